This design comes from an exercise in tuning for small area on the open sky130 flow, not from production work. Where RTL was checked, it was by simulation tests only, not by an equivalence proof against the original. Order is by start time. A run may have started before the one above it ended, and the first run may already hold edits. Not every run is shown, and edits may drop behaviour that the tests do not exercise. For run 2, only the layout was checked, not whether the RTL still works. Power and IR drop assume default switching activity.

$ cat flow/design.v
module mac #(
    parameter WIDTH = 8
) (
    input logic [WIDTH-1 : 0] a_in, b_in,
    input logic valid_a, valid_b, reset, clk,
    output logic [WIDTH-1 : 0] a_out, b_out,
    output logic [WIDTH*4-1 : 0] acc_out,
    output logic valid_a_out, valid_b_out
);
    logic [WIDTH*2-1 : 0] x;
    always_comb begin : multiply
        x = a_in * b_in;
    end
    always_ff @(posedge clk) begin : valid_reg
        if (~reset) begin
            valid_a_out <= 0;
            valid_b_out <= 0;
        end
        else begin
            valid_a_out <= valid_a;
            valid_b_out <= valid_b;
        end
    end
    always_ff @(posedge clk) begin : accumulator
        if (~reset) begin
            a_out   <= 0;
            b_out   <= 0;
            acc_out <= 0;
        end
        else begin
            if (valid_a && valid_b) begin
                a_out <= a_in;
                b_out <= b_in;
            end
            if (valid_a && valid_b)
                acc_out <= acc_out + x;
        end
    end
endmodule
module systolic #(parameter SIZE = 4) (
    input  logic                     clk, reset,
    input  logic [SIZE*8-1:0]        a_in,
    input  logic [SIZE*8-1:0]        b_in,
    input  logic [SIZE-1:0]          valid_a,
    input  logic [SIZE-1:0]          valid_b,
    output logic [SIZE*SIZE*32-1:0]  out
    );
    logic [7:0] a_bus [SIZE][SIZE+1];
    logic       valid_a_bus [SIZE][SIZE+1];
    logic [7:0] b_bus [SIZE+1][SIZE];
    logic       valid_b_bus [SIZE+1][SIZE];
    genvar i, j;
    generate
        for (i = 0; i < SIZE; i = i + 1) begin : g_edge
            assign a_bus[i][0]       = a_in[8*i +: 8];
            assign valid_a_bus[i][0] = valid_a[i];
            assign b_bus[0][i]       = b_in[8*i +: 8];
            assign valid_b_bus[0][i] = valid_b[i];
        end
        for (i = 0; i < SIZE; i = i + 1) begin : g_systolic_row
            for (j = 0; j < SIZE; j = j + 1) begin : g_systolic_col
                mac u_mac (
                    .clk(clk),
                    .reset(reset),
                    .a_in(a_bus[i][j]),
                    .valid_a(valid_a_bus[i][j]),
                    .b_in(b_bus[i][j]),
                    .valid_b(valid_b_bus[i][j]),
                    .a_out(a_bus[i][j+1]),
                    .valid_a_out(valid_a_bus[i][j+1]),
                    .b_out(b_bus[i+1][j]),
                    .valid_b_out(valid_b_bus[i+1][j]),
                    .acc_out(out[32*(i*SIZE+j) +: 32])
                );
            end
        end
    endgenerate
endmodule
$ cat flow/run.sh
#!/bin/bash
# synth_recipe.tcl (not shown) runs the flow's synth.tcl, then flattens the netlist and writes it again
# the make line also repeats each setting of config.mk as NAME=value (left out here)
make -C /OpenROAD-flow-scripts/flow DESIGN_CONFIG=/design/flow/config.mk WORK_HOME=/design/flow/orfs CLKGATE_MAP_FILE= SYNTH_SCRIPT=/design/flow/synth_recipe.tcl finish
$ cat flow/config.mk
export PLATFORM = sky130hd
export DESIGN_NAME = systolic
export DESIGN_NICKNAME = systolic
export VERILOG_FILES = /design/flow/design.v
export SDC_FILE = /design/flow/constraint.sdc
export NUM_CORES = 4
export LEC_CHECK = 0
export CAP_MARGIN = 20
export CORE_MARGIN = 2
export CORE_UTILIZATION = 40
export SLEW_MARGIN = 20
$ cat flow/constraint.sdc
create_clock -name core_clock -period 8.0 [get_ports {clk}]
set_input_delay 1.6000 -clock core_clock [delete_from_list [all_inputs] [get_ports {clk}]]
set_output_delay 1.6000 -clock core_clock [all_outputs]
set_load 0.01 [all_outputs]
==> results of run 1 <==
metrics by stage:
stage | setup WS, ns | instance area [um^2] | hold slack [ns]
final | 1.78 | 82300 | 0.467
after global routing | 1.47 | 82300 | 0.487
after CTS | 1.89 | 82300 | 0.469
after detailed placement | 1.09 | 79100 | 0.461
after global placement | 1.17 | 79100 | 0.457
after floorplan | 2.04 | 71500 | 0.444
cell families after synthesis:
kind of cell | after synthesis | synth area share
XOR/XNOR | 211 | 0.0258
multiplexers | 72 | 0.0101
buffers and inverters | 1952 | 0.103
flip-flops | 728 | 0.204
adder cells (fa/ha/maj) | 1456 | 0.339
AO/OA/AOI/OAI | 1318 | 0.113
AND/OR/NAND/NOR | 3018 | 0.206
cell usage in the layout, fill, tap and decap left out, types with 39 or more instances in the layout:
| cell type | synthesis | routed |
|---|---|---|
| a211oi_1 | 62 | 62 |
| a21o_1 | 74 | 74 |
| a21oi_1 | 587 | 587 |
| and2_1 | 633 | 634 |
| and3_1 | 73 | 73 |
| buf_4 | 1 | 39 |
| clkbuf_16 | 0 | 98 |
| clkdlybuf4s50_1 | 0 | 584 |
| dfxtp_1 | 728 | 728 |
| fa_1 | 800 | 800 |
| ha_1 | 656 | 656 |
| inv_1 | 1546 | 1545 |
| mux2i_1 | 68 | 68 |
| nand2_1 | 1393 | 1392 |
| nand2b_1 | 86 | 86 |
| nand3_1 | 189 | 189 |
| nand4_1 | 74 | 74 |
| nor2_1 | 269 | 269 |
| nor3_1 | 53 | 53 |
| o211ai_1 | 67 | 67 |
| o21a_1 | 52 | 52 |
| o21ai_0 | 210 | 210 |
| o31ai_1 | 39 | 39 |
| or3_1 | 56 | 56 |
| xnor2_1 | 112 | 112 |
| xor2_1 | 99 | 99 |
critical path: cells and delay by family:
family                   cells  cell delay [ns]
AO/OA/AOI/OAI                4             1.36
multiplexers                 1             0.18
AND/OR/NAND/NOR              3             0.52
adder cells (fa/ha/maj)      5             2.34
buffers and inverters        4             0.85
final timing paths:
check	start	end	slack, ns	cells past startpoint
min reg2reg	register	register	0.47	2
max	a_in[22]	register	1.78	17
min	register	register	0.47	2
max reg2reg	register	register	2.44	16
power by group through the flow:
stage	logic [uW]	registers, uW	clock network [uW]
finish	1510	3780	4440
global route	1710	3780	4700
CTS	1520	3770	4560
detailed placement	1500	3850	0
global placement	1470	3850	0
floorplan	1050	3810	0
area by class of cell:
cell class              instances  area (um^2)
repair buffers                627         6210
flip-flops and latches        728        14600
multi-input cells            6075        49600
fillers                     17500        95700
clock inverters                42          450
well taps                    2355         2950
clock buffers                 127         2710
inverters                    1546         5810
layer usage:
layer | up-vias | track usage | part of all wire
met4 | 6 | 0.101 | 0.049
met3 | 360 | 0.0304 | 0.042
met5 | - | 0 | 0.00020
li1 | 28600 | - | -
met2 | 1331 | 0.398 | 0.49
met1 | 29400 | 0.281 | 0.42
flip-flops by register name, indices dropped and copies added, names as in the netlist:
signal / count
g_systolic_row.g_systolic_col.u_mac.a_out: 96
g_systolic_row.g_systolic_col.u_mac.acc_out: 512
g_systolic_row.g_systolic_col.u_mac.b_out: 96
g_systolic_row.g_systolic_col.u_mac.valid_a_out: 12
g_systolic_row.g_systolic_col.u_mac.valid_b_out: 12
==> out/metrics.csv, run 1 <==
metric;value;unit
grt_usage;0.228;
p_leak;0.0380;uW
drt_iter0_drc;3349;
drive_above_1_share;0.0264;
setup.worst_path.start_class;input pin;
ys_seq_area_frac;0.204;
die_area;0.182;mm^2
htreeDepth;3;
yosysMostFrequentCell;inv_1;
maxSlewViolCount;0;
final_nets;10600;
cts_tree;yes;
p_comb_frac;0.155;
fin_crit_sh;0.778;
irDropWorstVdd;0.190;mV
synthesis.nets;10300;
end_kind;register;
synth_seq_cells;728;
start_util;0.402;
ys_warn_count;10;
grt_max_degree;144;
hpwlAfterDp;163;mm
setup_tns;0;ns
cts_buffer_depth;3;
synthArstFlopShare;0;
fmax;0.161;GHz
numCtsBuffers;95;
cts_root_buffer;clkbuf_16;
power_density;118;mW/mm^2
syn_area;0.0715;mm^2
synth-edff-count;0;
cts.clk_slew.worst_paths;0.06;ns
finalSetupViolations;0;
clock-sinks;728;
p_switching;2830;uW
grt_pass1_wl;333;mm
core;0.178;mm^2
drtPass1Iterations;6;
ios;586;
antenna_left;0;
synthTopCellsByCount;inv_1, nand2_1, fa_1, dfxtp_1, ha_1;
p_int;6890;uW
netlist_instances;8755;
first_global_vias;60300;
globalplace.congestion;0.905;
yosysTopAreaCellShare;0.224;
grt-ovfl-total;0;
diodes;0;
arrival;6.87;ns
skew;0.0341;ns
finish.utilization;0.462;
hold_class;register to register;
seq_power_share;0.389;
tightest_slew;1.10;ns
stdcell_count;11500;
hold_viol;0;
wl_per_cell;18.1;um
clk_latency;0.74;ns
port_buffers;585;
route.detailed.drc;0;
rsz0062_at_grt;no;
synth_ff_type;dfxtp_1;
vias_per_cell;5.19;
core.rowCount;155;
period_minus_slack;6.22;ns
die_x;427;um
status;no timing/DRC/antenna violations;
dp_cells;11300;
yosysUniqueCellTypes;83;
cap_violations;0;
yosys.area.top_type;fa_1;
hold_buffers;0;
antenna_found_initial;4;
post_cts_resized;0;
die_y;427;um
crit_path_cell_trace;clkdlybuf4s50_1, nand2_1, fa_1, inv_1, fa_1, inv_1, fa_1, fa_1, inv_1, ha_1, o21a_1, a211oi_1, a21boi_0, o211ai_1, nand2_1, nand4_1, mux2i_1;
power;9720;uW
syn_to_final_growth;15.1;%
slew_headroom;0.270;
crit_slowest_cell;clkdlybuf4s50_1;
crit_path_frequent_cell;fa_1;
path_class;input pin to register;
synth_area_leaders;fa_1, dfxtp_1, ha_1, inv_1, nand2_1;
required;8.65;ns
path_max_fanout;9;
clock_power_share;0.456;
swShare;0.291;
vias;59600;
syn_area_per_cell;8.17;um^2
postCtsSetupBuffers;0;
max_stage_delay;0.71;ns
wl;208;mm
==> inputs of run 2 (changes only) <==
==> flow/design.v (replaced) <==
module mac_e (
    input  logic [7:0]  a_in, b_in,
    input  logic        valid_a, valid_b, reset, clk,
    output logic [7:0]  a_out, b_out,
    output logic [31:0] acc_out,
    output logic        valid_a_out, valid_b_out
);
    logic en;
    logic [7:0] ag;
    logic [15:0] s0;        
    logic [15:0] lo;        
    logic c0;               
    logic [3:0] bc;        
    logic [3:0] ci;        
    logic c16;
    logic [31:0] nxt;
    logic pp0_0;
    logic pp0_1;
    logic pp0_2;
    logic pp0_3;
    logic pp0_4;
    logic pp0_5;
    logic pp0_6;
    logic pp0_7;
    logic pp1_0;
    logic pp1_1;
    logic pp1_2;
    logic pp1_3;
    logic pp1_4;
    logic pp1_5;
    logic pp1_6;
    logic pp1_7;
    logic pp2_0;
    logic pp2_1;
    logic pp2_2;
    logic pp2_3;
    logic pp2_4;
    logic pp2_5;
    logic pp2_6;
    logic pp2_7;
    logic pp3_0;
    logic pp3_1;
    logic pp3_2;
    logic pp3_3;
    logic pp3_4;
    logic pp3_5;
    logic pp3_6;
    logic pp3_7;
    logic pp4_0;
    logic pp4_1;
    logic pp4_2;
    logic pp4_3;
    logic pp4_4;
    logic pp4_5;
    logic pp4_6;
    logic pp4_7;
    logic pp5_0;
    logic pp5_1;
    logic pp5_2;
    logic pp5_3;
    logic pp5_4;
    logic pp5_5;
    logic pp5_6;
    logic pp5_7;
    logic pp6_0;
    logic pp6_1;
    logic pp6_2;
    logic pp6_3;
    logic pp6_4;
    logic pp6_5;
    logic pp6_6;
    logic pp6_7;
    logic pp7_0;
    logic pp7_1;
    logic pp7_2;
    logic pp7_3;
    logic pp7_4;
    logic pp7_5;
    logic pp7_6;
    logic pp7_7;
    logic fa1_s;
    logic fa1_c;
    logic fa2_s;
    logic fa2_c;
    logic fa3_s;
    logic fa3_c;
    logic fa4_s;
    logic fa4_c;
    logic fa5_s;
    logic fa5_c;
    logic fa6_s;
    logic fa6_c;
    logic fa7_s;
    logic fa7_c;
    logic fa8_s;
    logic fa8_c;
    logic fa9_s;
    logic fa9_c;
    logic fa10_s;
    logic fa10_c;
    logic fa11_s;
    logic fa11_c;
    logic fa12_s;
    logic fa12_c;
    logic fa13_s;
    logic fa13_c;
    logic fa14_s;
    logic fa14_c;
    logic fa15_s;
    logic fa15_c;
    logic fa16_s;
    logic fa16_c;
    logic fa17_s;
    logic fa17_c;
    logic fa18_s;
    logic fa18_c;
    logic fa19_s;
    logic fa19_c;
    logic fa20_s;
    logic fa20_c;
    logic fa21_s;
    logic fa21_c;
    logic fa22_s;
    logic fa22_c;
    logic fa23_s;
    logic fa23_c;
    logic fa24_s;
    logic fa24_c;
    logic fa25_s;
    logic fa25_c;
    logic fa26_s;
    logic fa26_c;
    logic fa27_s;
    logic fa27_c;
    logic fa28_s;
    logic fa28_c;
    logic fa29_s;
    logic fa29_c;
    logic fa30_s;
    logic fa30_c;
    logic fa31_s;
    logic fa31_c;
    logic fa32_s;
    logic fa32_c;
    logic fa33_s;
    logic fa33_c;
    logic fa34_s;
    logic fa34_c;
    logic fa35_s;
    logic fa35_c;
    logic fa36_s;
    logic fa36_c;
    logic fa37_s;
    logic fa37_c;
    logic fa38_s;
    logic fa38_c;
    logic fa39_s;
    logic fa39_c;
    logic fa40_s;
    logic fa40_c;
    logic fa41_s;
    logic fa41_c;
    logic fa42_s;
    logic fa42_c;
    logic fa43_s;
    logic fa43_c;
    logic fa44_s;
    logic fa44_c;
    logic fa45_s;
    logic fa45_c;
    logic fa46_s;
    logic fa46_c;
    logic fa47_s;
    logic fa47_c;
    logic fa48_s;
    logic fa48_c;
    logic fa49_s;
    logic fa49_c;
    logic fa50_s;
    logic fa50_c;
    logic fa51_s;
    logic fa51_c;
    logic fa52_s;
    logic fa52_c;
    logic fa53_s;
    logic fa53_c;
    logic fa54_s;
    logic fa54_c;
    logic fa55_s;
    logic fa55_c;
    logic fa56_s;
    logic fa56_c;
    logic ha1_s;
    logic ha1_c;
    logic ha2_s;
    logic ha2_c;
    logic ha3_s;
    logic ha3_c;
    logic ha4_s;
    logic ha4_c;
    logic ha5_s;
    logic ha5_c;
    logic ha6_s;
    logic ha6_c;
    logic ha7_s;
    logic ha7_c;
    logic fa57_s;
    logic fa57_c;
    logic fa58_s;
    logic fa58_c;
    logic fa59_s;
    logic fa59_c;
    logic fa60_s;
    logic fa60_c;
    logic fa61_s;
    logic fa61_c;
    assign en = valid_a & valid_b;
    assign ag = a_in & {8{en}};
    assign pp0_0 = ag[0] & b_in[0];
    assign pp0_1 = ag[0] & b_in[1];
    assign pp0_2 = ag[0] & b_in[2];
    assign pp0_3 = ag[0] & b_in[3];
    assign pp0_4 = ag[0] & b_in[4];
    assign pp0_5 = ag[0] & b_in[5];
    assign pp0_6 = ag[0] & b_in[6];
    assign pp0_7 = ag[0] & b_in[7];
    assign pp1_0 = ag[1] & b_in[0];
    assign pp1_1 = ag[1] & b_in[1];
    assign pp1_2 = ag[1] & b_in[2];
    assign pp1_3 = ag[1] & b_in[3];
    assign pp1_4 = ag[1] & b_in[4];
    assign pp1_5 = ag[1] & b_in[5];
    assign pp1_6 = ag[1] & b_in[6];
    assign pp1_7 = ag[1] & b_in[7];
    assign pp2_0 = ag[2] & b_in[0];
    assign pp2_1 = ag[2] & b_in[1];
    assign pp2_2 = ag[2] & b_in[2];
    assign pp2_3 = ag[2] & b_in[3];
    assign pp2_4 = ag[2] & b_in[4];
    assign pp2_5 = ag[2] & b_in[5];
    assign pp2_6 = ag[2] & b_in[6];
    assign pp2_7 = ag[2] & b_in[7];
    assign pp3_0 = ag[3] & b_in[0];
    assign pp3_1 = ag[3] & b_in[1];
    assign pp3_2 = ag[3] & b_in[2];
    assign pp3_3 = ag[3] & b_in[3];
    assign pp3_4 = ag[3] & b_in[4];
    assign pp3_5 = ag[3] & b_in[5];
    assign pp3_6 = ag[3] & b_in[6];
    assign pp3_7 = ag[3] & b_in[7];
    assign pp4_0 = ag[4] & b_in[0];
    assign pp4_1 = ag[4] & b_in[1];
    assign pp4_2 = ag[4] & b_in[2];
    assign pp4_3 = ag[4] & b_in[3];
    assign pp4_4 = ag[4] & b_in[4];
    assign pp4_5 = ag[4] & b_in[5];
    assign pp4_6 = ag[4] & b_in[6];
    assign pp4_7 = ag[4] & b_in[7];
    assign pp5_0 = ag[5] & b_in[0];
    assign pp5_1 = ag[5] & b_in[1];
    assign pp5_2 = ag[5] & b_in[2];
    assign pp5_3 = ag[5] & b_in[3];
    assign pp5_4 = ag[5] & b_in[4];
    assign pp5_5 = ag[5] & b_in[5];
    assign pp5_6 = ag[5] & b_in[6];
    assign pp5_7 = ag[5] & b_in[7];
    assign pp6_0 = ag[6] & b_in[0];
    assign pp6_1 = ag[6] & b_in[1];
    assign pp6_2 = ag[6] & b_in[2];
    assign pp6_3 = ag[6] & b_in[3];
    assign pp6_4 = ag[6] & b_in[4];
    assign pp6_5 = ag[6] & b_in[5];
    assign pp6_6 = ag[6] & b_in[6];
    assign pp6_7 = ag[6] & b_in[7];
    assign pp7_0 = ag[7] & b_in[0];
    assign pp7_1 = ag[7] & b_in[1];
    assign pp7_2 = ag[7] & b_in[2];
    assign pp7_3 = ag[7] & b_in[3];
    assign pp7_4 = ag[7] & b_in[4];
    assign pp7_5 = ag[7] & b_in[5];
    assign pp7_6 = ag[7] & b_in[6];
    assign pp7_7 = ag[7] & b_in[7];
    fa_cell u_fa1 (.a(acc_out[1]), .b(pp0_1), .c(pp1_0), .s(fa1_s), .co(fa1_c));
    fa_cell u_fa2 (.a(acc_out[2]), .b(pp0_2), .c(pp1_1), .s(fa2_s), .co(fa2_c));
    fa_cell u_fa3 (.a(pp2_0), .b(fa1_c), .c(fa2_s), .s(fa3_s), .co(fa3_c));
    fa_cell u_fa4 (.a(acc_out[3]), .b(pp0_3), .c(pp1_2), .s(fa4_s), .co(fa4_c));
    fa_cell u_fa5 (.a(pp2_1), .b(pp3_0), .c(fa2_c), .s(fa5_s), .co(fa5_c));
    fa_cell u_fa6 (.a(fa4_s), .b(fa5_s), .c(fa3_c), .s(fa6_s), .co(fa6_c));
    fa_cell u_fa7 (.a(acc_out[4]), .b(pp0_4), .c(pp1_3), .s(fa7_s), .co(fa7_c));
    fa_cell u_fa8 (.a(pp2_2), .b(pp3_1), .c(pp4_0), .s(fa8_s), .co(fa8_c));
    fa_cell u_fa9 (.a(fa4_c), .b(fa7_s), .c(fa8_s), .s(fa9_s), .co(fa9_c));
    fa_cell u_fa10 (.a(fa5_c), .b(fa9_s), .c(fa6_c), .s(fa10_s), .co(fa10_c));
    fa_cell u_fa11 (.a(acc_out[5]), .b(pp0_5), .c(pp1_4), .s(fa11_s), .co(fa11_c));
    fa_cell u_fa12 (.a(pp2_3), .b(pp3_2), .c(pp4_1), .s(fa12_s), .co(fa12_c));
    fa_cell u_fa13 (.a(pp5_0), .b(fa7_c), .c(fa8_c), .s(fa13_s), .co(fa13_c));
    fa_cell u_fa14 (.a(fa11_s), .b(fa12_s), .c(fa9_c), .s(fa14_s), .co(fa14_c));
    fa_cell u_fa15 (.a(fa13_s), .b(fa14_s), .c(fa10_c), .s(fa15_s), .co(fa15_c));
    fa_cell u_fa16 (.a(acc_out[6]), .b(pp0_6), .c(pp1_5), .s(fa16_s), .co(fa16_c));
    fa_cell u_fa17 (.a(pp2_4), .b(pp3_3), .c(pp4_2), .s(fa17_s), .co(fa17_c));
    fa_cell u_fa18 (.a(pp5_1), .b(pp6_0), .c(fa11_c), .s(fa18_s), .co(fa18_c));
    fa_cell u_fa19 (.a(fa12_c), .b(fa16_s), .c(fa17_s), .s(fa19_s), .co(fa19_c));
    fa_cell u_fa20 (.a(fa13_c), .b(fa18_s), .c(fa19_s), .s(fa20_s), .co(fa20_c));
    fa_cell u_fa21 (.a(fa14_c), .b(fa20_s), .c(fa15_c), .s(fa21_s), .co(fa21_c));
    fa_cell u_fa22 (.a(acc_out[7]), .b(pp0_7), .c(pp1_6), .s(fa22_s), .co(fa22_c));
    fa_cell u_fa23 (.a(pp2_5), .b(pp3_4), .c(pp4_3), .s(fa23_s), .co(fa23_c));
    fa_cell u_fa24 (.a(pp5_2), .b(pp6_1), .c(pp7_0), .s(fa24_s), .co(fa24_c));
    fa_cell u_fa25 (.a(fa16_c), .b(fa17_c), .c(fa22_s), .s(fa25_s), .co(fa25_c));
    fa_cell u_fa26 (.a(fa23_s), .b(fa24_s), .c(fa18_c), .s(fa26_s), .co(fa26_c));
    fa_cell u_fa27 (.a(fa19_c), .b(fa25_s), .c(fa26_s), .s(fa27_s), .co(fa27_c));
    fa_cell u_fa28 (.a(fa20_c), .b(fa27_s), .c(fa21_c), .s(fa28_s), .co(fa28_c));
    fa_cell u_fa29 (.a(acc_out[8]), .b(pp1_7), .c(pp2_6), .s(fa29_s), .co(fa29_c));
    fa_cell u_fa30 (.a(pp3_5), .b(pp4_4), .c(pp5_3), .s(fa30_s), .co(fa30_c));
    fa_cell u_fa31 (.a(pp6_2), .b(pp7_1), .c(fa22_c), .s(fa31_s), .co(fa31_c));
    fa_cell u_fa32 (.a(fa23_c), .b(fa24_c), .c(fa29_s), .s(fa32_s), .co(fa32_c));
    fa_cell u_fa33 (.a(fa30_s), .b(fa31_s), .c(fa25_c), .s(fa33_s), .co(fa33_c));
    fa_cell u_fa34 (.a(fa32_s), .b(fa26_c), .c(fa33_s), .s(fa34_s), .co(fa34_c));
    fa_cell u_fa35 (.a(fa27_c), .b(fa34_s), .c(fa28_c), .s(fa35_s), .co(fa35_c));
    fa_cell u_fa36 (.a(acc_out[9]), .b(pp2_7), .c(pp3_6), .s(fa36_s), .co(fa36_c));
    fa_cell u_fa37 (.a(pp4_5), .b(pp5_4), .c(pp6_3), .s(fa37_s), .co(fa37_c));
    fa_cell u_fa38 (.a(pp7_2), .b(fa29_c), .c(fa30_c), .s(fa38_s), .co(fa38_c));
    fa_cell u_fa39 (.a(fa36_s), .b(fa37_s), .c(fa31_c), .s(fa39_s), .co(fa39_c));
    fa_cell u_fa40 (.a(fa32_c), .b(fa38_s), .c(fa39_s), .s(fa40_s), .co(fa40_c));
    fa_cell u_fa41 (.a(fa33_c), .b(fa40_s), .c(fa34_c), .s(fa41_s), .co(fa41_c));
    fa_cell u_fa42 (.a(acc_out[10]), .b(pp3_7), .c(pp4_6), .s(fa42_s), .co(fa42_c));
    fa_cell u_fa43 (.a(pp5_5), .b(pp6_4), .c(pp7_3), .s(fa43_s), .co(fa43_c));
    fa_cell u_fa44 (.a(fa36_c), .b(fa37_c), .c(fa42_s), .s(fa44_s), .co(fa44_c));
    fa_cell u_fa45 (.a(fa43_s), .b(fa38_c), .c(fa44_s), .s(fa45_s), .co(fa45_c));
    fa_cell u_fa46 (.a(fa39_c), .b(fa45_s), .c(fa40_c), .s(fa46_s), .co(fa46_c));
    fa_cell u_fa47 (.a(acc_out[11]), .b(pp4_7), .c(pp5_6), .s(fa47_s), .co(fa47_c));
    fa_cell u_fa48 (.a(pp6_5), .b(pp7_4), .c(fa42_c), .s(fa48_s), .co(fa48_c));
    fa_cell u_fa49 (.a(fa43_c), .b(fa47_s), .c(fa48_s), .s(fa49_s), .co(fa49_c));
    fa_cell u_fa50 (.a(fa44_c), .b(fa49_s), .c(fa45_c), .s(fa50_s), .co(fa50_c));
    fa_cell u_fa51 (.a(acc_out[12]), .b(pp5_7), .c(pp6_6), .s(fa51_s), .co(fa51_c));
    fa_cell u_fa52 (.a(pp7_5), .b(fa47_c), .c(fa51_s), .s(fa52_s), .co(fa52_c));
    fa_cell u_fa53 (.a(fa48_c), .b(fa52_s), .c(fa49_c), .s(fa53_s), .co(fa53_c));
    fa_cell u_fa54 (.a(acc_out[13]), .b(pp6_7), .c(pp7_6), .s(fa54_s), .co(fa54_c));
    fa_cell u_fa55 (.a(fa51_c), .b(fa54_s), .c(fa52_c), .s(fa55_s), .co(fa55_c));
    fa_cell u_fa56 (.a(acc_out[14]), .b(pp7_7), .c(fa54_c), .s(fa56_s), .co(fa56_c));
    ha_cell u_ha1 (.a(acc_out[0]), .b(pp0_0), .s(ha1_s), .co(ha1_c));
    ha_cell u_ha2 (.a(fa1_s), .b(ha1_c), .s(ha2_s), .co(ha2_c));
    ha_cell u_ha3 (.a(fa3_s), .b(ha2_c), .s(ha3_s), .co(ha3_c));
    ha_cell u_ha4 (.a(fa6_s), .b(ha3_c), .s(ha4_s), .co(ha4_c));
    ha_cell u_ha5 (.a(fa10_s), .b(ha4_c), .s(ha5_s), .co(ha5_c));
    ha_cell u_ha6 (.a(fa41_s), .b(fa35_c), .s(ha6_s), .co(ha6_c));
    ha_cell u_ha7 (.a(fa46_s), .b(fa41_c), .s(ha7_s), .co(ha7_c));
    fa_cell u_fa57 (.a(fa50_s), .b(fa46_c), .c(ha7_c), .s(fa57_s), .co(fa57_c));
    fa_cell u_fa58 (.a(fa53_s), .b(fa50_c), .c(fa57_c), .s(fa58_s), .co(fa58_c));
    fa_cell u_fa59 (.a(fa55_s), .b(fa53_c), .c(fa58_c), .s(fa59_s), .co(fa59_c));
    fa_cell u_fa60 (.a(fa56_s), .b(fa55_c), .c(fa59_c), .s(fa60_s), .co(fa60_c));
    fa_cell u_fa61 (.a(acc_out[15]), .b(fa56_c), .c(fa60_c), .s(fa61_s), .co(fa61_c));
    assign s0[0] = ha1_s;
    assign s0[1] = ha2_s;
    assign s0[2] = ha3_s;
    assign s0[3] = ha4_s;
    assign s0[4] = ha5_s;
    assign s0[5] = fa15_s;
    assign s0[6] = fa21_s;
    assign s0[7] = fa28_s;
    assign s0[8] = fa35_s;
    assign s0[9] = ha6_s;
    assign s0[10] = ha7_s;
    assign s0[11] = fa57_s;
    assign s0[12] = fa58_s;
    assign s0[13] = fa59_s;
    assign s0[14] = fa60_s;
    assign s0[15] = fa61_s;
    assign c0 = fa61_c;
    assign bc[1] = ha5_c;
    assign bc[2] = ha6_c;
    assign ci[0] = 1'b0;
    assign bc[0] = 1'b0;
    assign lo[4:0] = s0[4:0];
    assign ci[1] = bc[1] | (ci[0] & (&s0[4:0]));
    for (genvar k = 5; k < 10; k++) begin : g_b1
        assign lo[k] = s0[k] ^ (ci[1] & ((k == 5) ? 1'b1 : &s0[k-1:5]));
    end
    assign ci[2] = bc[2] | (ci[1] & (&s0[9:5]));
    for (genvar k = 10; k < 16; k++) begin : g_b2
        assign lo[k] = s0[k] ^ (ci[2] & ((k == 10) ? 1'b1 : &s0[k-1:10]));
    end
    assign c16 = c0 | (ci[2] & (&s0[15:10]));
    for (genvar k = 16; k < 32; k++) begin : g_hi
        assign nxt[k] = acc_out[k] ^ (c16 & ((k == 16) ? 1'b1 : &acc_out[k-1:16]));
    end
    assign nxt[15:0] = lo;
    always_ff @(posedge clk) begin : valid_reg
        if (~reset) begin
            valid_a_out <= 0;
            valid_b_out <= 0;
        end
        else begin
            valid_a_out <= valid_a;
            valid_b_out <= valid_b;
        end
    end
    always_ff @(posedge clk) begin : accumulator
        if (~reset) begin
            a_out   <= 0;
            b_out   <= 0;
            acc_out <= 0;
        end
        else begin
            if (en) begin
                a_out <= a_in;
                b_out <= b_in;
            end
            acc_out <= nxt;
        end
    end
endmodule
module mac_i (
    input  logic [7:0]  a_in, b_in,
    input  logic        valid_a, valid_b, reset, clk,
    output logic [7:0]  a_out, b_out,
    output logic [31:0] acc_out,
    output logic        valid_a_out, valid_b_out
);
    logic en;
    logic [7:0] ag;
    logic [15:0] s0;        
    logic [15:0] lo;        
    logic c0;               
    logic [2:0] bc;        
    logic [2:0] ci;        
    logic c16;
    logic [31:0] nxt;
    logic pp0_0;
    logic pp0_1;
    logic pp0_2;
    logic pp0_3;
    logic pp0_4;
    logic pp0_5;
    logic pp0_6;
    logic pp0_7;
    logic pp1_0;
    logic pp1_1;
    logic pp1_2;
    logic pp1_3;
    logic pp1_4;
    logic pp1_5;
    logic pp1_6;
    logic pp1_7;
    logic pp2_0;
    logic pp2_1;
    logic pp2_2;
    logic pp2_3;
    logic pp2_4;
    logic pp2_5;
    logic pp2_6;
    logic pp2_7;
    logic pp3_0;
    logic pp3_1;
    logic pp3_2;
    logic pp3_3;
    logic pp3_4;
    logic pp3_5;
    logic pp3_6;
    logic pp3_7;
    logic pp4_0;
    logic pp4_1;
    logic pp4_2;
    logic pp4_3;
    logic pp4_4;
    logic pp4_5;
    logic pp4_6;
    logic pp4_7;
    logic pp5_0;
    logic pp5_1;
    logic pp5_2;
    logic pp5_3;
    logic pp5_4;
    logic pp5_5;
    logic pp5_6;
    logic pp5_7;
    logic pp6_0;
    logic pp6_1;
    logic pp6_2;
    logic pp6_3;
    logic pp6_4;
    logic pp6_5;
    logic pp6_6;
    logic pp6_7;
    logic pp7_0;
    logic pp7_1;
    logic pp7_2;
    logic pp7_3;
    logic pp7_4;
    logic pp7_5;
    logic pp7_6;
    logic pp7_7;
    logic fa1_s;
    logic fa1_c;
    logic fa2_s;
    logic fa2_c;
    logic fa3_s;
    logic fa3_c;
    logic fa4_s;
    logic fa4_c;
    logic fa5_s;
    logic fa5_c;
    logic fa6_s;
    logic fa6_c;
    logic fa7_s;
    logic fa7_c;
    logic fa8_s;
    logic fa8_c;
    logic fa9_s;
    logic fa9_c;
    logic fa10_s;
    logic fa10_c;
    logic fa11_s;
    logic fa11_c;
    logic fa12_s;
    logic fa12_c;
    logic fa13_s;
    logic fa13_c;
    logic fa14_s;
    logic fa14_c;
    logic fa15_s;
    logic fa15_c;
    logic fa16_s;
    logic fa16_c;
    logic fa17_s;
    logic fa17_c;
    logic fa18_s;
    logic fa18_c;
    logic fa19_s;
    logic fa19_c;
    logic fa20_s;
    logic fa20_c;
    logic fa21_s;
    logic fa21_c;
    logic fa22_s;
    logic fa22_c;
    logic fa23_s;
    logic fa23_c;
    logic fa24_s;
    logic fa24_c;
    logic fa25_s;
    logic fa25_c;
    logic fa26_s;
    logic fa26_c;
    logic fa27_s;
    logic fa27_c;
    logic fa28_s;
    logic fa28_c;
    logic fa29_s;
    logic fa29_c;
    logic fa30_s;
    logic fa30_c;
    logic fa31_s;
    logic fa31_c;
    logic fa32_s;
    logic fa32_c;
    logic fa33_s;
    logic fa33_c;
    logic fa34_s;
    logic fa34_c;
    logic fa35_s;
    logic fa35_c;
    logic fa36_s;
    logic fa36_c;
    logic fa37_s;
    logic fa37_c;
    logic fa38_s;
    logic fa38_c;
    logic fa39_s;
    logic fa39_c;
    logic fa40_s;
    logic fa40_c;
    logic fa41_s;
    logic fa41_c;
    logic fa42_s;
    logic fa42_c;
    logic fa43_s;
    logic fa43_c;
    logic fa44_s;
    logic fa44_c;
    logic fa45_s;
    logic fa45_c;
    logic fa46_s;
    logic fa46_c;
    logic fa47_s;
    logic fa47_c;
    logic fa48_s;
    logic fa48_c;
    logic fa49_s;
    logic fa49_c;
    logic fa50_s;
    logic fa50_c;
    logic fa51_s;
    logic fa51_c;
    logic fa52_s;
    logic fa52_c;
    logic fa53_s;
    logic fa53_c;
    logic fa54_s;
    logic fa54_c;
    logic fa55_s;
    logic fa55_c;
    logic fa56_s;
    logic fa56_c;
    logic ha1_s;
    logic ha1_c;
    logic ha2_s;
    logic ha2_c;
    logic ha3_s;
    logic ha3_c;
    logic ha4_s;
    logic ha4_c;
    logic ha5_s;
    logic ha5_c;
    logic ha6_s;
    logic ha6_c;
    logic ha7_s;
    logic ha7_c;
    logic ha8_s;
    logic ha8_c;
    logic ha9_s;
    logic ha9_c;
    logic fa57_s;
    logic fa57_c;
    logic fa58_s;
    logic fa58_c;
    logic fa59_s;
    logic fa59_c;
    logic fa60_s;
    logic fa60_c;
    logic ha10_s;
    logic ha10_c;
    logic fa61_s;
    logic fa61_c;
    logic fa62_s;
    logic fa62_c;
    assign en = valid_a & valid_b;
    assign ag = a_in & {8{en}};
    assign pp0_0 = ag[0] & b_in[0];
    assign pp0_1 = ag[0] & b_in[1];
    assign pp0_2 = ag[0] & b_in[2];
    assign pp0_3 = ag[0] & b_in[3];
    assign pp0_4 = ag[0] & b_in[4];
    assign pp0_5 = ag[0] & b_in[5];
    assign pp0_6 = ag[0] & b_in[6];
    assign pp0_7 = ag[0] & b_in[7];
    assign pp1_0 = ag[1] & b_in[0];
    assign pp1_1 = ag[1] & b_in[1];
    assign pp1_2 = ag[1] & b_in[2];
    assign pp1_3 = ag[1] & b_in[3];
    assign pp1_4 = ag[1] & b_in[4];
    assign pp1_5 = ag[1] & b_in[5];
    assign pp1_6 = ag[1] & b_in[6];
    assign pp1_7 = ag[1] & b_in[7];
    assign pp2_0 = ag[2] & b_in[0];
    assign pp2_1 = ag[2] & b_in[1];
    assign pp2_2 = ag[2] & b_in[2];
    assign pp2_3 = ag[2] & b_in[3];
    assign pp2_4 = ag[2] & b_in[4];
    assign pp2_5 = ag[2] & b_in[5];
    assign pp2_6 = ag[2] & b_in[6];
    assign pp2_7 = ag[2] & b_in[7];
    assign pp3_0 = ag[3] & b_in[0];
    assign pp3_1 = ag[3] & b_in[1];
    assign pp3_2 = ag[3] & b_in[2];
    assign pp3_3 = ag[3] & b_in[3];
    assign pp3_4 = ag[3] & b_in[4];
    assign pp3_5 = ag[3] & b_in[5];
    assign pp3_6 = ag[3] & b_in[6];
    assign pp3_7 = ag[3] & b_in[7];
    assign pp4_0 = ag[4] & b_in[0];
    assign pp4_1 = ag[4] & b_in[1];
    assign pp4_2 = ag[4] & b_in[2];
    assign pp4_3 = ag[4] & b_in[3];
    assign pp4_4 = ag[4] & b_in[4];
    assign pp4_5 = ag[4] & b_in[5];
    assign pp4_6 = ag[4] & b_in[6];
    assign pp4_7 = ag[4] & b_in[7];
    assign pp5_0 = ag[5] & b_in[0];
    assign pp5_1 = ag[5] & b_in[1];
    assign pp5_2 = ag[5] & b_in[2];
    assign pp5_3 = ag[5] & b_in[3];
    assign pp5_4 = ag[5] & b_in[4];
    assign pp5_5 = ag[5] & b_in[5];
    assign pp5_6 = ag[5] & b_in[6];
    assign pp5_7 = ag[5] & b_in[7];
    assign pp6_0 = ag[6] & b_in[0];
    assign pp6_1 = ag[6] & b_in[1];
    assign pp6_2 = ag[6] & b_in[2];
    assign pp6_3 = ag[6] & b_in[3];
    assign pp6_4 = ag[6] & b_in[4];
    assign pp6_5 = ag[6] & b_in[5];
    assign pp6_6 = ag[6] & b_in[6];
    assign pp6_7 = ag[6] & b_in[7];
    assign pp7_0 = ag[7] & b_in[0];
    assign pp7_1 = ag[7] & b_in[1];
    assign pp7_2 = ag[7] & b_in[2];
    assign pp7_3 = ag[7] & b_in[3];
    assign pp7_4 = ag[7] & b_in[4];
    assign pp7_5 = ag[7] & b_in[5];
    assign pp7_6 = ag[7] & b_in[6];
    assign pp7_7 = ag[7] & b_in[7];
    fa_cell u_fa1 (.a(acc_out[1]), .b(pp0_1), .c(pp1_0), .s(fa1_s), .co(fa1_c));
    fa_cell u_fa2 (.a(acc_out[2]), .b(pp0_2), .c(pp1_1), .s(fa2_s), .co(fa2_c));
    fa_cell u_fa3 (.a(pp2_0), .b(fa1_c), .c(fa2_s), .s(fa3_s), .co(fa3_c));
    fa_cell u_fa4 (.a(acc_out[3]), .b(pp0_3), .c(pp1_2), .s(fa4_s), .co(fa4_c));
    fa_cell u_fa5 (.a(pp2_1), .b(pp3_0), .c(fa2_c), .s(fa5_s), .co(fa5_c));
    fa_cell u_fa6 (.a(fa4_s), .b(fa3_c), .c(fa5_s), .s(fa6_s), .co(fa6_c));
    fa_cell u_fa7 (.a(acc_out[4]), .b(pp0_4), .c(pp1_3), .s(fa7_s), .co(fa7_c));
    fa_cell u_fa8 (.a(pp2_2), .b(pp3_1), .c(pp4_0), .s(fa8_s), .co(fa8_c));
    fa_cell u_fa9 (.a(fa4_c), .b(fa7_s), .c(fa8_s), .s(fa9_s), .co(fa9_c));
    fa_cell u_fa10 (.a(fa5_c), .b(fa9_s), .c(fa6_c), .s(fa10_s), .co(fa10_c));
    fa_cell u_fa11 (.a(acc_out[5]), .b(pp0_5), .c(pp1_4), .s(fa11_s), .co(fa11_c));
    fa_cell u_fa12 (.a(pp2_3), .b(pp3_2), .c(pp4_1), .s(fa12_s), .co(fa12_c));
    fa_cell u_fa13 (.a(pp5_0), .b(fa7_c), .c(fa8_c), .s(fa13_s), .co(fa13_c));
    fa_cell u_fa14 (.a(fa11_s), .b(fa12_s), .c(fa13_s), .s(fa14_s), .co(fa14_c));
    fa_cell u_fa15 (.a(fa9_c), .b(fa14_s), .c(fa10_c), .s(fa15_s), .co(fa15_c));
    fa_cell u_fa16 (.a(acc_out[6]), .b(pp0_6), .c(pp1_5), .s(fa16_s), .co(fa16_c));
    fa_cell u_fa17 (.a(pp2_4), .b(pp3_3), .c(pp4_2), .s(fa17_s), .co(fa17_c));
    fa_cell u_fa18 (.a(pp5_1), .b(pp6_0), .c(fa11_c), .s(fa18_s), .co(fa18_c));
    fa_cell u_fa19 (.a(fa12_c), .b(fa16_s), .c(fa17_s), .s(fa19_s), .co(fa19_c));
    fa_cell u_fa20 (.a(fa13_c), .b(fa18_s), .c(fa19_s), .s(fa20_s), .co(fa20_c));
    fa_cell u_fa21 (.a(fa14_c), .b(fa20_s), .c(fa15_c), .s(fa21_s), .co(fa21_c));
    fa_cell u_fa22 (.a(acc_out[7]), .b(pp0_7), .c(pp1_6), .s(fa22_s), .co(fa22_c));
    fa_cell u_fa23 (.a(pp2_5), .b(pp3_4), .c(pp4_3), .s(fa23_s), .co(fa23_c));
    fa_cell u_fa24 (.a(pp5_2), .b(pp6_1), .c(pp7_0), .s(fa24_s), .co(fa24_c));
    fa_cell u_fa25 (.a(fa16_c), .b(fa17_c), .c(fa22_s), .s(fa25_s), .co(fa25_c));
    fa_cell u_fa26 (.a(fa23_s), .b(fa24_s), .c(fa18_c), .s(fa26_s), .co(fa26_c));
    fa_cell u_fa27 (.a(fa19_c), .b(fa25_s), .c(fa26_s), .s(fa27_s), .co(fa27_c));
    fa_cell u_fa28 (.a(fa20_c), .b(fa27_s), .c(fa21_c), .s(fa28_s), .co(fa28_c));
    fa_cell u_fa29 (.a(acc_out[8]), .b(pp1_7), .c(pp2_6), .s(fa29_s), .co(fa29_c));
    fa_cell u_fa30 (.a(pp3_5), .b(pp4_4), .c(pp5_3), .s(fa30_s), .co(fa30_c));
    fa_cell u_fa31 (.a(pp6_2), .b(pp7_1), .c(fa22_c), .s(fa31_s), .co(fa31_c));
    fa_cell u_fa32 (.a(fa23_c), .b(fa24_c), .c(fa29_s), .s(fa32_s), .co(fa32_c));
    fa_cell u_fa33 (.a(fa30_s), .b(fa25_c), .c(fa31_s), .s(fa33_s), .co(fa33_c));
    fa_cell u_fa34 (.a(fa32_s), .b(fa26_c), .c(fa33_s), .s(fa34_s), .co(fa34_c));
    fa_cell u_fa35 (.a(fa27_c), .b(fa34_s), .c(fa28_c), .s(fa35_s), .co(fa35_c));
    fa_cell u_fa36 (.a(acc_out[9]), .b(pp2_7), .c(pp3_6), .s(fa36_s), .co(fa36_c));
    fa_cell u_fa37 (.a(pp4_5), .b(pp5_4), .c(pp6_3), .s(fa37_s), .co(fa37_c));
    fa_cell u_fa38 (.a(pp7_2), .b(fa29_c), .c(fa30_c), .s(fa38_s), .co(fa38_c));
    fa_cell u_fa39 (.a(fa36_s), .b(fa37_s), .c(fa31_c), .s(fa39_s), .co(fa39_c));
    fa_cell u_fa40 (.a(fa32_c), .b(fa38_s), .c(fa39_s), .s(fa40_s), .co(fa40_c));
    fa_cell u_fa41 (.a(fa33_c), .b(fa40_s), .c(fa34_c), .s(fa41_s), .co(fa41_c));
    fa_cell u_fa42 (.a(acc_out[10]), .b(pp3_7), .c(pp4_6), .s(fa42_s), .co(fa42_c));
    fa_cell u_fa43 (.a(pp5_5), .b(pp6_4), .c(pp7_3), .s(fa43_s), .co(fa43_c));
    fa_cell u_fa44 (.a(fa36_c), .b(fa37_c), .c(fa42_s), .s(fa44_s), .co(fa44_c));
    fa_cell u_fa45 (.a(fa43_s), .b(fa38_c), .c(fa44_s), .s(fa45_s), .co(fa45_c));
    fa_cell u_fa46 (.a(fa39_c), .b(fa45_s), .c(fa40_c), .s(fa46_s), .co(fa46_c));
    fa_cell u_fa47 (.a(acc_out[11]), .b(pp4_7), .c(pp5_6), .s(fa47_s), .co(fa47_c));
    fa_cell u_fa48 (.a(pp6_5), .b(pp7_4), .c(fa42_c), .s(fa48_s), .co(fa48_c));
    fa_cell u_fa49 (.a(fa43_c), .b(fa47_s), .c(fa44_c), .s(fa49_s), .co(fa49_c));
    fa_cell u_fa50 (.a(fa48_s), .b(fa45_c), .c(fa49_s), .s(fa50_s), .co(fa50_c));
    fa_cell u_fa51 (.a(acc_out[12]), .b(pp5_7), .c(pp6_6), .s(fa51_s), .co(fa51_c));
    fa_cell u_fa52 (.a(pp7_5), .b(fa47_c), .c(fa51_s), .s(fa52_s), .co(fa52_c));
    fa_cell u_fa53 (.a(fa48_c), .b(fa52_s), .c(fa49_c), .s(fa53_s), .co(fa53_c));
    fa_cell u_fa54 (.a(acc_out[13]), .b(pp6_7), .c(pp7_6), .s(fa54_s), .co(fa54_c));
    fa_cell u_fa55 (.a(fa51_c), .b(fa54_s), .c(fa52_c), .s(fa55_s), .co(fa55_c));
    fa_cell u_fa56 (.a(acc_out[14]), .b(pp7_7), .c(fa54_c), .s(fa56_s), .co(fa56_c));
    ha_cell u_ha1 (.a(acc_out[0]), .b(pp0_0), .s(ha1_s), .co(ha1_c));
    ha_cell u_ha2 (.a(fa1_s), .b(ha1_c), .s(ha2_s), .co(ha2_c));
    ha_cell u_ha3 (.a(fa3_s), .b(ha2_c), .s(ha3_s), .co(ha3_c));
    ha_cell u_ha4 (.a(fa6_s), .b(ha3_c), .s(ha4_s), .co(ha4_c));
    ha_cell u_ha5 (.a(fa10_s), .b(ha4_c), .s(ha5_s), .co(ha5_c));
    ha_cell u_ha6 (.a(fa15_s), .b(ha5_c), .s(ha6_s), .co(ha6_c));
    ha_cell u_ha7 (.a(fa21_s), .b(ha6_c), .s(ha7_s), .co(ha7_c));
    ha_cell u_ha8 (.a(fa28_s), .b(ha7_c), .s(ha8_s), .co(ha8_c));
    ha_cell u_ha9 (.a(fa35_s), .b(ha8_c), .s(ha9_s), .co(ha9_c));
    fa_cell u_fa57 (.a(fa41_s), .b(fa35_c), .c(ha9_c), .s(fa57_s), .co(fa57_c));
    fa_cell u_fa58 (.a(fa46_s), .b(fa41_c), .c(fa57_c), .s(fa58_s), .co(fa58_c));
    fa_cell u_fa59 (.a(fa50_s), .b(fa46_c), .c(fa58_c), .s(fa59_s), .co(fa59_c));
    fa_cell u_fa60 (.a(fa53_s), .b(fa50_c), .c(fa59_c), .s(fa60_s), .co(fa60_c));
    ha_cell u_ha10 (.a(fa55_s), .b(fa53_c), .s(ha10_s), .co(ha10_c));
    fa_cell u_fa61 (.a(fa56_s), .b(fa55_c), .c(ha10_c), .s(fa61_s), .co(fa61_c));
    fa_cell u_fa62 (.a(acc_out[15]), .b(fa56_c), .c(fa61_c), .s(fa62_s), .co(fa62_c));
    assign s0[0] = ha1_s;
    assign s0[1] = ha2_s;
    assign s0[2] = ha3_s;
    assign s0[3] = ha4_s;
    assign s0[4] = ha5_s;
    assign s0[5] = ha6_s;
    assign s0[6] = ha7_s;
    assign s0[7] = ha8_s;
    assign s0[8] = ha9_s;
    assign s0[9] = fa57_s;
    assign s0[10] = fa58_s;
    assign s0[11] = fa59_s;
    assign s0[12] = fa60_s;
    assign s0[13] = ha10_s;
    assign s0[14] = fa61_s;
    assign s0[15] = fa62_s;
    assign c0 = fa62_c;
    assign bc[1] = fa60_c;
    assign ci[0] = 1'b0;
    assign bc[0] = 1'b0;
    assign lo[12:0] = s0[12:0];
    assign ci[1] = bc[1] | (ci[0] & (&s0[12:0]));
    for (genvar k = 13; k < 16; k++) begin : g_b1
        assign lo[k] = s0[k] ^ (ci[1] & ((k == 13) ? 1'b1 : &s0[k-1:13]));
    end
    assign c16 = c0 | (ci[1] & (&s0[15:13]));
    for (genvar k = 16; k < 32; k++) begin : g_hi
        assign nxt[k] = acc_out[k] ^ (c16 & ((k == 16) ? 1'b1 : &acc_out[k-1:16]));
    end
    assign nxt[15:0] = lo;
    always_ff @(posedge clk) begin : valid_reg
        if (~reset) begin
            valid_a_out <= 0;
            valid_b_out <= 0;
        end
        else begin
            valid_a_out <= valid_a;
            valid_b_out <= valid_b;
        end
    end
    always_ff @(posedge clk) begin : accumulator
        if (~reset) begin
            a_out   <= 0;
            b_out   <= 0;
            acc_out <= 0;
        end
        else begin
            if (en) begin
                a_out <= a_in;
                b_out <= b_in;
            end
            acc_out <= nxt;
        end
    end
endmodule
module fa_cell (input logic a, b, c, output logic s, co);
    assign s  = a ^ b ^ c;
    assign co = (a & b) | (a & c) | (b & c);
endmodule
module ha_cell (input logic a, b, output logic s, co);
    assign s  = a ^ b;
    assign co = a & b;
endmodule
module systolic #(parameter SIZE = 4) (
    input  logic                     clk, reset,
    input  logic [SIZE*8-1:0]        a_in,
    input  logic [SIZE*8-1:0]        b_in,
    input  logic [SIZE-1:0]          valid_a,
    input  logic [SIZE-1:0]          valid_b,
    output logic [SIZE*SIZE*32-1:0]  out
    );
    logic [7:0] a_bus [SIZE][SIZE+1];
    logic       valid_a_bus [SIZE][SIZE+1];
    logic [7:0] b_bus [SIZE+1][SIZE];
    logic       valid_b_bus [SIZE+1][SIZE];
    genvar i, j;
    generate
        for (i = 0; i < SIZE; i = i + 1) begin : g_edge
            assign a_bus[i][0]       = a_in[8*i +: 8];
            assign valid_a_bus[i][0] = valid_a[i];
            assign b_bus[0][i]       = b_in[8*i +: 8];
            assign valid_b_bus[0][i] = valid_b[i];
        end
        for (i = 0; i < SIZE; i = i + 1) begin : g_systolic_row
            for (j = 0; j < SIZE; j = j + 1) begin : g_systolic_col
                if (i == 0 || j == 0) begin : g_cell
                    mac_e u_mac (
                        .clk(clk),
                        .reset(reset),
                        .a_in(a_bus[i][j]),
                        .valid_a(valid_a_bus[i][j]),
                        .b_in(b_bus[i][j]),
                        .valid_b(valid_b_bus[i][j]),
                        .a_out(a_bus[i][j+1]),
                        .valid_a_out(valid_a_bus[i][j+1]),
                        .b_out(b_bus[i+1][j]),
                        .valid_b_out(valid_b_bus[i+1][j]),
                        .acc_out(out[32*(i*SIZE+j) +: 32])
                    );
                end else begin : g_cell
                    mac_i u_mac (
                        .clk(clk),
                        .reset(reset),
                        .a_in(a_bus[i][j]),
                        .valid_a(valid_a_bus[i][j]),
                        .b_in(b_bus[i][j]),
                        .valid_b(valid_b_bus[i][j]),
                        .a_out(a_bus[i][j+1]),
                        .valid_a_out(valid_a_bus[i][j+1]),
                        .b_out(b_bus[i+1][j]),
                        .valid_b_out(valid_b_bus[i+1][j]),
                        .acc_out(out[32*(i*SIZE+j) +: 32])
                    );
                end
            end
        end
    endgenerate
endmodule
--- a/flow/config.mk
+++ b/flow/config.mk
@@ -10,2 +10,4 @@
 export CORE_UTILIZATION = 40
 export SLEW_MARGIN = 20
+export SYNTH_HIERARCHICAL = 1
+export SYNTH_MINIMUM_KEEP_SIZE = 0
==> out/metrics.csv, run 2 <==
metric;value;unit
p_leak;0.0334;uW
drt_iter0_drc;2558;
mostFrequentLayoutCell;and3_1;
core.rowCount;136;
wl;157;mm
netlist_instances;5235;
globalplace.congestion;0.857;
vias;41800;
htreeDepth;3;
die_x;377;um
setup_tns;0;ns
multiInputGateArea;0.0399;mm^2
clock_power_share;0.511;
reg.largest.list;g_systolic_row.g_systolic_col.g_cell.u_mac.acc_out x512, g_systolic_row.g_systolic_col.g_cell.u_mac.a_out x96, g_systolic_row.g_systolic_col.g_cell.u_mac.b_out x96;
cts_buffer_depth;3;
p_int;6780;uW
maxSlewViolCount;0;
fillers;12600;
clock-sinks;728;
crit_path_frequent_cell;fa_1;
numCtsBuffers;92;
start_util;0.404;
clk_latency;0.71;ns
swShare;0.246;
dp_cells;7543;
setup.worst_path.start_class;input pin;
finish.utilization;0.490;
slew_headroom;0.309;
hold_buffers;0;
path_max_fanout;25;
hold_class;register to register;
rsz0062_at_grt;no;
hpwlAfterDp;120;mm
ys_warn_count;17;
route.detailed.drc;0;
final_nets;7080;
ios;586;
worst_slack;0.421;ns
power_density;133;mW/mm^2
antenna_found_initial;4;
cts_tree;yes;
crit_slowest_cell;fa_1;
largest-register;g_systolic_row.g_systolic_col.g_cell.u_mac.acc_out;
pre_cts_slack;-0.283;ns
syn_to_final_growth;21.3;%
final_cell_mix;and3_1, fa_1, dfxtp_1;
wl_met1;67.3;mm
core;0.138;mm^2
tightest_slew;1.04;ns
p_switching;2210;uW
grt_max_degree;69;
stdcell_count;7713;
path_class;input pin to register;
largest_register_ffs;512;
wl_per_cell;20.4;um
dr.max_layer_used;met4;
vias_per_cell;5.42;
cap_violations;0;
finalSetupViolations;0;
antenna_left;0;
cts_root_buffer;clkbuf_16;
grt_usage;0.223;
wl_met2;75.3;mm
grt-ovfl-total;0;
status;no timing/DRC/antenna violations;
die_area;0.142;mm^2
drtPass1Iterations;5;
fin_crit_sh;0.947;
period_minus_slack;7.58;ns
fmax;0.132;GHz
die_y;377;um
hold_viol;0;
port_buffers;585;
p_comb_frac;0.073;
post_cts_resized;0;
syn_area_per_cell;10.6;um^2
routed-wl-met3;9.35;mm
irDropWorstVdd;0.176;mV
path_buf_inv;3;
seq_area;0.0146;mm^2
end_kind;register;
synthesis.nets;6472;
required;8.57;ns
skew;0.0363;ns
seq_power_share;0.416;
postCtsSetupBuffers;0;
crit_path_cell_trace;clkdlybuf4s50_1, and2_1, buf_4, and3_1, fa_1, fa_1, fa_1, fa_1, ha_1, fa_1, fa_1, fa_1, fa_1, fa_1, and4_4, a21oi_4, inv_2, ha_1, xnor2_1, nor2_1;
syn_area;0.0557;mm^2
grt_pass1_wl;251;mm
drive_above_1_share;0.0749;
arrival;8.15;ns
cts.clk_slew.worst_paths;0.06;ns
first_global_vias;44000;
max_stage_delay;0.51;ns
cpLargestDelayFamily;adder cells;
run 2: metrics by stage:
step           cell area, um^2  hold slack [ns]  total power [uW]
4_1_cts                  67600            0.487              9120
5_1_grt                  67600            0.510              9320
3_5_place_dp             64300            0.477              4470
2_1_floorplan            55700            0.444              4150
3_3_place_gp             64300            0.465              4470
6_report                 67600            0.482              8990
run 2: final timing paths:
kind	startpoint	to	slack, ns	depth (start not counted)
worst min register to register	register	register	0.48	2
worst min-delay path	register	register	0.48	2
worst max-delay path	valid_a[3]	register	0.42	20
worst max register to register	register	register	0.61	20
run 2: layer usage:
layer,GRT usage,up-vias
met2,0.365,1071
met1,0.292,21300
met5,0,-
met4,0.0749,0
met3,0.0472,254
li1,-,19200
run 2: power by group through the flow:
stage | clock network (uW) | registers (uW) | logic [uW]
final | 4590 | 3740 | 652
after global routing | 4850 | 3750 | 719
after CTS | 4720 | 3740 | 657
after detailed placement | 0 | 3820 | 653
after global placement | 0 | 3820 | 643
after floorplan | 0 | 3800 | 348
run 2: layout make-up:
| class | instances | share of cell area |
|---|---|---|
| Inverter | 39 | 0.00217 |
| Multi-Input combinational cell | 4200 | 0.590 |
| Timing Repair Buffer | 782 | 0.110 |
| Clock buffer | 124 | 0.0385 |
| Antenna cell | 5 | 0.000185 |
| Sequential cell | 728 | 0.216 |
| Tap cell | 1794 | 0.0332 |
| Clock inverter | 41 | 0.0107 |
run 2: worst register-to-register path, stage by stage, from the launching register on:
cell	delay, ns
dfxtp_1	0.43
and2_1	0.23
buf_4	0.45
and3_1	0.26
fa_1	0.44
fa_1	0.49
fa_1	0.43
fa_1	0.40
fa_1	0.42
fa_1	0.40
fa_1	0.44
ha_1	0.22
fa_1	0.38
fa_1	0.40
fa_1	0.39
fa_1	0.44
a41oi_2	0.42
inv_1	0.14
ha_1	0.22
xnor2_1	0.15
nor2_1	0.05
==> inputs of run 3 (changes only) <==
--- a/flow/design.v
+++ b/flow/design.v
@@ -11,6 +11,6 @@
     logic [15:0] lo;        
     logic c0;               
-    logic [3:0] bc;        
-    logic [3:0] ci;        
+    logic [2:0] bc;        
+    logic [2:0] ci;        
     logic c16;
     logic [31:0] nxt;
@@ -205,6 +205,12 @@
     logic ha7_s;
     logic ha7_c;
+    logic ha8_s;
+    logic ha8_c;
+    logic ha9_s;
+    logic ha9_c;
     logic fa57_s;
     logic fa57_c;
+    logic ha10_s;
+    logic ha10_c;
     logic fa58_s;
     logic fa58_c;
@@ -215,4 +221,6 @@
     logic fa61_s;
     logic fa61_c;
+    logic fa62_s;
+    logic fa62_c;
     assign en = valid_a & valid_b;
     assign ag = a_in & {8{en}};
@@ -342,11 +350,15 @@
     ha_cell u_ha4 (.a(fa6_s), .b(ha3_c), .s(ha4_s), .co(ha4_c));
     ha_cell u_ha5 (.a(fa10_s), .b(ha4_c), .s(ha5_s), .co(ha5_c));
-    ha_cell u_ha6 (.a(fa41_s), .b(fa35_c), .s(ha6_s), .co(ha6_c));
-    ha_cell u_ha7 (.a(fa46_s), .b(fa41_c), .s(ha7_s), .co(ha7_c));
-    fa_cell u_fa57 (.a(fa50_s), .b(fa46_c), .c(ha7_c), .s(fa57_s), .co(fa57_c));
-    fa_cell u_fa58 (.a(fa53_s), .b(fa50_c), .c(fa57_c), .s(fa58_s), .co(fa58_c));
-    fa_cell u_fa59 (.a(fa55_s), .b(fa53_c), .c(fa58_c), .s(fa59_s), .co(fa59_c));
-    fa_cell u_fa60 (.a(fa56_s), .b(fa55_c), .c(fa59_c), .s(fa60_s), .co(fa60_c));
-    fa_cell u_fa61 (.a(acc_out[15]), .b(fa56_c), .c(fa60_c), .s(fa61_s), .co(fa61_c));
+    ha_cell u_ha6 (.a(fa15_s), .b(ha5_c), .s(ha6_s), .co(ha6_c));
+    ha_cell u_ha7 (.a(fa21_s), .b(ha6_c), .s(ha7_s), .co(ha7_c));
+    ha_cell u_ha8 (.a(fa28_s), .b(ha7_c), .s(ha8_s), .co(ha8_c));
+    ha_cell u_ha9 (.a(fa35_s), .b(ha8_c), .s(ha9_s), .co(ha9_c));
+    fa_cell u_fa57 (.a(fa41_s), .b(fa35_c), .c(ha9_c), .s(fa57_s), .co(fa57_c));
+    ha_cell u_ha10 (.a(fa46_s), .b(fa41_c), .s(ha10_s), .co(ha10_c));
+    fa_cell u_fa58 (.a(fa50_s), .b(fa46_c), .c(ha10_c), .s(fa58_s), .co(fa58_c));
+    fa_cell u_fa59 (.a(fa53_s), .b(fa50_c), .c(fa58_c), .s(fa59_s), .co(fa59_c));
+    fa_cell u_fa60 (.a(fa55_s), .b(fa53_c), .c(fa59_c), .s(fa60_s), .co(fa60_c));
+    fa_cell u_fa61 (.a(fa56_s), .b(fa55_c), .c(fa60_c), .s(fa61_s), .co(fa61_c));
+    fa_cell u_fa62 (.a(acc_out[15]), .b(fa56_c), .c(fa61_c), .s(fa62_s), .co(fa62_c));
     assign s0[0] = ha1_s;
     assign s0[1] = ha2_s;
@@ -354,30 +366,25 @@
     assign s0[3] = ha4_s;
     assign s0[4] = ha5_s;
-    assign s0[5] = fa15_s;
-    assign s0[6] = fa21_s;
-    assign s0[7] = fa28_s;
-    assign s0[8] = fa35_s;
-    assign s0[9] = ha6_s;
-    assign s0[10] = ha7_s;
-    assign s0[11] = fa57_s;
-    assign s0[12] = fa58_s;
-    assign s0[13] = fa59_s;
-    assign s0[14] = fa60_s;
-    assign s0[15] = fa61_s;
-    assign c0 = fa61_c;
-    assign bc[1] = ha5_c;
-    assign bc[2] = ha6_c;
+    assign s0[5] = ha6_s;
+    assign s0[6] = ha7_s;
+    assign s0[7] = ha8_s;
+    assign s0[8] = ha9_s;
+    assign s0[9] = fa57_s;
+    assign s0[10] = ha10_s;
+    assign s0[11] = fa58_s;
+    assign s0[12] = fa59_s;
+    assign s0[13] = fa60_s;
+    assign s0[14] = fa61_s;
+    assign s0[15] = fa62_s;
+    assign c0 = fa62_c;
+    assign bc[1] = fa57_c;
     assign ci[0] = 1'b0;
     assign bc[0] = 1'b0;
-    assign lo[4:0] = s0[4:0];
-    assign ci[1] = bc[1] | (ci[0] & (&s0[4:0]));
-    for (genvar k = 5; k < 10; k++) begin : g_b1
-        assign lo[k] = s0[k] ^ (ci[1] & ((k == 5) ? 1'b1 : &s0[k-1:5]));
+    assign lo[9:0] = s0[9:0];
+    assign ci[1] = bc[1] | (ci[0] & (&s0[9:0]));
+    for (genvar k = 10; k < 16; k++) begin : g_b1
+        assign lo[k] = s0[k] ^ (ci[1] & ((k == 10) ? 1'b1 : &s0[k-1:10]));
     end
-    assign ci[2] = bc[2] | (ci[1] & (&s0[9:5]));
-    for (genvar k = 10; k < 16; k++) begin : g_b2
-        assign lo[k] = s0[k] ^ (ci[2] & ((k == 10) ? 1'b1 : &s0[k-1:10]));
-    end
-    assign c16 = c0 | (ci[2] & (&s0[15:10]));
+    assign c16 = c0 | (ci[1] & (&s0[15:10]));
     for (genvar k = 16; k < 32; k++) begin : g_hi
         assign nxt[k] = acc_out[k] ^ (c16 & ((k == 16) ? 1'b1 : &acc_out[k-1:16]));
==> out/metrics.csv, run 3 <==
metric;value;unit
final_cell_mix;and3_1, fa_1, dfxtp_1;
vias;41200;
design_area;0.0670;mm^2
irDropWorstVdd;0.128;mV
route.detailed.drc;0;
final_nets;7030;
status;no timing/DRC/antenna violations;
arrival;8.16;ns
syn_to_final_growth;21.2;%
largest_register_ffs;512;
slew_headroom;0.325;
p_leak;0.0335;uW
setup.worst_path.start_class;input pin;
grt_max_degree;72;
cts_tree;yes;
cap_violations;0;
syn_area_per_cell;10.7;um^2
post_cts_resized;0;
syn_area;0.0553;mm^2
wl_per_cell;20.5;um
drtPass1Iterations;7;
cts_buffer_depth;3;
path_class;input pin to register;
dpl-instance-area;0.0638;mm^2
numCtsBuffers;90;
grt_usage;0.224;
htreeDepth;3;
fmax;0.132;GHz
hold_class;register to register;
period_minus_slack;7.59;ns
ios;586;
core.rowCount;136;
mostFrequentLayoutCell;and3_1;
hpwlAfterDp;120;mm
postCtsSetupBuffers;0;
vias_per_cell;5.39;
synthesis.nets;6430;
port_buffers;585;
reg.largest.list;g_systolic_row.g_systolic_col.g_cell.u_mac.acc_out x512, g_systolic_row.g_systolic_col.g_cell.u_mac.a_out x96, g_systolic_row.g_systolic_col.g_cell.u_mac.b_out x96;
hold_buffers;0;
drt_iter0_drc;2573;
tightest_slew;1.01;ns
largest-register;g_systolic_row.g_systolic_col.g_cell.u_mac.acc_out;
globalplace.congestion;0.868;
stdcell_count;7640;
drive_above_1_share;0.0700;
die_y;376;um
die_area;0.141;mm^2
grt_pass1_wl;251;mm
start_util;0.403;
ys_warn_count;17;
power_density;129;mW/mm^2
skew;0.0302;ns
grt-ovfl-total;0;
cts.clk_slew.worst_paths;0.06;ns
required;8.58;ns
antenna_left;0;
wl;157;mm
power;8660;uW
first_global_vias;43300;
clk_latency;0.69;ns
path_max_fanout;19;
core;0.137;mm^2
cts_root_buffer;clkbuf_16;
finalSetupViolations;0;
rsz0062_at_grt;no;
rrSetupSlack;0.56;ns
hold_viol;0;
netlist_instances;5172;
end_kind;register;
antenna_found_initial;3;
hold_slack;0.484;ns
fin_crit_sh;0.948;
dp_cells;7472;
clock-sinks;728;
maxSlewViolCount;0;
die_x;376;um
run 3: worst paths after layout:
kind / from / endpoint / cells after the start
worst max-delay path: valid_a[3] / register / 18
worst min-delay path: register / register / 1
worst max register to register: register / register / 21
worst min register to register: register / register / 1
run 3: power breakdown:
part	internal, uW	switching, uW	total, uW
Sequential	3670	67.1	3740
Clock	2570	1740	4310
Combinational	264	345	609
Total	6510	2150	8660
run 3: critical path: stages:
cell	delay [ns]
clkdlybuf4s50_1	0.47
and2_1	0.39
buf_4	0.28
and3_1	0.20
fa_1	0.43
fa_1	0.52
fa_1	0.45
fa_1	0.47
ha_1	0.22
fa_1	0.38
fa_1	0.40
fa_1	0.39
fa_1	0.39
fa_1	0.57
a41oi_4	0.15
buf_12	0.18
or4_1	0.50
a21oi_1	0.17
run 3: area by class of cell:
cell class,instances,area (um^2)
Antenna cell,1,2.50
Clock inverter,40,445
Tap cell,1794,2240
Timing Repair Buffer,783,7440
Inverter,32,120
Fill cell,12600,70300
Multi-Input combinational cell,4137,39500
Clock buffer,125,2660
Sequential cell,728,14600
run 3: layer usage:
| layer | vias to the layer above | wire length, um | GRT usage |
|---|---|---|---|
| met1 | 21000 | 67100 | 0.295 |
| met2 | 1004 | 75200 | 0.368 |
| met3 | 189 | 10700 | 0.0517 |
| li1 | 19000 | - | - |
| met5 | - | 27 | 0 |
| met4 | 4 | 3790 | 0.0623 |
run 3: stage by stage:
| step | TNS [ns] | worst slack, ns | util |
|---|---|---|---|
| 5_1_grt | 0 | 0.175 | 0.488 |
| 6_report | 0 | 0.413 | 0.488 |
| 3_5_place_dp | -11.84 | -0.302 | 0.465 |
| 2_1_floorplan | 0 | 0.294 | - |
| 4_1_cts | 0 | 0.468 | 0.487 |
| 3_3_place_gp | -3.16 | -0.129 | 0.465 |
==> inputs of run 4 (changes only) <==
==> flow/flow/run.sh (new file) <==
#!/bin/bash
# Standard layout, with the port buffers made of the smallest buffer cell.
set -e
export BUFFER_PORTS_ARGS="-buffer_cell sky130_fd_sc_hd__buf_1"
bash standard.sh > standard.log 2>&1
==> flow/standard.sh (new file) <==
#!/bin/bash
# synth_recipe.tcl (not shown) runs the flow's synth.tcl, then flattens the netlist and writes it again
# the make line also repeats each setting of config.mk as NAME=value (left out here)
make -C /OpenROAD-flow-scripts/flow DESIGN_CONFIG=/design/flow/config.mk WORK_HOME=/design/flow/orfs CLKGATE_MAP_FILE= SYNTH_SCRIPT=/design/flow/synth_recipe.tcl "${@:-finish}"
removed: flow/run.sh
==> out/metrics.csv, run 4 <==
metric;value;unit
globalplace.congestion;0.873;
drive_above_1_share;0.0552;
slew_headroom;0.320;
maxSlewViolCount;0;
finish.utilization;0.457;
status;no timing/DRC/antenna violations;
final_nets;6941;
route.detailed.drc;0;
power_density;137;mW/mm^2
setup_tns;0;ns
rsz0062_at_grt;no;
syn_to_final_growth;13.5;%
first_global_vias;42700;
grt_usage;0.217;
grtUsageMet3;0.0441;
tightest_slew;1.01;ns
hold_class;register to register;
postCtsSetupBuffers;0;
hold_slack;0.480;ns
rrSetupSlack;0.66;ns
syn_area;0.0553;mm^2
syn_area_per_cell;10.7;um^2
fin_crit_sh;0.917;
largest_register_ffs;512;
antenna_left;0;
p_switching;2130;uW
grt_max_degree;86;
ios;586;
core;0.137;mm^2
p_int;6480;uW
cts_root_buffer;clkbuf_16;
clock_power_share;0.505;
setup.worst_path.start_class;register;
wl;152;mm
core.rowCount;136;
clock-sinks;728;
netlist_instances;5172;
cts_tree;yes;
hold_depth;2;
end_kind;register;
reg.largest.list;g_systolic_row.g_systolic_col.g_cell.u_mac.acc_out x512, g_systolic_row.g_systolic_col.g_cell.u_mac.a_out x96, g_systolic_row.g_systolic_col.g_cell.u_mac.b_out x96;
largest-register;g_systolic_row.g_systolic_col.g_cell.u_mac.acc_out;
vias_per_cell;5.41;
p_comb_frac;0.061;
die_x;376;um
cap_violations;0;
start_util;0.403;
arrival;7.87;ns
fillers;13000;
die_y;376;um
irDropWorstVdd;0.148;mV
hold_viol;0;
antenna_found_initial;5;
r2r_cells;20;
seq_power_share;0.434;
p_leak;0.0317;uW
finalSetupViolations;0;
hold_buffers;0;
grt_use_met2;0.359;
drtPass1Iterations;5;
path_class;register to register;
required;8.53;ns
final_cell_mix;and3_1, fa_1, dfxtp_1;
wl_per_cell;20.1;um
ys_warn_count;17;
mostFrequentLayoutCell;and3_1;
cts.clk_slew.worst_paths;0.06;ns
post_cts_resized;0;
grt_pass1_wl;245;mm
path_max_fanout;20;
grt_use_met1;0.289;
numCtsBuffers;92;
drt_iter0_drc;2558;
htreeDepth;3;
pre_cts_slack;0.0650;ns
hpwlAfterDp;116;mm
die_area;0.141;mm^2
worst_slack;0.661;ns
skew;0.0328;ns
clk_latency;0.68;ns
synthesis.nets;6430;
period_minus_slack;7.34;ns
fmax;0.136;GHz
stdcell_count;7552;
cts_buffer_depth;3;
busiest_layer;met2;
swShare;0.247;
port_buffers;585;
vias;40900;
grt-ovfl-total;0;
dp_cells;7381;
run 4: worst max-delay path: stages, from the launching register on:
cell	delay, ns
dfxtp_1	0.45
and2_2	0.36
and3_1	0.23
fa_1	0.43
fa_1	0.40
fa_1	0.42
fa_1	0.38
fa_1	0.39
fa_1	0.39
fa_1	0.38
fa_1	0.45
ha_1	0.23
fa_1	0.39
fa_1	0.39
fa_1	0.39
fa_1	0.46
a41oi_2	0.45
buf_4	0.26
or3_4	0.16
or3_1	0.11
a21oi_1	0.06
run 4: how the worst max path moves through the flow:
| stage | start | endpoint | slack [ns] | depth (start not counted) |
|---|---|---|---|---|
| 2_1_floorplan | valid_a[0] | register | 0.29 | 21 |
| 3_3_place_gp | valid_a[3] | register | 0.18 | 20 |
| 3_5_place_dp | valid_a[2] | register | 0.07 | 19 |
| 4_1_cts | register | register | 0.59 | 20 |
| 5_1_grt | register | register | 0.32 | 20 |
| 6_report | register | register | 0.66 | 20 |
run 4: final cells by class:
type | count | area, um^2 | share of cell area
diodes | 2 | 5.00 | 0.0000798
repair buffers | 692 | 3130 | 0.0498
clock buffers | 125 | 2700 | 0.0430
clock inverters | 42 | 464 | 0.00740
well taps | 1794 | 2240 | 0.0358
multi-input cells | 4137 | 39500 | 0.630
inverters | 32 | 120 | 0.00191
flip-flops and latches | 728 | 14600 | 0.232
run 4: metrics by stage:
step                      cell area, um^2  total power, uW
after global placement              59400             4330
after CTS                           62700             8740
after global routing                62700             8980
after floorplan                     55300             4110
after detailed placement            59500             4340
final                               62700             8610
run 4: power groups by stage:
stage / Sequential [uW] / Combinational [uW] / Clock [uW]
global route: 3740 / 597 / 4630
global placement: 3820 / 511 / 0
floorplan: 3800 / 309 / 0
detailed placement: 3820 / 524 / 0
finish: 3740 / 521 / 4350
CTS: 3740 / 525 / 4480
run 4: per-layer routing:
metal  up-vias  share of wire  routed length, um
met5         -        0.00023                 35
met4         6          0.023               3510
met3       195          0.065               9840
met2      1036           0.48              73100
met1     20800           0.43              65500
li1      18800              -                  -
==> inputs of run 5 (changes only) <==
--- a/flow/config.mk
+++ b/flow/config.mk
@@ -8,5 +8,6 @@
 export CAP_MARGIN = 20
 export CORE_MARGIN = 2
-export CORE_UTILIZATION = 40
+export CORE_UTILIZATION = 55
+export CTS_BUF_LIST = sky130_fd_sc_hd__clkbuf_4 sky130_fd_sc_hd__clkbuf_8
 export SLEW_MARGIN = 20
 export SYNTH_HIERARCHICAL = 1
==> out/metrics.csv, run 5 <==
metric;value;unit
antenna_found_initial;10;
cts.clk_slew.worst_paths;0.06;ns
path_max_fanout;66;
finalSetupViolations;0;
port_buffers;585;
hold_class;register to register;
cts_buffer_depth;3;
path_class;register to register;
core.rowCount;116;
die_x;321;um
drive_above_1_share;0.0675;
required;8.67;ns
grt_max_degree;111;
post_cts_resized;0;
cts_root_buffer;clkbuf_8;
postCtsSetupBuffers;0;
die_y;321;um
setup_tns;0;ns
route.detailed.drc;0;
drt_iter0_drc;2525;
fmax;0.134;GHz
antenna_left;0;
largest_register_ffs;512;
p_leak;0.0317;uW
fin_crit_sh;0.935;
grt-ovfl-total;0;
hpwlAfterDp;107;mm
wl;142;mm
finish.utilization;0.621;
clk_latency;0.83;ns
clock-sinks;728;
start_util;0.554;
hold_buffers;0;
setup.worst_path.start_class;register;
vias;40900;
synthesis.nets;6430;
mostFrequentLayoutCell;and3_1;
globalplace.congestion;0.851;
hold_viol;0;
ios;586;
final_cell_mix;and3_1, fa_1, dfxtp_1;
status;no timing/DRC/antenna violations;
htreeDepth;4;
core;0.0999;mm^2
maxSlewViolCount;0;
seq_power_share;0.450;
skew;0.0316;ns
slew_headroom;0.397;
arrival;8.15;ns
cts_tree;yes;
period_minus_slack;7.48;ns
drtPass1Iterations;6;
vias_per_cell;5.74;
end_kind;register;
die_area;0.103;mm^2
syn_area;0.0553;mm^2
grt_usage;0.282;
reg.largest.list;g_systolic_row.g_systolic_col.g_cell.u_mac.acc_out x512, g_systolic_row.g_systolic_col.g_cell.u_mac.a_out x96, g_systolic_row.g_systolic_col.g_cell.u_mac.b_out x96;
numCtsBuffers;135;
rsz0062_at_grt;no;
final_nets;6975;
cap_violations;0;
tightest_slew;0.904;ns
netlist_instances;5172;
p_switching;2090;uW
power_density;134;mW/mm^2
irDropWorstVdd;0.129;mV
wl_per_cell;20.0;um
p_int;6220;uW
grt_pass1_wl;231;mm
swShare;0.251;
p_comb_frac;0.063;
syn_to_final_growth;12.1;%
largest-register;g_systolic_row.g_systolic_col.g_cell.u_mac.acc_out;
clock_power_share;0.487;
first_global_vias;41600;
syn_area_per_cell;10.7;um^2
ys_warn_count;17;
-- run 5: layout make-up --
class	count	area (um^2)
Antenna cell	3	7.51
Clock buffer	207	2680
Clock inverter	36	384
Fill cell	8639	37900
Inverter	32	120
Multi-Input combinational cell	4137	39500
Sequential cell	728	14600
Tap cell	1298	1620
Timing Repair Buffer	683	3070
-- run 5: worst paths after layout --
kind	from	to	slack, ns	cells past startpoint
setup / recovery	register	register	0.52	20
hold / removal	register	register	0.48	2
setup reg to reg	register	register	0.52	20
hold reg to reg	register	register	0.48	2
-- run 5: power groups by stage --
| stage | clock (uW) | sequential [uW] | combinational (uW) |
|---|---|---|---|
| final | 4050 | 3740 | 522 |
| after global routing | 4320 | 3750 | 596 |
| after CTS | 4160 | 3740 | 521 |
| after detailed placement | 0 | 3820 | 517 |
| after global placement | 0 | 3820 | 505 |
| after floorplan | 0 | 3800 | 309 |
-- run 5: per-layer routing --
layer / vias up / global-route usage / wire, um
met4: 14 / 0.0859 / 3760
met1: 20700 / 0.381 / 60800
met3: 237 / 0.0669 / 9670
met2: 1096 / 0.451 / 68000
met5: - / 0 / 92
li1: 18900 / - / -
-- run 5: stage by stage --
step / total power [uW] / instance area [um^2] / setup WS (ns) / hold WS [ns] / cells
after floorplan: 4110 / 55300 / 0.294 / 0.444 / 5172
after global routing: 8670 / 62000 / 0.143 / 0.504 / 7124
final: 8310 / 62000 / 0.521 / 0.482 / 7124
after detailed placement: 4340 / 58800 / 0.0924 / 0.471 / 6871
after CTS: 8430 / 61800 / 0.539 / 0.483 / 7114
after global placement: 4330 / 58700 / 0.204 / 0.464 / 6870
-- run 5: worst max-delay path, stage by stage, from the launching register on --
cell and delay (ns):
dfxtp_1 0.34, and2_1 0.24, buf_4 0.45, and3_1 0.25, fa_1 0.44, fa_1 0.50
fa_1 0.44, fa_1 0.40, fa_1 0.41, fa_1 0.45, fa_1 0.45, ha_1 0.22
fa_1 0.39, fa_1 0.39, fa_1 0.39, fa_1 0.43, a41oi_2 0.54, inv_1 0.16
ha_1 0.23, xnor2_1 0.15, nor2_1 0.05
==> inputs of run 6 (changes only) <==
--- a/flow/design.v
+++ b/flow/design.v
@@ -211,8 +211,8 @@
     logic fa57_s;
     logic fa57_c;
-    logic ha10_s;
-    logic ha10_c;
     logic fa58_s;
     logic fa58_c;
+    logic ha10_s;
+    logic ha10_c;
     logic fa59_s;
     logic fa59_c;
@@ -355,7 +355,7 @@
     ha_cell u_ha9 (.a(fa35_s), .b(ha8_c), .s(ha9_s), .co(ha9_c));
     fa_cell u_fa57 (.a(fa41_s), .b(fa35_c), .c(ha9_c), .s(fa57_s), .co(fa57_c));
-    ha_cell u_ha10 (.a(fa46_s), .b(fa41_c), .s(ha10_s), .co(ha10_c));
-    fa_cell u_fa58 (.a(fa50_s), .b(fa46_c), .c(ha10_c), .s(fa58_s), .co(fa58_c));
-    fa_cell u_fa59 (.a(fa53_s), .b(fa50_c), .c(fa58_c), .s(fa59_s), .co(fa59_c));
+    fa_cell u_fa58 (.a(fa46_s), .b(fa41_c), .c(fa57_c), .s(fa58_s), .co(fa58_c));
+    ha_cell u_ha10 (.a(fa50_s), .b(fa46_c), .s(ha10_s), .co(ha10_c));
+    fa_cell u_fa59 (.a(fa53_s), .b(fa50_c), .c(ha10_c), .s(fa59_s), .co(fa59_c));
     fa_cell u_fa60 (.a(fa55_s), .b(fa53_c), .c(fa59_c), .s(fa60_s), .co(fa60_c));
     fa_cell u_fa61 (.a(fa56_s), .b(fa55_c), .c(fa60_c), .s(fa61_s), .co(fa61_c));
@@ -371,6 +371,6 @@
     assign s0[8] = ha9_s;
     assign s0[9] = fa57_s;
-    assign s0[10] = ha10_s;
-    assign s0[11] = fa58_s;
+    assign s0[10] = fa58_s;
+    assign s0[11] = ha10_s;
     assign s0[12] = fa59_s;
     assign s0[13] = fa60_s;
@@ -378,13 +378,13 @@
     assign s0[15] = fa62_s;
     assign c0 = fa62_c;
-    assign bc[1] = fa57_c;
+    assign bc[1] = fa58_c;
     assign ci[0] = 1'b0;
     assign bc[0] = 1'b0;
-    assign lo[9:0] = s0[9:0];
-    assign ci[1] = bc[1] | (ci[0] & (&s0[9:0]));
-    for (genvar k = 10; k < 16; k++) begin : g_b1
-        assign lo[k] = s0[k] ^ (ci[1] & ((k == 10) ? 1'b1 : &s0[k-1:10]));
+    assign lo[10:0] = s0[10:0];
+    assign ci[1] = bc[1] | (ci[0] & (&s0[10:0]));
+    for (genvar k = 11; k < 16; k++) begin : g_b1
+        assign lo[k] = s0[k] ^ (ci[1] & ((k == 11) ? 1'b1 : &s0[k-1:11]));
     end
-    assign c16 = c0 | (ci[1] & (&s0[15:10]));
+    assign c16 = c0 | (ci[1] & (&s0[15:11]));
     for (genvar k = 16; k < 32; k++) begin : g_hi
         assign nxt[k] = acc_out[k] ^ (c16 & ((k == 16) ? 1'b1 : &acc_out[k-1:16]));
@@ -428,6 +428,6 @@
     logic [15:0] lo;        
     logic c0;               
-    logic [2:0] bc;        
-    logic [2:0] ci;        
+    logic [1:0] bc;        
+    logic [1:0] ci;        
     logic c16;
     logic [31:0] nxt;
@@ -634,10 +634,10 @@
     logic fa60_s;
     logic fa60_c;
-    logic ha10_s;
-    logic ha10_c;
     logic fa61_s;
     logic fa61_c;
     logic fa62_s;
     logic fa62_c;
+    logic fa63_s;
+    logic fa63_c;
     assign en = valid_a & valid_b;
     assign ag = a_in & {8{en}};
@@ -775,7 +775,7 @@
     fa_cell u_fa59 (.a(fa50_s), .b(fa46_c), .c(fa58_c), .s(fa59_s), .co(fa59_c));
     fa_cell u_fa60 (.a(fa53_s), .b(fa50_c), .c(fa59_c), .s(fa60_s), .co(fa60_c));
-    ha_cell u_ha10 (.a(fa55_s), .b(fa53_c), .s(ha10_s), .co(ha10_c));
-    fa_cell u_fa61 (.a(fa56_s), .b(fa55_c), .c(ha10_c), .s(fa61_s), .co(fa61_c));
-    fa_cell u_fa62 (.a(acc_out[15]), .b(fa56_c), .c(fa61_c), .s(fa62_s), .co(fa62_c));
+    fa_cell u_fa61 (.a(fa55_s), .b(fa53_c), .c(fa60_c), .s(fa61_s), .co(fa61_c));
+    fa_cell u_fa62 (.a(fa56_s), .b(fa55_c), .c(fa61_c), .s(fa62_s), .co(fa62_c));
+    fa_cell u_fa63 (.a(acc_out[15]), .b(fa56_c), .c(fa62_c), .s(fa63_s), .co(fa63_c));
     assign s0[0] = ha1_s;
     assign s0[1] = ha2_s;
@@ -791,17 +791,12 @@
     assign s0[11] = fa59_s;
     assign s0[12] = fa60_s;
-    assign s0[13] = ha10_s;
-    assign s0[14] = fa61_s;
-    assign s0[15] = fa62_s;
-    assign c0 = fa62_c;
-    assign bc[1] = fa60_c;
+    assign s0[13] = fa61_s;
+    assign s0[14] = fa62_s;
+    assign s0[15] = fa63_s;
+    assign c0 = fa63_c;
     assign ci[0] = 1'b0;
     assign bc[0] = 1'b0;
-    assign lo[12:0] = s0[12:0];
-    assign ci[1] = bc[1] | (ci[0] & (&s0[12:0]));
-    for (genvar k = 13; k < 16; k++) begin : g_b1
-        assign lo[k] = s0[k] ^ (ci[1] & ((k == 13) ? 1'b1 : &s0[k-1:13]));
-    end
-    assign c16 = c0 | (ci[1] & (&s0[15:13]));
+    assign lo[15:0] = s0[15:0];
+    assign c16 = c0;
     for (genvar k = 16; k < 32; k++) begin : g_hi
         assign nxt[k] = acc_out[k] ^ (c16 & ((k == 16) ? 1'b1 : &acc_out[k-1:16]));
--- a/flow/config.mk
+++ b/flow/config.mk
@@ -6,4 +6,5 @@
 export NUM_CORES = 4
 export LEC_CHECK = 0
+export ABC_AREA = 1
 export CAP_MARGIN = 20
 export CORE_MARGIN = 2
==> out/metrics.csv, run 6 <==
metric;value;unit
pre_cts_slack;0.0172;ns
wl_per_cell;17.5;um
hpwlAfterDp;108;mm
irDropWorstVdd;0.122;mV
fillers;8528;
hold_viol;0;
end_kind;register;
grt_max_degree;144;
core.rowCount;114;
vias;40300;
fin_crit_sh;0.959;
synthesis.nets;6984;
drive_above_1_share;0.107;
syn_to_final_growth;13.3;%
drt_iter0_drc;2346;
cts.clk_slew.worst_paths;0.06;ns
grt_pass1_wl;223;mm
netlist_instances;5735;
ios;586;
grt_usage;0.283;
port_buffers;585;
tightest_slew;0.754;ns
setup_tns;0;ns
skew;0.0381;ns
wl;138;mm
r2r_cells;26;
grt-ovfl-total;0;
antenna_left;0;
status;no timing/DRC/antenna violations;
arrival;8.38;ns
first_global_vias;41600;
die_area;0.100;mm^2
slew_headroom;0.498;
cts_buffer_depth;3;
syn_area;0.0538;mm^2
largest_register_ffs;512;
period_minus_slack;7.67;ns
syn_area_per_cell;9.38;um^2
final_cell_mix;nor2_1, fa_1, nand2_1;
htreeDepth;4;
worst_slack;0.327;ns
ys_warn_count;17;
route.detailed.drc;0;
final_nets;7708;
drtPass1Iterations;5;
fmax;0.130;GHz
post_cts_resized;0;
antenna_found_initial;5;
setup.worst_path.start_class;register;
start_util;0.556;
cap_violations;0;
postCtsSetupBuffers;0;
clock-sinks;728;
required;8.70;ns
rsz0062_at_grt;no;
hold_buffers;0;
reg.largest.list;g_systolic_row.g_systolic_col.g_cell.u_mac.acc_out x512, g_systolic_row.g_systolic_col.g_cell.u_mac.a_out x96, g_systolic_row.g_systolic_col.g_cell.u_mac.b_out x96;
core;0.0969;mm^2
cts_root_buffer;clkbuf_8;
clk_latency;0.84;ns
numCtsBuffers;137;
die_x;317;um
path_max_fanout;8;
maxSlewViolCount;0;
cts_tree;yes;
globalplace.congestion;0.889;
power_density;136;mW/mm^2
p_leak;0.0302;uW
hold_class;register to register;
hold_depth;2;
die_y;317;um
mostFrequentLayoutCell;nor2_1;
vias_per_cell;5.14;
finalSetupViolations;0;
largest-register;g_systolic_row.g_systolic_col.g_cell.u_mac.acc_out;
path_class;register to register;
run 6: changes by cell type in the layout (fill, tap and decap cells not counted), sizes merged, moves of 27 or more:
cell and change:
xnor2 -88, nand2 +506, clkinv +111, nor2 +1220
inv +488, a21oi +73, or3 -122, xor2 -48
and2 -259, nand4 -62, and3 -1031, and4 -37
o21ai +42, nor4b -27
run 6: power by group:
part           internal [uW]  switching (uW)  leakage [uW]
Clock                   2320            1650       0.00157
Sequential              3690            49.8       0.00588
Combinational            203             385        0.0228
Total                   6210            2080        0.0302
run 6: worst max-delay path, cell delays in order, from the launching register on:
cell	delay, ns
dfxtp_1	0.32
nand2_2	0.05
inv_2	0.13
nand2_2	0.12
nor2_1	0.15
fa_1	0.45
fa_1	0.41
fa_1	0.42
fa_1	0.39
fa_1	0.40
fa_1	0.39
fa_1	0.39
fa_1	0.44
ha_1	0.22
fa_1	0.38
fa_1	0.38
fa_1	0.38
fa_1	0.40
fa_1	0.39
fa_1	0.39
fa_2	0.40
nand3_2	0.11
nor2_4	0.06
nand2_1	0.17
nor2_1	0.07
nor2_1	0.10
nor2_1	0.05
run 6: area by class of cell:
| cell class | instances | area, um^2 | area share |
|---|---|---|---|
| diodes | 2 | 5.00 | 0.0000821 |
| inverters | 641 | 2420 | 0.0397 |
| flip-flops and latches | 728 | 14600 | 0.239 |
| clock inverters | 27 | 312 | 0.00511 |
| repair buffers | 707 | 3180 | 0.0521 |
| clock buffers | 215 | 2690 | 0.0441 |
| well taps | 1276 | 1600 | 0.0262 |
| multi-input cells | 4244 | 36200 | 0.594 |
run 6: per-layer routing:
metal / global-route usage / routed length (um)
met5: 0 / 38
met4: 0.0849 / 3570
met2: 0.459 / 65700
met1: 0.372 / 57400
met3: 0.0766 / 10800
run 6: metrics by stage:
step | utilization | cell area [um^2] | instances | total power, uW | hold slack [ns]
2_1_floorplan | - | 53800 | 5735 | 4200 | 0.419
3_5_place_dp | 0.596 | 57700 | 7596 | 4400 | 0.428
5_1_grt | 0.629 | 61000 | 7840 | 8640 | 0.475
4_1_cts | 0.627 | 60700 | 7838 | 8410 | 0.450
3_3_place_gp | 0.596 | 57700 | 7596 | 4400 | 0.425
6_report | 0.629 | 61000 | 7840 | 8290 | 0.456
run 6: final timing paths:
| check | from | end | slack (ns) |
|---|---|---|---|
| max | register | register | 0.33 |
| min | register | register | 0.46 |
| max reg2reg | register | register | 0.33 |
| min reg2reg | register | register | 0.46 |
==> inputs of run 7 (changes only) <==
==> flow/flow/run.sh (replaced) <==
#!/bin/bash
# Standard layout (standard.sh), with two changes:
# - the port buffers are the smallest buffer cell (buf_1);
# - clock tree synthesis builds larger sink clusters and inserts no dummy loads.
set -e
export BUFFER_PORTS_ARGS="-buffer_cell sky130_fd_sc_hd__buf_1"
export CTS_ARGS="-sink_clustering_enable -repair_clock_nets -dont_use_dummy_load -buf_list {sky130_fd_sc_hd__clkbuf_8 sky130_fd_sc_hd__clkbuf_16} -sink_clustering_size 20 -sink_clustering_max_diameter 100"
bash standard.sh > standard.log 2>&1
--- a/flow/config.mk
+++ b/flow/config.mk
@@ -9,6 +9,5 @@
 export CAP_MARGIN = 20
 export CORE_MARGIN = 2
-export CORE_UTILIZATION = 55
-export CTS_BUF_LIST = sky130_fd_sc_hd__clkbuf_4 sky130_fd_sc_hd__clkbuf_8
+export CORE_UTILIZATION = 60
 export SLEW_MARGIN = 20
 export SYNTH_HIERARCHICAL = 1
==> out/metrics.csv, run 7 <==
metric;value;unit
wl;133;mm
fmax;0.130;GHz
path_buf_inv;3;
core.rowCount;109;
ios;586;
hold_viol;0;
port_buffers;585;
p_leak;0.0291;uW
syn_to_final_growth;9.16;%
core;0.0886;mm^2
end_kind;register;
reg.largest.list;g_systolic_row.g_systolic_col.g_cell.u_mac.acc_out x512, g_systolic_row.g_systolic_col.g_cell.u_mac.a_out x96, g_systolic_row.g_systolic_col.g_cell.u_mac.b_out x96;
p_switching;1680;uW
setup.worst_path.start_class;register;
tightest_slew;0.900;ns
finalSetupViolations;0;
ys_warn_count;17;
swShare;0.257;
p_int;4840;uW
route.detailed.drc;0;
hpwlAfterDp;105;mm
required;8.53;ns
maxSlewViolCount;0;
path_max_fanout;22;
netlist_instances;5735;
seq_power_share;0.572;
drt_iter0_drc;2865;
period_minus_slack;7.70;ns
grt-ovfl-total;0;
drive_above_1_share;0.0769;
skew;0.0195;ns
largest_register_ffs;512;
antenna_found_initial;5;
design_area;0.0587;mm^2
syn_area_per_cell;9.38;um^2
globalplace.congestion;0.895;
htreeDepth;2;
numCtsBuffers;43;
final_nets;7597;
clock-sinks;728;
cts_root_buffer;clkbuf_16;
mostFrequentLayoutCell;nor2_1;
first_global_vias;41000;
slew_headroom;0.400;
crit_path_frequent_cell;fa_1;
fin_crit_sh;0.963;
status;no timing/DRC/antenna violations;
arrival;8.23;ns
grt_max_degree;165;
vias;39700;
clk_latency;0.61;ns
antenna_left;0;
stdcell_count;7514;
hold_class;register to register;
largest-register;g_systolic_row.g_systolic_col.g_cell.u_mac.acc_out;
hold_buffers;0;
die_y;303;um
wl_per_cell;17.7;um
die_area;0.0921;mm^2
vias_per_cell;5.29;
start_util;0.607;
cpLargestDelayFamily;adder cells;
cts_tree;yes;
dp_cells;7468;
cap_violations;0;
max_stage_delay;0.47;ns
cts_buffer_depth;3;
synthesis.nets;6984;
grt_usage;0.296;
clock_power_share;0.337;
grt_pass1_wl;216;mm
dpl-instance-area;0.0575;mm^2
cts.clk_slew.worst_paths;0.08;ns
rrSetupSlack;0.30;ns
irDropWorstVdd;0.165;mV
syn_area;0.0538;mm^2
drtPass1Iterations;5;
path_class;register to register;
power_density;111;mW/mm^2
p_comb_frac;0.091;
final_cell_mix;nor2_1, fa_1, nand2_1;
die_x;303;um
crit_slowest_cell;fa_1;
==> run 7: worst paths after layout <==
check	from	to	cells past startpoint
setup / recovery	register	register	27
hold / removal	register	register	2
setup reg to reg	register	register	27
hold reg to reg	register	register	2
==> run 7: final cells by class <==
| type | count | area, um^2 |
|---|---|---|
| Multi-Input combinational cell | 4244 | 36200 |
| Fill cell | 7572 | 29900 |
| Sequential cell | 728 | 14600 |
| Timing Repair Buffer | 690 | 3040 |
| Inverter | 641 | 2410 |
| Tap cell | 1165 | 1460 |
| Clock buffer | 43 | 1080 |
| Antenna cell | 3 | 7.51 |
==> run 7: tightest hold or removal path: stages, from the launching register on <==
cell	delay (ns)
dfxtp_1	0.32
nand2_1	0.05
inv_1	0.04
==> run 7: what timing repair did <==
action,CTS,global route
gates resized for setup,0,58
buffers inserted,0,0
endpoints found under the setup margin,0,118
==> run 7: layer usage <==
metal,routed length (um),vias to the layer above,global-route usage,share of wire
met1,55000,19800,0.397,0.41
met4,3460,4,0.0776,0.026
met5,24,-,0,0.00018
met2,64400,1073,0.488,0.49
li1,-,18700,-,-
met3,9740,171,0.0671,0.073
==> run 7: metrics by stage <==
| step | total power (uW) | setup slack (ns) | hold slack (ns) | utilization | setup TNS, ns |
|---|---|---|---|---|---|
| 3_5_place_dp | 4410 | 0.0500 | 0.436 | 0.648 | 0 |
| 4_1_cts | 6600 | 0.0752 | 0.443 | 0.661 | 0 |
| 5_1_grt | 6790 | -0.0157 | 0.483 | 0.663 | -0.0157 |
| 2_1_floorplan | 4200 | 0.394 | 0.419 | - | 0 |
| 3_3_place_gp | 4400 | 0.213 | 0.442 | 0.648 | 0 |
| 6_report | 6520 | 0.297 | 0.450 | 0.663 | 0 |
==> run 7: power groups by stage <==
stage	clock [uW]	combinational, uW	sequential (uW)
after detailed placement	0	593	3810
after global routing	2380	672	3740
after CTS	2270	600	3730
after global placement	0	588	3810
final	2200	594	3730
after floorplan	0	390	3810
==> inputs of run 8 (changes only) <==
==> flow/flow/run.sh (replaced) <==
#!/bin/bash
# Standard layout (standard.sh), with two changes:
# - the port buffers are the smallest buffer cell (buf_1);
# - clock tree synthesis builds larger sink clusters and inserts no dummy loads.
set -e
export BUFFER_PORTS_ARGS="-buffer_cell sky130_fd_sc_hd__buf_1"
export CTS_ARGS="-sink_clustering_enable -repair_clock_nets -dont_use_dummy_load -buf_list {sky130_fd_sc_hd__clkbuf_4 sky130_fd_sc_hd__clkbuf_8} -sink_clustering_size 14 -sink_clustering_max_diameter 80"
bash standard.sh > standard.log 2>&1
==> out/metrics.csv, run 8 <==
metric;value;unit
syn_to_final_growth;8.69;%
syn_area_per_cell;9.38;um^2
setup.worst_path.start_class;register;
ys_warn_count;17;
wl_per_cell;17.7;um
hpwlAfterDp;105;mm
largest_register_ffs;512;
rsz0062_at_grt;yes;
cts_tree;yes;
start_util;0.607;
vias_per_cell;5.28;
route.detailed.drc;0;
tightest_slew;0.896;ns
die_x;303;um
grt-ovfl-total;0;
worst_slack;0.299;ns
synthesis.nets;6984;
period_minus_slack;7.70;ns
core;0.0886;mm^2
cap_violations;0;
first_global_vias;41000;
reg.largest.list;g_systolic_row.g_systolic_col.g_cell.u_mac.acc_out x512, g_systolic_row.g_systolic_col.g_cell.u_mac.a_out x96, g_systolic_row.g_systolic_col.g_cell.u_mac.b_out x96;
crit_path_frequent_cell;fa_1;
ios;586;
rrSetupSlack;0.30;ns
irDropWorstVdd;0.117;mV
arrival;8.36;ns
skew;0.0655;ns
grt_pass1_wl;216;mm
path_max_fanout;9;
hold_viol;0;
die_area;0.0921;mm^2
port_buffers;585;
stdcell_count;7532;
drive_above_1_share;0.0797;
fillers;7605;
antenna_left;0;
fin_crit_sh;0.963;
multiInputGateArea;0.0362;mm^2
crit_slowest_cell;fa_1;
globalplace.congestion;0.895;
wl;133;mm
maxSlewViolCount;0;
cts_root_buffer;clkbuf_8;
clock-sinks;728;
finalSetupViolations;0;
drtPass1Iterations;5;
dp_cells;7468;
clk_latency;0.77;ns
largest-register;g_systolic_row.g_systolic_col.g_cell.u_mac.acc_out;
grt_usage;0.297;
cts_buffer_depth;3;
slew_headroom;0.403;
netlist_instances;5735;
max_stage_delay;0.44;ns
path_class;register to register;
fmax;0.130;GHz
p_leak;0.0289;uW
power_density;107;mW/mm^2
pre_cts_slack;0.0500;ns
htreeDepth;2;
r2r_cells;27;
status;no timing/DRC/antenna violations;
die_y;303;um
hold_class;register to register;
cts.clk_slew.worst_paths;0.10;ns
syn_area;0.0538;mm^2
hold_depth;2;
drt_iter0_drc;2814;
mostFrequentLayoutCell;nor2_1;
final_cell_mix;nor2_1, fa_1, nand2_1;
seq_area;0.0146;mm^2
end_kind;register;
vias;39800;
final_nets;7615;
postCtsSetupBuffers;0;
numCtsBuffers;61;
antenna_found_initial;5;
grt_max_degree;165;
required;8.66;ns
core.rowCount;109;
## run 8: cell types whose count changed in the layout (fill, tap and decap cells not counted), sizes merged
cell,delta
clkbuf,+18
## run 8: final cells by class
cell class,instances,area share
antenna,3,0.000128
inverter,641,0.0412
tap,1165,0.0249
multi-input combinational,4244,0.618
timing repair buffer,690,0.0520
clock buffer,61,0.0144
sequential,728,0.249
## run 8: critical path: cells and delay by family (launching register included)
family | cells | cell delay, ns
and+or+nand+nor | 8 | 0.66
DFF | 1 | 0.36
buffers and inverters | 2 | 0.20
adders and majority gates | 16 | 6.23
AOI/OAI and AO/OA | 1 | 0.14
## run 8: per-stage QoR
step                      power, uW  TNS (ns)  area [um^2]   util  hold WS [ns]
after floorplan                4200         0        53800      -         0.419
after global placement         4400         0        57500  0.648         0.442
after detailed placement       4410         0        57500  0.648         0.436
after CTS                      6330         0        58300  0.658         0.447
after global routing           6520   -0.0308        58500  0.660         0.482
final                          6240         0        58500  0.660         0.448
## run 8: how the worst max path moves through the flow
stage | to | cells past startpoint | slack, ns | startpoint
global route | register | 27 | -0.02 | register
floorplan | register | 27 | 0.39 | register
CTS | register | 27 | 0.06 | register
global placement | register | 27 | 0.21 | register
detailed placement | register | 26 | 0.05 | register
finish | register | 27 | 0.30 | register
## run 8: metal layers
layer  track usage  share of wire  up-vias
li1              -              -    18700
met1         0.395           0.42    19800
met2         0.489           0.48     1001
met3        0.0720          0.074      194
met4        0.0790          0.026        4
met5             0        0.00018        -
## run 8: repair_timing
item,CTS,global route
gates resized for setup,0,56
hold buffers,0,0
setup endpoints to repair,0,117
## run 8: where the power goes
part           leakage [uW]  internal (uW)  switching (uW)
registers           0.00588           3680            49.8
logic                0.0226            207             386
clock network      0.000439            675            1250
total                0.0289           4560            1680
==> inputs of run 9 (changes only) <==
--- a/flow/config.mk
+++ b/flow/config.mk
@@ -9,5 +9,5 @@
 export CAP_MARGIN = 20
 export CORE_MARGIN = 2
-export CORE_UTILIZATION = 60
+export CORE_UTILIZATION = 70
 export SLEW_MARGIN = 20
 export SYNTH_HIERARCHICAL = 1
==> out/metrics.csv, run 9 <==
metric;value;unit
slew_headroom;0.552;
clock-sinks;728;
drtPass1Iterations;5;
rrSetupSlack;0.27;ns
fin_crit_sh;0.967;
synthesis.nets;6984;
route.detailed.drc;0;
die_x;281;um
cts_buffer_depth;3;
routed-wl-met3;11.1;mm
design_area;0.0583;mm^2
hpwlAfterDp;103;mm
drive_above_1_share;0.0787;
start_util;0.707;
antenna_found_initial;5;
hold_class;register to register;
core;0.0761;mm^2
power;6190;uW
finalSetupViolations;0;
mostFrequentLayoutCell;nor2_1;
numCtsBuffers;59;
antenna_left;0;
die_area;0.0791;mm^2
vias;40600;
grt_usage;0.338;
largest_register_ffs;512;
drt_iter0_drc;2571;
hold_slack;0.463;ns
arrival;8.39;ns
end_kind;register;
cts.clk_slew.worst_paths;0.10;ns
wl_met2;62.3;mm
final_nets;7608;
wl_met1;51.1;mm
dr.max_layer_used;met5;
first_global_vias;42100;
vias_per_cell;5.49;
fmax;0.129;GHz
clk_latency;0.72;ns
power_density;106;mW/mm^2
ys_warn_count;17;
dpl-instance-area;0.0573;mm^2
period_minus_slack;7.73;ns
die_y;281;um
grt_max_degree;140;
grt-ovfl-total;0;
irDropWorstVdd;0.242;mV
cts_tree;yes;
wl_per_cell;17.5;um
status;no timing/DRC/antenna violations;
port_buffers;585;
syn_area;0.0538;mm^2
setup_tns;0;ns
largest-register;g_systolic_row.g_systolic_col.g_cell.u_mac.acc_out;
cts_root_buffer;clkbuf_8;
ios;586;
netlist_instances;5735;
core.rowCount;101;
reg.largest.list;g_systolic_row.g_systolic_col.g_cell.u_mac.acc_out x512, g_systolic_row.g_systolic_col.g_cell.u_mac.a_out x96, g_systolic_row.g_systolic_col.g_cell.u_mac.b_out x96;
skew;0.0363;ns
r2r_cells;25;
htreeDepth;2;
syn_to_final_growth;8.32;%
finish.utilization;0.766;
cap_violations;0;
maxSlewViolCount;0;
setup.worst_path.start_class;register;
grt_pass1_wl;213;mm
required;8.65;ns
path_class;register to register;
globalplace.congestion;0.923;
final_cell_mix;nor2_1, fa_1, nand2_1;
syn_area_per_cell;9.38;um^2
tightest_slew;0.672;ns
hold_viol;0;
wl;130;mm
path_max_fanout;9;
p_leak;0.0290;uW
[run 9: cell count changes in the layout (fill, tap and decap cells not counted), sizes merged]
cell      before  now
buf          689  684
diode          3    5
clkbuf        62   60
clkinv       128  127
clkinvlp       0    1
[run 9: worst min path at each step]
stage | start | endpoint | slack (ns) | cells past startpoint
2_1_floorplan | register | register | 0.42 | 2
3_5_place_dp | register | register | 0.44 | 2
3_3_place_gp | register | register | 0.44 | 2
6_report | register | register | 0.46 | 2
4_1_cts | register | register | 0.46 | 2
5_1_grt | register | register | 0.48 | 2
[run 9: cell type report]
type / count / area [um^2]
Tap cell: 1030 / 1290
Antenna cell: 5 / 12.5
Clock buffer: 59 / 812
Timing Repair Buffer: 685 / 3000
Multi-Input combinational cell: 4244 / 36200
Sequential cell: 728 / 14600
Inverter: 641 / 2420
Fill cell: 5665 / 17800
[run 9: metrics by stage]
step | instances | setup slack (ns)
after CTS | 7387 | 0.0134
final | 7392 | 0.268
after global routing | 7391 | -0.00700
after global placement | 7328 | 0.211
after floorplan | 5735 | 0.394
after detailed placement | 7328 | 0.0215
[run 9: metal layers]
metal | global-route usage | vias up
met5 | 0 | -
met4 | 0.126 | 4
met3 | 0.0791 | 288
met2 | 0.553 | 1419
met1 | 0.443 | 20100
li1 | - | 18700
[run 9: repair_timing]
item	in CTS	in global routing
hold buffers	0	0
buffers inserted	0	0
setup endpoints to repair	0	125
gates resized for setup	0	64
[run 9: power by group]
part / total (uW) / internal, uW / switching (uW)
sequential: 3730 / 3680 / 47.9
combinational: 589 / 204 / 385
clock: 1880 / 655 / 1220
total: 6190 / 4540 / 1650
[run 9: critical path: stages, from the launching register on]
cell and delay (ns):
dfxtp_1 0.35, nand2_2 0.07, inv_2 0.08, nand2_2 0.13, nor2_1 0.15, fa_1 0.44, fa_1 0.41, fa_1 0.42
fa_1 0.39, fa_1 0.39, fa_1 0.41, fa_1 0.40, fa_1 0.46, ha_1 0.23, fa_1 0.39, fa_1 0.39
fa_1 0.40, fa_1 0.43, fa_1 0.40, fa_1 0.41, fa_2 0.40, nand3_2 0.12, nor2_4 0.06, nand2_2 0.12
o21ai_0 0.10, nor2_1 0.14
==> inputs of run 10 (changes only) <==
==> flow/flow/run.sh (replaced) <==
#!/bin/bash
# Standard layout (standard.sh), with two changes:
# - the port buffers are the smallest buffer cell (buf_1);
# - clock tree synthesis builds larger sink clusters and inserts no dummy loads.
set -e
export BUFFER_PORTS_ARGS="-buffer_cell sky130_fd_sc_hd__buf_1"
export CTS_ARGS="-sink_clustering_enable -repair_clock_nets -dont_use_dummy_load -buf_list {sky130_fd_sc_hd__clkbuf_4 sky130_fd_sc_hd__clkbuf_8 sky130_fd_sc_hd__clkbuf_16} -sink_clustering_size 18 -sink_clustering_max_diameter 90"
bash standard.sh > standard.log 2>&1
--- a/flow/config.mk
+++ b/flow/config.mk
@@ -9,5 +9,5 @@
 export CAP_MARGIN = 20
 export CORE_MARGIN = 2
-export CORE_UTILIZATION = 70
+export CORE_UTILIZATION = 60
 export SLEW_MARGIN = 20
 export SYNTH_HIERARCHICAL = 1
==> out/metrics.csv, run 10 <==
metric;value;unit
p_int;4940;uW
multiInputGateArea;0.0362;mm^2
syn_to_final_growth;9.37;%
fmax;0.130;GHz
p_switching;1720;uW
hold_depth;2;
reg.largest.list;g_systolic_row.g_systolic_col.g_cell.u_mac.acc_out x512, g_systolic_row.g_systolic_col.g_cell.u_mac.a_out x96, g_systolic_row.g_systolic_col.g_cell.u_mac.b_out x96;
p_leak;0.0291;uW
maxSlewViolCount;0;
drt_iter0_drc;2794;
hold_viol;0;
start_util;0.607;
setup.worst_path.start_class;register;
rrSetupSlack;0.31;ns
die_y;303;um
grt_max_degree;165;
vias;39800;
status;no timing/DRC/antenna violations;
cts_root_buffer;clkbuf_16;
seq_area;0.0146;mm^2
netlist_instances;5735;
grt_pass1_wl;217;mm
fillers;7567;
slew_headroom;0.430;
path_class;register to register;
mostFrequentLayoutCell;nor2_1;
clk_latency;0.65;ns
arrival;8.27;ns
tightest_slew;0.855;ns
grt_usage;0.297;
swShare;0.258;
grt-ovfl-total;0;
syn_area;0.0538;mm^2
seq_power_share;0.559;
core.rowCount;109;
period_minus_slack;7.69;ns
fin_crit_sh;0.962;
port_buffers;585;
cts_buffer_depth;3;
die_area;0.0921;mm^2
cap_violations;0;
final_cell_mix;nor2_1, fa_1, nand2_1;
globalplace.congestion;0.895;
core;0.0886;mm^2
vias_per_cell;5.29;
irDropWorstVdd;0.149;mV
final_nets;7602;
max_stage_delay;0.47;ns
required;8.58;ns
die_x;303;um
antenna_found_initial;4;
finalSetupViolations;0;
htreeDepth;2;
wl_per_cell;17.7;um
wl;133;mm
cts_tree;yes;
dpl-instance-area;0.0575;mm^2
path_max_fanout;22;
antenna_left;0;
finish.utilization;0.664;
synthesis.nets;6984;
largest_register_ffs;512;
clock_power_share;0.352;
first_global_vias;41100;
end_kind;register;
hpwlAfterDp;105;mm
crit_slowest_cell;fa_1;
p_comb_frac;0.089;
cts.clk_slew.worst_paths;0.08;ns
r2r_cells;27;
syn_area_per_cell;9.38;um^2
ios;586;
numCtsBuffers;48;
drtPass1Iterations;5;
drive_above_1_share;0.0775;
design_area;0.0589;mm^2
ys_warn_count;17;
skew;0.0356;ns
postCtsSetupBuffers;0;
power_density;113;mW/mm^2
crit_path_frequent_cell;fa_1;
largest-register;g_systolic_row.g_systolic_col.g_cell.u_mac.acc_out;
hold_class;register to register;
route.detailed.drc;0;
clock-sinks;728;
## run 10: area by class of cell
class | instances | area share
antenna | 3 | 0.000128
timing repair buffer | 690 | 0.0517
tap | 1165 | 0.0248
multi-input combinational | 4244 | 0.614
inverter | 641 | 0.0409
clock buffer | 48 | 0.0204
sequential | 728 | 0.248
## run 10: critical path, delay by kind of cell (launching register included)
| kind | cells | cell delay, ns |
|---|---|---|
| adder cells (fa/ha/maj) | 15 | 5.89 |
| AND/OR/NAND/NOR | 8 | 0.75 |
| buffers and inverters | 3 | 0.44 |
| flip-flops | 1 | 0.38 |
| AO/OA/AOI/OAI | 1 | 0.14 |
## run 10: worst max-delay path by stage
stage	from	endpoint	slack, ns	cells past startpoint
finish	register	register	0.31	27
global route	register	register	-0.01	27
floorplan	register	register	0.39	27
global placement	register	register	0.21	27
CTS	register	register	0.1	27
detailed placement	register	register	0.05	26
## run 10: power groups by stage
| stage | logic (uW) | registers [uW] | clock network [uW] |
|---|---|---|---|
| after detailed placement | 593 | 3810 | 0 |
| final | 593 | 3730 | 2350 |
| after floorplan | 390 | 3810 | 0 |
| after CTS | 599 | 3730 | 2430 |
| after global placement | 588 | 3810 | 0 |
| after global routing | 671 | 3730 | 2530 |
## run 10: metal layers
layer | GRT usage | share of wire | up-vias
met3 | 0.0697 | 0.072 | 173
met2 | 0.490 | 0.48 | 1026
met4 | 0.0846 | 0.028 | 2
li1 | - | - | 18700
met5 | 0 | 0.000098 | -
met1 | 0.396 | 0.42 | 19800
## run 10: timing repair
item | 4_1_cts | 5_1_grt
setup endpoints to repair | 0 | 118
gates resized for setup | 0 | 56
hold buffers | 0 | 0
endpoints found under the hold margin | 0 | 0
## run 10: stage by stage
| stage | setup TNS (ns) | setup WS (ns) | cells | hold slack, ns | total power (uW) |
|---|---|---|---|---|---|
| after global routing | -0.0146 | -0.0146 | 7517 | 0.481 | 6940 |
| final | 0 | 0.307 | 7519 | 0.448 | 6670 |
| after CTS | 0 | 0.0987 | 7516 | 0.448 | 6750 |
| after floorplan | 0 | 0.394 | 5735 | 0.419 | 4200 |
| after detailed placement | 0 | 0.0500 | 7468 | 0.436 | 4410 |
| after global placement | 0 | 0.213 | 7468 | 0.442 | 4400 |
==> inputs of run 11 (changes only) <==
--- a/flow/design.v
+++ b/flow/design.v
@@ -213,8 +213,8 @@
     logic fa58_s;
     logic fa58_c;
-    logic ha10_s;
-    logic ha10_c;
     logic fa59_s;
     logic fa59_c;
+    logic ha10_s;
+    logic ha10_c;
     logic fa60_s;
     logic fa60_c;
@@ -356,7 +356,7 @@
     fa_cell u_fa57 (.a(fa41_s), .b(fa35_c), .c(ha9_c), .s(fa57_s), .co(fa57_c));
     fa_cell u_fa58 (.a(fa46_s), .b(fa41_c), .c(fa57_c), .s(fa58_s), .co(fa58_c));
-    ha_cell u_ha10 (.a(fa50_s), .b(fa46_c), .s(ha10_s), .co(ha10_c));
-    fa_cell u_fa59 (.a(fa53_s), .b(fa50_c), .c(ha10_c), .s(fa59_s), .co(fa59_c));
-    fa_cell u_fa60 (.a(fa55_s), .b(fa53_c), .c(fa59_c), .s(fa60_s), .co(fa60_c));
+    fa_cell u_fa59 (.a(fa50_s), .b(fa46_c), .c(fa58_c), .s(fa59_s), .co(fa59_c));
+    ha_cell u_ha10 (.a(fa53_s), .b(fa50_c), .s(ha10_s), .co(ha10_c));
+    fa_cell u_fa60 (.a(fa55_s), .b(fa53_c), .c(ha10_c), .s(fa60_s), .co(fa60_c));
     fa_cell u_fa61 (.a(fa56_s), .b(fa55_c), .c(fa60_c), .s(fa61_s), .co(fa61_c));
     fa_cell u_fa62 (.a(acc_out[15]), .b(fa56_c), .c(fa61_c), .s(fa62_s), .co(fa62_c));
@@ -372,19 +372,19 @@
     assign s0[9] = fa57_s;
     assign s0[10] = fa58_s;
-    assign s0[11] = ha10_s;
-    assign s0[12] = fa59_s;
+    assign s0[11] = fa59_s;
+    assign s0[12] = ha10_s;
     assign s0[13] = fa60_s;
     assign s0[14] = fa61_s;
     assign s0[15] = fa62_s;
     assign c0 = fa62_c;
-    assign bc[1] = fa58_c;
+    assign bc[1] = fa59_c;
     assign ci[0] = 1'b0;
     assign bc[0] = 1'b0;
-    assign lo[10:0] = s0[10:0];
-    assign ci[1] = bc[1] | (ci[0] & (&s0[10:0]));
-    for (genvar k = 11; k < 16; k++) begin : g_b1
-        assign lo[k] = s0[k] ^ (ci[1] & ((k == 11) ? 1'b1 : &s0[k-1:11]));
+    assign lo[11:0] = s0[11:0];
+    assign ci[1] = bc[1] | (ci[0] & (&s0[11:0]));
+    for (genvar k = 12; k < 16; k++) begin : g_b1
+        assign lo[k] = s0[k] ^ (ci[1] & ((k == 12) ? 1'b1 : &s0[k-1:12]));
     end
-    assign c16 = c0 | (ci[1] & (&s0[15:11]));
+    assign c16 = c0 | (ci[1] & (&s0[15:12]));
     for (genvar k = 16; k < 32; k++) begin : g_hi
         assign nxt[k] = acc_out[k] ^ (c16 & ((k == 16) ? 1'b1 : &acc_out[k-1:16]));
@@ -428,6 +428,6 @@
     logic [15:0] lo;        
     logic c0;               
-    logic [1:0] bc;        
-    logic [1:0] ci;        
+    logic [2:0] bc;        
+    logic [2:0] ci;        
     logic c16;
     logic [31:0] nxt;
@@ -636,8 +636,8 @@
     logic fa61_s;
     logic fa61_c;
+    logic ha10_s;
+    logic ha10_c;
     logic fa62_s;
     logic fa62_c;
-    logic fa63_s;
-    logic fa63_c;
     assign en = valid_a & valid_b;
     assign ag = a_in & {8{en}};
@@ -776,6 +776,6 @@
     fa_cell u_fa60 (.a(fa53_s), .b(fa50_c), .c(fa59_c), .s(fa60_s), .co(fa60_c));
     fa_cell u_fa61 (.a(fa55_s), .b(fa53_c), .c(fa60_c), .s(fa61_s), .co(fa61_c));
-    fa_cell u_fa62 (.a(fa56_s), .b(fa55_c), .c(fa61_c), .s(fa62_s), .co(fa62_c));
-    fa_cell u_fa63 (.a(acc_out[15]), .b(fa56_c), .c(fa62_c), .s(fa63_s), .co(fa63_c));
+    ha_cell u_ha10 (.a(fa56_s), .b(fa55_c), .s(ha10_s), .co(ha10_c));
+    fa_cell u_fa62 (.a(acc_out[15]), .b(fa56_c), .c(ha10_c), .s(fa62_s), .co(fa62_c));
     assign s0[0] = ha1_s;
     assign s0[1] = ha2_s;
@@ -792,11 +792,16 @@
     assign s0[12] = fa60_s;
     assign s0[13] = fa61_s;
-    assign s0[14] = fa62_s;
-    assign s0[15] = fa63_s;
-    assign c0 = fa63_c;
+    assign s0[14] = ha10_s;
+    assign s0[15] = fa62_s;
+    assign c0 = fa62_c;
+    assign bc[1] = fa61_c;
     assign ci[0] = 1'b0;
     assign bc[0] = 1'b0;
-    assign lo[15:0] = s0[15:0];
-    assign c16 = c0;
+    assign lo[13:0] = s0[13:0];
+    assign ci[1] = bc[1] | (ci[0] & (&s0[13:0]));
+    for (genvar k = 14; k < 16; k++) begin : g_b1
+        assign lo[k] = s0[k] ^ (ci[1] & ((k == 14) ? 1'b1 : &s0[k-1:14]));
+    end
+    assign c16 = c0 | (ci[1] & (&s0[15:14]));
     for (genvar k = 16; k < 32; k++) begin : g_hi
         assign nxt[k] = acc_out[k] ^ (c16 & ((k == 16) ? 1'b1 : &acc_out[k-1:16]));
==> flow/flow/run.sh (replaced) <==
#!/bin/bash
# Standard layout (standard.sh), with two changes:
# - the port buffers are the smallest buffer cell (buf_1);
# - clock tree synthesis builds larger sink clusters and inserts no dummy loads.
set -e
export RECOVER_POWER=100
export BUFFER_PORTS_ARGS="-buffer_cell sky130_fd_sc_hd__buf_1"
export CTS_ARGS="-sink_clustering_enable -repair_clock_nets -dont_use_dummy_load -buf_list {sky130_fd_sc_hd__clkbuf_4 sky130_fd_sc_hd__clkbuf_8} -sink_clustering_size 14 -sink_clustering_max_diameter 80"
bash standard.sh > standard.log 2>&1
==> out/metrics.csv, run 11 <==
metric;value;unit
core;0.0886;mm^2
period_minus_slack;7.66;ns
clock_power_share;0.305;
path_max_fanout;22;
vias;39800;
final_nets;7571;
cts.clk_slew.worst_paths;0.09;ns
wl;133;mm
finalSetupViolations;0;
pre_cts_slack;-0.123;ns
syn_area_per_cell;9.41;um^2
rsz0062_at_grt;no;
clock-sinks;728;
required;8.63;ns
p_comb_frac;0.095;
swShare;0.271;
path_class;input pin to register;
netlist_instances;5714;
final_cell_mix;nor2_1, fa_1, nand2_1;
end_kind;register;
finish.utilization;0.654;
cts_tree;yes;
fin_crit_sh;0.958;
globalplace.congestion;0.906;
grt_max_degree;159;
clk_latency;0.80;ns
cap_violations;3;
hpwlAfterDp;105;mm
largest_register_ffs;512;
route.detailed.drc;0;
mostFrequentLayoutCell;nor2_1;
dpl-instance-area;0.0573;mm^2
ys_warn_count;17;
numCtsBuffers;59;
stdcell_count;7480;
port_buffers;585;
maxSlewViolCount;248;
drtPass1Iterations;5;
grt-ovfl-total;0;
antenna_found_initial;6;
die_x;303;um
die_y;303;um
antenna_left;0;
syn_to_final_growth;7.81;%
core.rowCount;109;
failed_checks;max-capacitance violations, max-slew violations;
htreeDepth;2;
seq_area;0.0146;mm^2
fillers;7673;
grt_pass1_wl;215;mm
slew_headroom;-1.12;
arrival;8.29;ns
worst_slack;0.339;ns
hold_viol;0;
tightest_slew;3.18;ns
synthesis.nets;6972;
postCtsSetupBuffers;0;
skew;0.0628;ns
multiInputGateArea;0.0361;mm^2
first_global_vias;40700;
p_switching;1690;uW
wl_per_cell;17.8;um
status;complete, but fails checks;
setup.worst_path.start_class;input pin;
drive_above_1_share;0.0566;
power_density;107;mW/mm^2
hold_buffers;0;
dp_cells;7417;
p_leak;0.0286;uW
syn_area;0.0538;mm^2
vias_per_cell;5.31;
cts_root_buffer;clkbuf_8;
grt_usage;0.295;
reg.largest.list;g_systolic_row.g_systolic_col.g_cell.u_mac.acc_out x512, g_systolic_row.g_systolic_col.g_cell.u_mac.a_out x96, g_systolic_row.g_systolic_col.g_cell.u_mac.b_out x96;
design_area;0.0580;mm^2
start_util;0.607;
die_area;0.0920;mm^2
irDropWorstVdd;0.139;mV
drt_iter0_drc;2499;
p_int;4540;uW
ios;586;
hold_class;register to register;
largest-register;g_systolic_row.g_systolic_col.g_cell.u_mac.acc_out;
seq_power_share;0.599;
hold_slack;0.420;ns
fmax;0.131;GHz
cts_buffer_depth;3;
-- run 11: timing repair --
action,CTS,global route
setup endpoints to repair,0,7
gates resized for setup,0,2
endpoints found under the hold margin,0,0
-- run 11: metal layers --
metal,global-route usage,vias to the layer above,wire [um]
met5,0,-,45
met1,0.394,19700,55300
met2,0.490,1120,64200
met3,0.0561,219,8830
met4,0.0954,6,4450
li1,-,18700,-
-- run 11: path summary, 6_finish.rpt --
kind / from / endpoint / slack, ns / depth (start not counted)
hold / removal: register / register / 0.42 / 2
setup / recovery: valid_a[2] / register / 0.34 / 22
setup reg to reg: register / register / 0.34 / 23
hold reg to reg: register / register / 0.42 / 2
-- run 11: power by group through the flow --
stage	combinational (uW)	clock, uW	sequential, uW
2_1_floorplan	385	0	3810
3_3_place_gp	593	0	3810
3_5_place_dp	596	0	3810
4_1_cts	603	1990	3730
5_1_grt	669	2090	3740
6_report	594	1900	3730
-- run 11: worst max-delay path: stages --
cell	delay (ns)
buf_1	0.09
nand2_1	0.20
inv_1	0.34
nand2_1	0.28
nor2_1	0.20
fa_1	0.46
fa_1	0.39
fa_1	0.39
fa_1	0.39
fa_1	0.39
fa_1	0.39
fa_1	0.41
fa_1	0.45
ha_1	0.23
fa_1	0.38
fa_1	0.39
fa_1	0.41
nand3_1	0.23
o21bai_4	0.21
ha_1	0.25
xnor2_1	0.16
nor2_1	0.06
-- run 11: layout make-up --
class,count,area share
multi-input combinational,4265,0.622
timing repair buffer,669,0.0487
sequential,728,0.251
tap,1165,0.0251
inverter,590,0.0383
clock buffer,59,0.0140
antenna,4,0.000173
-- run 11: stage by stage --
step / setup TNS (ns) / total power [uW]
6_report: 0 / 6220
5_1_grt: 0 / 6500
4_1_cts: 0 / 6320
3_5_place_dp: -0.237 / 4410
3_3_place_gp: 0 / 4410
2_1_floorplan: 0 / 4200
==> inputs of run 12 (changes only) <==
--- a/flow/flow/run.sh
+++ b/flow/flow/run.sh
@@ -4,5 +4,4 @@
 # - clock tree synthesis builds larger sink clusters and inserts no dummy loads.
 set -e
-export RECOVER_POWER=100
 export BUFFER_PORTS_ARGS="-buffer_cell sky130_fd_sc_hd__buf_1"
 export CTS_ARGS="-sink_clustering_enable -repair_clock_nets -dont_use_dummy_load -buf_list {sky130_fd_sc_hd__clkbuf_4 sky130_fd_sc_hd__clkbuf_8} -sink_clustering_size 14 -sink_clustering_max_diameter 80"
==> out/metrics.csv, run 12 <==
metric;value;unit
status;no timing/DRC/antenna violations;
cap_violations;0;
required;8.70;ns
syn_area_per_cell;9.41;um^2
route.detailed.drc;0;
vias_per_cell;5.32;
grtUsageMet3;0.0561;
wl_per_cell;17.8;um
cts_root_buffer;clkbuf_8;
start_util;0.607;
antenna_left;0;
numCtsBuffers;59;
hold_slack;0.422;ns
hold_viol;0;
cts.clk_slew.worst_paths;0.09;ns
worst_slack;0.351;ns
clock-sinks;728;
wl;133;mm
grt_max_degree;159;
hold_depth;2;
fmax;0.131;GHz
first_global_vias;40700;
path_class;register to register;
grt_pass1_wl;215;mm
final_nets;7571;
hpwlAfterDp;105;mm
rrSetupSlack;0.35;ns
path_max_fanout;12;
setup.worst_path.start_class;register;
slew_headroom;0.493;
power;6230;uW
hold_class;register to register;
ys_warn_count;17;
busiest_layer;met2;
grt-ovfl-total;0;
htreeDepth;2;
crit_path_cell_trace;nand2_2, clkinvlp_4, nand2_2, nor2_1, fa_1, fa_1, fa_1, fa_1, fa_1, fa_1, fa_1, fa_1, ha_1, fa_1, fa_1, fa_1, fa_1, fa_1, nand3_1, nand2_2, nand3_2, nand2_1, o21ba_2;
pre_cts_slack;-0.123;ns
crit_slowest_cell;fa_1;
largest-register;g_systolic_row.g_systolic_col.g_cell.u_mac.acc_out;
core.rowCount;109;
mostFrequentLayoutCell;nor2_1;
drive_above_1_share;0.0632;
finalSetupViolations;0;
globalplace.congestion;0.906;
arrival;8.35;ns
end_kind;register;
power_density;107;mW/mm^2
grt_use_met2;0.490;
grt_use_met1;0.394;
period_minus_slack;7.65;ns
clk_latency;0.80;ns
tightest_slew;0.760;ns
irDropWorstVdd;0.139;mV
vias;39800;
post_cts_resized;0;
grt_usage;0.295;
reg.largest.list;g_systolic_row.g_systolic_col.g_cell.u_mac.acc_out x512, g_systolic_row.g_systolic_col.g_cell.u_mac.a_out x96, g_systolic_row.g_systolic_col.g_cell.u_mac.b_out x96;
crit_path_frequent_cell;fa_1;
skew;0.0643;ns
syn_area;0.0538;mm^2
rsz0062_at_grt;no;
postCtsSetupBuffers;0;
drt_iter0_drc;2615;
r2r_cells;23;
hold_buffers;0;
die_area;0.0920;mm^2
largest_register_ffs;512;
maxSlewViolCount;0;
port_buffers;585;
die_x;303;um
netlist_instances;5714;
cts_buffer_depth;3;
synthesis.nets;6972;
core;0.0886;mm^2
final_cell_mix;nor2_1, fa_1, nand2_1;
drtPass1Iterations;5;
ios;586;
syn_to_final_growth;8.09;%
p_leak;0.0286;uW
max_stage_delay;0.48;ns
fin_crit_sh;0.956;
antenna_found_initial;6;
die_y;303;um
cts_tree;yes;
==> run 12: worst max path at each step <==
stage	from	endpoint	slack [ns]	cells after the start
after global routing	register	register	0.06	25
after global placement	valid_a[2]	register	0.14	22
final	register	register	0.35	23
after detailed placement	valid_a[1]	register	-0.12	22
after floorplan	valid_a[1]	register	0.43	23
after CTS	register	register	0.23	23
==> run 12: where the power goes <==
part           switching (uW)  internal, uW  total, uW
sequential               51.4          3680       3730
combinational             391           206        597
clock                    1250           654       1900
==> run 12: layer usage <==
| layer | up-vias | share of wire |
|---|---|---|
| met2 | 1125 | 0.48 |
| met3 | 230 | 0.067 |
| met1 | 19700 | 0.42 |
| met5 | - | 0.00034 |
| li1 | 18700 | - |
| met4 | 6 | 0.034 |
==> run 12: final cells by class <==
| class | instances | area (um^2) |
|---|---|---|
| inverter | 590 | 2220 |
| fill | 7642 | 30500 |
| multi-input combinational | 4265 | 36200 |
| timing repair buffer | 669 | 2870 |
| tap | 1165 | 1460 |
| clock buffer | 59 | 812 |
| sequential | 728 | 14600 |
| antenna | 4 | 10.0 |
==> run 12: metrics by stage <==
step | util | setup TNS, ns | area, um^2 | std cells
global placement | 0.646 | 0 | 57300 | 7417
detailed placement | 0.646 | -0.237 | 57300 | 7417
floorplan | - | 0 | 53800 | 5714
global route | 0.656 | 0 | 58100 | 7480
finish | 0.656 | 0 | 58100 | 7480
CTS | 0.656 | 0 | 58100 | 7476
==> run 12: critical path, delay by kind of cell (launching register included) <==
| family | cells | cell delay (ns) |
|---|---|---|
| buffers and inverters | 1 | 0.28 |
| DFF | 1 | 0.33 |
| adders and majority gates | 14 | 5.63 |
| and+or+nand+nor | 7 | 1.11 |
| AOI/OAI and AO/OA | 1 | 0.24 |
==> inputs of run 13 (changes only) <==
--- a/flow/config.mk
+++ b/flow/config.mk
@@ -10,4 +10,5 @@
 export CORE_MARGIN = 2
 export CORE_UTILIZATION = 60
+export GPL_TIMING_DRIVEN = 0
 export SLEW_MARGIN = 20
 export SYNTH_HIERARCHICAL = 1
==> out/metrics.csv, run 13 <==
metric;value;unit
arrival;8.47;ns
clock-sinks;728;
fin_crit_sh;0.965;
wl_per_cell;18.2;um
period_minus_slack;7.72;ns
syn_area_per_cell;9.41;um^2
grt_usage;0.303;
cts.clk_slew.worst_paths;0.10;ns
hpwlAfterDp;108;mm
status;no timing/DRC/antenna violations;
syn_to_final_growth;8.48;%
power_density;107;mW/mm^2
hold_depth;2;
p_int;4540;uW
drtPass1Iterations;5;
slew_headroom;0.494;
cts_tree;yes;
swShare;0.274;
rrSetupSlack;0.28;ns
globalplace.congestion;0.889;
cap_violations;0;
p_leak;0.0287;uW
path_class;register to register;
path_max_fanout;10;
wl_met2;66.3;mm
port_buffers;585;
clock_power_share;0.306;
numCtsBuffers;59;
cts_buffer_depth;3;
ios;586;
maxSlewViolCount;0;
grt_pass1_wl;219;mm
first_global_vias;41400;
crit_slowest_cell;fa_1;
vias_per_cell;5.35;
synthesis.nets;6972;
cpLargestDelayFamily;adder cells;
grt_max_degree;22;
ys_warn_count;17;
dr.max_layer_used;met5;
path_buf_inv;3;
largest_register_ffs;512;
dp_cells;7466;
wl_met1;56.0;mm
drive_above_1_share;0.0638;
netlist_instances;5714;
crit_path_frequent_cell;fa_1;
max_stage_delay;0.48;ns
grt-ovfl-total;0;
cts_root_buffer;clkbuf_8;
core;0.0886;mm^2
die_y;303;um
p_comb_frac;0.097;
core.rowCount;109;
reg.largest.list;g_systolic_row.g_systolic_col.g_cell.u_mac.acc_out x512, g_systolic_row.g_systolic_col.g_cell.u_mac.a_out x96, g_systolic_row.g_systolic_col.g_cell.u_mac.b_out x96;
mostFrequentLayoutCell;nor2_1;
setup.worst_path.start_class;register;
p_switching;1710;uW
skew;0.0702;ns
stdcell_count;7527;
hold_viol;0;
power;6250;uW
htreeDepth;2;
setup_tns;0;ns
hold_slack;0.420;ns
required;8.75;ns
routed-wl-met3;9.48;mm
tightest_slew;0.759;ns
r2r_cells;25;
largest-register;g_systolic_row.g_systolic_col.g_cell.u_mac.acc_out;
final_nets;7620;
finalSetupViolations;0;
irDropWorstVdd;0.130;mV
postCtsSetupBuffers;0;
syn_area;0.0538;mm^2
clk_latency;0.79;ns
pre_cts_slack;-0.332;ns
worst_slack;0.278;ns
route.detailed.drc;0;
antenna_left;0;
fmax;0.130;GHz
end_kind;register;
hold_class;register to register;
wl;137;mm
die_x;303;um
antenna_found_initial;3;
final_cell_mix;nor2_1, fa_1, nand2_1;
rsz0062_at_grt;no;
drt_iter0_drc;2530;
start_util;0.607;
vias;40300;
die_area;0.0920;mm^2
seq_power_share;0.597;
==> run 13: how the worst max path moves through the flow <==
| stage | from | to | slack, ns | cells after the start |
|---|---|---|---|---|
| after floorplan | valid_a[1] | register | 0.43 | 23 |
| after global placement | valid_b[0] | register | -0.26 | 24 |
| after detailed placement | valid_b[2] | register | -0.33 | 24 |
| after CTS | register | register | 0.20 | 25 |
| after global routing | register | register | 0.002 | 25 |
| final | register | register | 0.28 | 25 |
==> run 13: what timing repair did <==
item / 4_1_cts / 5_1_grt
hold buffers: 0 / 0
resized for setup: 0 / 14
setup endpoints to repair: 0 / 25
==> run 13: final cells by class <==
cell class / count / area, um^2
clock buffer: 59 / 812
antenna: 2 / 5.00
timing repair buffer: 587 / 2240
fill: 7587 / 30300
buffer: 131 / 806
sequential: 728 / 14600
inverter: 590 / 2230
tap: 1165 / 1460
multi-input combinational: 4265 / 36200
==> run 13: tightest hold or removal path, delay by kind of cell (launching register included) <==
| kind | cells | cell delay, ns |
|---|---|---|
| flip-flops | 1 | 0.35 |
| buffers and inverters | 1 | 0.03 |
| AND/OR/NAND/NOR | 1 | 0.07 |
==> run 13: through the flow <==
stage | instance area, um^2 | utilization
after floorplan | 53800 | -
after global placement | 57400 | 0.648
after detailed placement | 57500 | 0.648
after CTS | 58300 | 0.658
after global routing | 58300 | 0.658
final | 58300 | 0.658
==> run 13: power groups by stage <==
stage	Sequential, uW	Clock, uW	Combinational, uW
2_1_floorplan	3810	0	385
3_3_place_gp	3810	0	600
3_5_place_dp	3810	0	606
4_1_cts	3730	1990	610
5_1_grt	3740	2090	682
6_report	3730	1910	605
==> run 13: layer usage <==
metal,up-vias,global-route usage
met1,20200,0.396
li1,18800,-
met4,2,0.107
met5,-,0
met2,1107,0.503
met3,227,0.0648

-- port drivers added, routing unchanged --
No port has a modelled driver above. Below, the same layouts with a new extraction and two added sets of constraints. Step 1 sets driving cells, clkbuf_16 on the clock port and buf_2 on the other inputs (assumed; they add their load-dependent delay and slew). Step 2 adds t to the input delays and takes it off the output delays; t is the mean of the earliest and latest rising clock arrival at the registers after step 1. Input paths then give back, and output paths get back, about the clock's delay inside the block. Three values: ideal ports, drivers, drivers and shift; two values: the first two.
run | t, ns | setup slack, ns | worst register clock-pin slew, ns
run 1 | 0.806 | 1.779 / 1.837 / 1.031 | 0.07 / 0.07
run 2 | 0.776 | 0.421 / 0.447 / -0.329 | 0.06 / 0.06
run 3 | 0.756 | 0.413 / 0.438 / -0.319 | 0.07 / 0.07
run 4 | 0.745 | 0.661 / 0.661 / 0.026 | 0.06 / 0.06
run 5 | 0.887 | 0.521 / 0.521 / 0.025 | 0.07 / 0.07
run 6 | 0.894 | 0.327 / 0.327 / 0.209 | 0.07 / 0.07
run 7 | 0.669 | 0.297 / 0.297 / 0.193 | 0.09 / 0.09
run 8 | 0.806 | 0.299 / 0.299 / 0.151 | 0.11 / 0.11
run 9 | 0.770 | 0.268 / 0.268 / 0.234 | 0.11 / 0.11
run 10 | 0.705 | 0.307 / 0.307 / 0.206 | 0.09 / 0.09
run 11 | 0.839 | 0.339 / 0.326 / -0.513 | 0.10 / 0.10
run 12 | 0.838 | 0.351 / 0.351 / -0.184 | 0.10 / 0.10
run 13 | 0.829 | 0.278 / 0.278 / -0.347 | 0.11 / 0.11
For run 11, which loses most, drivers alone change the setup slack by -0.013 ns; drivers and shift together by -0.852 ns.
